Background: an optimization exercise with open tools, aiming at small area and a short achievable clock period. Do not read the settings as production practice. Where RTL was checked, it was by simulation tests only, not by an equivalence proof against the original. Runs are listed by start time; runs that overlapped did not see each other's results, and the first one shown may already differ from the original design. Not every run is shown, and edits may drop behaviour that the tests do not exercise. Function not checked in runs 1 to 4, 6 and 9: the RTL went through the layout flow alone. Power figures rest on the tool's default switching activity, not on a simulated workload.

==> flow/design.v <==
module block(inp_north, inp_west, clk, rst, outp_south, outp_east, result);
input [15:0] inp_north, inp_west;   
output reg [31:0] outp_south, outp_east;   
input clk, rst;
output reg [31:0] result;   
always @(posedge clk) begin
    if (rst) begin
        result <= 0;
        outp_east <= 0;
        outp_south <= 0;
    end else begin
        result <= result + (inp_west * inp_north);   
        outp_east <= inp_west;   
        outp_south <= inp_north;   
    end
end
endmodule
module systolic_array(
    inp_west0, inp_west4, inp_west8, inp_west12,
    inp_north0, inp_north1, inp_north2, inp_north3,
    result0, result1, result2, result3, result4, result5, result6, result7,
    result8, result9, result10, result11, result12, result13, result14, result15,
    clk, rst,count
);
input wire [31:0] inp_west0, inp_west4, inp_west8, inp_west12,
                  inp_north0, inp_north1, inp_north2, inp_north3;
output wire [63:0] result0, result1, result2, result3, result4, result5, result6, result7,
                   result8, result9, result10, result11, result12, result13, result14, result15;
output reg [7:0] count;
input clk, rst;
wire [31:0] outp_south0, outp_south1, outp_south2, outp_south3, outp_south4, outp_south5, outp_south6, outp_south7,
            outp_south8, outp_south9, outp_south10, outp_south11, outp_south12, outp_south13, outp_south14, outp_south15;
wire [31:0] outp_east0, outp_east1, outp_east2, outp_east3, outp_east4, outp_east5, outp_east6, outp_east7,
            outp_east8, outp_east9, outp_east10, outp_east11, outp_east12, outp_east13, outp_east14, outp_east15;
always @(posedge clk) begin
    if (rst) begin
	count<=0;
    end else begin
	count<=count+1;
    end
end
block P0 (inp_north0, inp_west0, clk, rst, outp_south0, outp_east0, result0[31:0]);
block P1 (inp_north1, outp_east0, clk, rst, outp_south1, outp_east1, result1[31:0]);
block P2 (inp_north2, outp_east1, clk, rst, outp_south2, outp_east2, result2[31:0]);
block P3 (inp_north3, outp_east2, clk, rst, outp_south3, outp_east3, result3[31:0]);
block P4 (outp_south0, inp_west4, clk, rst, outp_south4, outp_east4, result4[31:0]);
block P5 (outp_south1, outp_east4, clk, rst, outp_south5, outp_east5, result5[31:0]);
block P6 (outp_south2, outp_east5, clk, rst, outp_south6, outp_east6, result6[31:0]);
block P7 (outp_south3, outp_east6, clk, rst, outp_south7, outp_east7, result7[31:0]);
block P8 (outp_south4, inp_west8, clk, rst, outp_south8, outp_east8, result8[31:0]);
block P9 (outp_south5, outp_east8, clk, rst, outp_south9, outp_east9, result9[31:0]);
block P10 (outp_south6, outp_east9, clk, rst, outp_south10, outp_east10, result10[31:0]);
block P11 (outp_south7, outp_east10, clk, rst, outp_south11, outp_east11, result11[31:0]);
block P12 (outp_south8, inp_west12, clk, rst, outp_south12, outp_east12, result12[31:0]);
block P13 (outp_south9, outp_east12, clk, rst, outp_south13, outp_east13, result13[31:0]);
block P14 (outp_south10, outp_east13, clk, rst, outp_south14, outp_east14, result14[31:0]);
block P15 (outp_south11, outp_east14, clk, rst, outp_south15, outp_east15, result15[31:0]);
assign result0[63:32] = 32'd0;
assign result1[63:32] = 32'd0;
assign result2[63:32] = 32'd0;
assign result3[63:32] = 32'd0;
assign result4[63:32] = 32'd0;
assign result5[63:32] = 32'd0;
assign result6[63:32] = 32'd0;
assign result7[63:32] = 32'd0;
assign result8[63:32] = 32'd0;
assign result9[63:32] = 32'd0;
assign result10[63:32] = 32'd0;
assign result11[63:32] = 32'd0;
assign result12[63:32] = 32'd0;
assign result13[63:32] = 32'd0;
assign result14[63:32] = 32'd0;
assign result15[63:32] = 32'd0;
endmodule
==> flow/run.sh <==
#!/bin/bash
# synth_recipe.tcl (not shown) runs the flow's synth.tcl, then flattens the netlist and writes it again
# the make line also repeats each setting of config.mk as NAME=value (left out here)
make -C /OpenROAD-flow-scripts/flow DESIGN_CONFIG=/design/flow/config.mk WORK_HOME=/design/flow/orfs CLKGATE_MAP_FILE= SYNTH_SCRIPT=/design/flow/synth_recipe.tcl finish
==> flow/config.mk <==
export PLATFORM = sky130hd
export DESIGN_NAME = systolic_array
export DESIGN_NICKNAME = systolic_array
export VERILOG_FILES = /design/flow/design.v
export SDC_FILE = /design/flow/constraint.sdc
export NUM_CORES = 4
export LEC_CHECK = 0
export CAP_MARGIN = 20
export CORE_MARGIN = 2
export CORE_UTILIZATION = 40
export SETUP_SLACK_MARGIN = 0.1
export SLEW_MARGIN = 20
==> flow/constraint.sdc <==
create_clock -name core_clock -period 7.0 [get_ports {clk}]
set_input_delay 1.4000 -clock core_clock [delete_from_list [all_inputs] [get_ports {clk}]]
set_output_delay 1.4000 -clock core_clock [all_outputs]
set_load 0.01 [all_outputs]
==> results of run 1 <==
==> repair_timing <==
action	in CTS	in global routing
setup buffers	0	4
pin swaps	0	19
endpoints found under the setup margin	2	59
resized for setup	2	114
==> routing by layer <==
| layer | share of wire [%] | routed length (um) | vias to the layer above |
|---|---|---|---|
| met5 | 0.056 | 287 | - |
| met4 | 5.1 | 26000 | 46 |
| met3 | 5.5 | 27900 | 706 |
| met2 | 48 | 247000 | 2919 |
| met1 | 41 | 210000 | 66117 |
| li1 | - | - | 60280 |
==> stage by stage <==
step / hold slack [ns] / instance area (um^2) / std cells
floorplan: 0.465 / 180000 / 20704
global placement: 0.461 / 196000 / 27214
detailed placement: 0.466 / 196000 / 27214
CTS: 0.479 / 201000 / 27473
global route: 0.524 / 202000 / 27507
finish: 0.478 / 202000 / 27520
==> kinds of logic (layout without fill, tap and decap cells) <==
logic type / count (synthesis) / in the layout / share of synthesized area, %
AOI/OAI and AO/OA: 1270 / 1270 / 4.63
xor gates and xnor gates: 405 / 405 / 2.00
adders and majority gates: 5185 / 5185 / 51.7
buffers and inverters: 6552 / 7421 / 14.9
DFF: 904 / 904 / 10.2
muxes: 14 / 14 / 0.0859
other: 1 / 555 / 0.00211
and+or+nand+nor: 5862 / 5862 / 16.4
==> power breakdown <==
group	internal, uW	switching [uW]
Clock	4500	3120
Sequential	6160	1080
Combinational	17100	19200
==> final timing paths <==
path / cells after the start / slack [ns] / start / endpoint
worst max-delay path: 26 / 0.24 / inp_north2[10] / P2.result[29]
worst min-delay path: 1 / 0.48 / count[0] / count[0]
worst max register to register: 20 / 0.31 / P9.outp_east[8] / P10.result[31]
worst min register to register: 1 / 0.48 / count[0] / count[0]
==> cells in the final DEF, fill, tap and decap left out, drive strengths merged, types with 50 or more instances in the layout <==
| cell | n |
|---|---|
| a21o | 272 |
| a21oi | 354 |
| a31oi | 66 |
| and2 | 1922 |
| and3 | 61 |
| buf | 1156 |
| clkbuf | 184 |
| clkdlybuf4s50 | 636 |
| conb | 512 |
| dfxtp | 904 |
| fa | 3600 |
| ha | 1585 |
| inv | 5369 |
| nand2 | 2408 |
| nand2b | 50 |
| nand3 | 80 |
| nand4 | 58 |
| nor2 | 535 |
| nor2b | 523 |
| nor3 | 101 |
| o21a | 58 |
| o21ai | 233 |
| xnor2 | 235 |
| xor2 | 170 |
==> area by class of cell <==
class	instances	area share, %
clock buffers	184	1.98
flip-flops and latches	904	9.00
well taps	5904	3.66
inverters	5358	9.97
repair buffers	1804	7.89
clock inverters	75	0.422
diodes	43	0.0534
multi-input cells	13248	67.0
==> flow_metrics.tcl, run 1 <==
set metrics [dict create \
    vias_per_cell 4.73 \
    dp_hpwl_um 432000 \
    use_met3_pct 3.56 \
    seq_area_frac_synth_pct 10.2 \
    final.min_clock_period_ns 6.76 \
    die_w_um 670 \
    ir_drop_mv 0.938 \
    cts_tree "done" \
    syn_avg_cell_area_um2 8.80 \
    use_met1_pct 29.1 \
    ctsRootBufferMaster "clkbuf_16" \
    yosysTopAreaCell "fa_1" \
    outcome "no timing/DRC/antenna violations" \
    coreArea_mm2 0.442 \
    grt_pass1_wl_um 805000 \
    crit_fanout 8 \
    final_hold_viol_count 0 \
    synthToLayoutAreaGrowth_pct 13.5 \
    grt_max_degree 161 \
    grt_pass1_vias 138757 \
    async_flop_share_pct 0 \
    hold_buffers 0 \
    synthesis.area_mm2 0.178 \
    synth_flop_cell "dfxtp_1" \
    required_ns 7.81 \
    post-route-period-util_pct 96.5 \
    route.detailed.drc 0 \
    fillers 43534 \
    nets 26902 \
    netlist-cell-type-count 76 \
    fmax_mhz 148 \
    synth_common_cells "inv_1, fa_1, nand2_1, and2_1, ha_1" \
    path_class "in -> reg" \
    dp_slack_ns -0.900 \
    crit_slowest_cell "fa_1" \
    clock-sinks 904 \
    synth_edf_count 0 \
    via_count 130068 \
    ios 1290 \
    fin_ws_ns 0.245 \
    cp-end-kind "flip-flop" \
    die-area_mm2 0.449 \
    utilization_pct 45.6 \
    yosys_warnings 34 \
    top_usage_layer "met2" \
    antenna_found_initial 51 \
    fin_worst_skew_ns 0.0597 \
    drt_iter0_markers 6470 \
    crit_top_cell "fa_1" \
    cp-start-kind "input pin" \
    power.total_uw 51200 \
    routed_wl_um 511000 \
    drv_cap 0 \
    synth.most_common_cell "inv_1" \
    max_slew_margin_pct 32.8 \
    synth_top_area_share_pct 40.6 \
    ys_seq_elements 904 \
    drt_pass1_iterations 6 \
    ant_nets 0 \
    avgRoutedWirePerCell_um 18.6 \
    use_met2_pct 39.0 \
    drive_gt1_share_pct 7.13 \
    clockBufferDepth 4 \
    gp_congestion 0.920 \
    worstMarginPinSlew_ns 1.01 \
    multi_input_area_mm2 0.135 \
    power.density_mw_per_mm2 254 \
    cts_max_level 4 \
    ys_top_cells_by_area "fa_1, inv_1, ha_1" \
    io_buffers 649 \
    rsz0062_at_grt "yes" \
    die-height_um 670 \
    overflow 0 \
    critical_path_buf_inv_count 10 \
    rows 244 \
    seqCellArea_mm2 0.0181 \
    crit_path_max_incr_delay_ns 0.53 \
    path_clk_slew_ns 0.06 \
    start_util_pct 40.2 \
    hold_class "reg -> reg" \
    path_delay_family "adder cells" \
    tns_ns 0 \
    grt.total_usage_pct 23.0 \
    postSynthCellCount 20193 \
    drv_slew 0 \
    clk_latency_ns 0.89 \
    total_leakage_power_uw 0.105 \
    setup_viol_count_final 0 \
    cp_data_arrival_time_ns 7.56 \
    numCtsBuffers 143 \
]
--- run 2: outline of the changes from run 1 ---
flow/design.v: 74 -> 12112 lines; modules unchanged: 0
  fa: new, 6 lines
  systolic_array: edited, 57 -> 12106 lines, shown in part
  removed: block
==> module fa as of run 2 <==
module fa(a, b, c, s, co);
input a, b, c;
output s, co;
assign s = a ^ b ^ c;
assign co = (a & b) | (a & c) | (b & c);
endmodule
==> module systolic_array as of run 2, first 49 of 12106 lines <==
module systolic_array(
    inp_west0, inp_west4, inp_west8, inp_west12,
    inp_north0, inp_north1, inp_north2, inp_north3,
    result0, result1, result2, result3, result4, result5, result6, result7,
    result8, result9, result10, result11, result12, result13, result14, result15,
    clk, rst, count
);
input wire [31:0] inp_west0, inp_west4, inp_west8, inp_west12,
                  inp_north0, inp_north1, inp_north2, inp_north3;
output wire [63:0] result0, result1, result2, result3, result4, result5, result6, result7,
                   result8, result9, result10, result11, result12, result13, result14, result15;
output reg [7:0] count;
input clk, rst;
always @(posedge clk) begin
    if (rst) count <= 0;
    else count <= count + 1;
end
wire [15:0] a0 = ~inp_west0[15:0];
wire [15:0] b0 = ~inp_north0[15:0];
reg [31:0] acc0;
reg [15:0] e0_0;
reg [15:0] s0_0;
wire m0_p0_0 = ~(a0[0] | b0[0]);
wire m0_p0_1 = ~(a0[0] | b0[1]);
wire m0_p0_2 = ~(a0[0] | b0[2]);
wire m0_p0_3 = ~(a0[0] | b0[3]);
wire m0_p0_4 = ~(a0[0] | b0[4]);
wire m0_p0_5 = ~(a0[0] | b0[5]);
wire m0_p0_6 = ~(a0[0] | b0[6]);
wire m0_p0_7 = ~(a0[0] | b0[7]);
wire m0_p0_8 = ~(a0[0] | b0[8]);
wire m0_p0_9 = ~(a0[0] | b0[9]);
wire m0_p0_10 = ~(a0[0] | b0[10]);
wire m0_p0_11 = ~(a0[0] | b0[11]);
wire m0_p0_12 = ~(a0[0] | b0[12]);
wire m0_p0_13 = ~(a0[0] | b0[13]);
wire m0_p0_14 = ~(a0[0] | b0[14]);
wire m0_p0_15 = ~(a0[0] | b0[15]);
wire m0_p1_0 = ~(a0[1] | b0[0]);
wire m0_p1_1 = ~(a0[1] | b0[1]);
wire m0_p1_2 = ~(a0[1] | b0[2]);
wire m0_p1_3 = ~(a0[1] | b0[3]);
wire m0_p1_4 = ~(a0[1] | b0[4]);
wire m0_p1_5 = ~(a0[1] | b0[5]);
wire m0_p1_6 = ~(a0[1] | b0[6]);
wire m0_p1_7 = ~(a0[1] | b0[7]);
wire m0_p1_8 = ~(a0[1] | b0[8]);
wire m0_p1_9 = ~(a0[1] | b0[9]);
wire m0_p1_10 = ~(a0[1] | b0[10]);
--- a/flow/config.mk
+++ b/flow/config.mk
@@ -12 +12,2 @@
 export SLEW_MARGIN = 20
+export SYNTH_HIERARCHICAL = 1
==> run 2 against run 1 <==
  * Combinational power fell by 2%
  * Flip-flop and latch count did not move
  * Final area fell by 15%
  * Count of clock-buffer cells in the layout rose by 1
  * Wire length fell by 2.5%
  * Global-route usage rose by 3.5 points
  * Sequential share of layout area rose by 1.6 points
  * Synthesized cell count fell by 27%
  * Non-clock buffer count rose by 8
  * First-iteration DRC count rose by 11%
  * Setup slack got worse by 0.031 ns
  * Fmax fell by 0.45%
  * Critical path type unchanged
==> flow_metrics.tcl, run 2 <==
set metrics [dict create \
    routed_wl_um 498000 \
    cts_setup_buffers 0 \
    seq_area_frac_synth_pct 12.1 \
    fin_worst_skew_ns 0.0701 \
    drt_pass1_iterations 6 \
    rows 224 \
    grt_pass1_vias 119709 \
    drive_gt1_share_pct 10.9 \
    power.total_uw 51200 \
    yosys_warnings 7 \
    drv_slew 0 \
    ios 1290 \
    synthesis.area_mm2 0.150 \
    worstMarginPinSlew_ns 1.12 \
    synth_common_cells "fa_1, nor2_1, nor2b_1, clkbuf_1, dfxtp_1" \
    antenna_found_initial 39 \
    ctsRootBufferMaster "clkbuf_16" \
    final_common_cell "fa_1" \
    ys_seq_elements 904 \
    synthToLayoutAreaGrowth_pct 14.2 \
    clockBufferDepth 4 \
    yosysTopAreaCell "fa_1" \
    path_class "in -> reg" \
    cp-end-kind "flip-flop" \
    synth_edf_count 0 \
    outcome "no timing/DRC/antenna violations" \
    start_util_pct 40.2 \
    p_comb_share_pct 69.8 \
    rsz0062_at_grt "yes" \
    hold_class "reg -> reg" \
    netlist-cell-type-count 80 \
    max_slew_margin_pct 25.2 \
    syn_avg_cell_area_um2 10.2 \
    ys_top_cells_by_area "fa_1, dfxtp_1, nor2_1" \
    via_count 109849 \
    power.density_mw_per_mm2 299 \
    cts_max_level 4 \
    seq_power_share_pct 15.5 \
    ant_nets 0 \
    clk_latency_ns 0.89 \
    numCtsBuffers 141 \
    route.detailed.drc 0 \
    grt.total_usage_pct 26.5 \
    final_hold_viol_count 0 \
    p_sw_uw 23400 \
    cp_data_arrival_time_ns 7.52 \
    clock-sinks 904 \
    drv_cap 0 \
    path_clk_slew_ns 0.06 \
    vias_per_cell 5.30 \
    avgRoutedWirePerCell_um 24.0 \
    post-route-period-util_pct 96.9 \
    grt_max_degree 192 \
    swShare_pct 45.6 \
    async_flop_share_pct 0 \
    required_ns 7.73 \
    rrSetupSlack_ns 0.33 \
    dp_hpwl_um 411000 \
    synth.most_common_cell "fa_1" \
    fmax_mhz 147 \
    grt_pass1_wl_um 760000 \
    postSynthCellCount 14664 \
    overflow 0 \
    die-area_mm2 0.380 \
    cts_tree "done" \
    hold_buffers 0 \
    total_leakage_power_uw 0.0830 \
    synth_flop_cell "dfxtp_1" \
    ir_drop_mv 1.16 \
    die-height_um 616 \
    cp-start-kind "input pin" \
    synth_top_area_share_pct 48.1 \
    die_w_um 616 \
    crit_fanout 6 \
    drt_iter0_markers 7168 \
    power_frac_clock_pct 14.7 \
    final.min_clock_period_ns 6.79 \
    io_buffers 649 \
    setup_viol_count_final 0 \
    final_cell_mix "fa_1, nor2_1, nor2b_1" \
    coreArea_mm2 0.372 \
    gp_congestion 0.938 \
    p_int_uw 27800 \
    nets 20252 \
    tns_ns 0 \
]
-- run 2: changes by cell type in the layout (fill, tap and decap cells not counted), sizes merged, moves of 32 or more --
cell | before | now
a21o | 272 | 313
nand2b | 50 | 162
nor2b | 523 | 1632
nor2 | 535 | 2935
a21oi | 354 | 408
a211oi | 41 | 74
nand2 | 2408 | 253
and2 | 1922 | 288
ha | 1585 | 753
inv | 5369 | 115
o21bai | 44 | 76
or2 | 23 | 269
-- run 2: area by class of cell --
cell class | instances | area, um^2
fillers | 35214 | 201000
multi-input cells | 12684 | 126000
flip-flops and latches | 904 | 18100
repair buffers | 1812 | 15800
well taps | 4972 | 6220
clock buffers | 185 | 3970
clock inverters | 65 | 772
inverters | 98 | 368
diodes | 25 | 62.6
-- run 2: worst paths after layout --
| check | startpoint | cells past startpoint | endpoint |
|---|---|---|---|
| worst max-delay path | inp_north1[0] | 19 | acc1[30] |
| worst min-delay path | e3_0[15] | 1 | e3_1[15] |
| worst max register to register | s1_3[6] | 18 | acc11[28] |
| worst min register to register | e3_0[15] | 1 | e3_1[15] |
-- run 2: timing repair --
| action | 4_1_cts | 5_1_grt |
|---|---|---|
| endpoints found under the hold margin | 0 | 0 |
| resized for setup | 0 | 6 |
| setup endpoints to repair | 0 | 6 |
-- run 2: modules after synthesis, one instance, submodules excluded --
| module | cells | area (um^2) |
|---|---|---|
| fa | 1 | 20.0 |
| systolic_array | 11080 | 78100 |
-- run 2: power by group through the flow --
| stage | Combinational, uW | Sequential, uW | Clock, uW |
|---|---|---|---|
| final | 35700 | 7950 | 7540 |
| after global routing | 39800 | 8050 | 7950 |
| after CTS | 35700 | 7990 | 7820 |
| after detailed placement | 35300 | 8080 | 0 |
| after global placement | 35200 | 8120 | 0 |
| after floorplan | 22000 | 7280 | 0 |
-- run 2: cell families (layout without fill, tap and decap cells) --
| group | count (synthesis) | count (layout) | share of synthesized area [%] |
|---|---|---|---|
| simple gates | 5919 | 5919 | 19.3 |
| compound gates | 1464 | 1464 | 6.39 |
| flops | 904 | 904 | 12.1 |
| other cells | 1 | 537 | 0.00250 |
| xor+xnor | 418 | 418 | 2.44 |
| buf+inv | 1587 | 2160 | 5.26 |
| mux | 18 | 18 | 0.136 |
| fa+ha+maj | 4353 | 4353 | 54.4 |
-- run 2: layer usage --
layer,up-vias,GRT usage [%],wire length [um]
met3,912,4.58,34300
met1,57146,34.6,201000
met2,4280,42.4,233000
met4,16,13.8,29700
li1,47495,-,-
met5,-,0,100
-- run 2: critical path: stages --
cell and delay [ns]:
clkdlybuf4s50_1 0.59, nor2b_1 0.24, fa_1 0.43, fa_1 0.47, fa_1 0.50, fa_1 0.59
fa_1 0.42, ha_1 0.20, ha_1 0.30, ha_1 0.30, a21o_1 0.20, a21o_1 0.17
o21ai_0 0.16, a31oi_1 0.11, or4_1 0.45, a31oi_1 0.39, or3_1 0.19, a32oi_1 0.11
mux2_2 0.28
-- run 2: through the flow --
stage	instance area, um^2	hold slack [ns]	instances	util (%)	setup WS (ns)
global route	171000	0.491	20740	45.9	0.0891
detailed placement	166000	0.439	20470	44.7	-0.615
floorplan	152000	0.465	15175	-	0.117
global placement	166000	0.434	20470	44.7	-0.625
CTS	171000	0.458	20720	45.9	0.297
finish	171000	0.448	20745	45.9	0.214
==> run 3: changes to the inputs <==
--- a/flow/config.mk
+++ b/flow/config.mk
@@ -10,3 +10,3 @@
 export CORE_UTILIZATION = 40
-export SETUP_SLACK_MARGIN = 0.1
+export SETUP_SLACK_MARGIN = 2.5
 export SLEW_MARGIN = 20
==> run 3 against run 2 <==
  * Now fails the layout checks on antenna rules
  * Sequential share of layout area down 1.1 points
  * Largest cell class unchanged
  * Synthesized cell count unchanged
  * Clock skew up 0.0032 ns
  * Critical path type unchanged
  * Count of clock-buffer cells in the layout down 12
  * Sequential power down 1%
  * Wire length up 8.5%
  * Non-clock buffer count up 1002
  * Die area unchanged
  * First-iteration DRC count up 6.7%
  * Via count up 5.9%
  * Largest power group unchanged
  * Flip-flop and latch count unchanged
==> flow_metrics.tcl, run 3 <==
set metrics [dict create \
    swShare_pct 44.9 \
    dp_hpwl_um 406000 \
    routed_wl_um 541000 \
    final_common_cell "fa_1" \
    critical_path.cell_chain "buf_6, buf_8, buf_6, nor2b_4, fa_2, fa_2, fa_1, fa_1, fa_1, fa_1, ha_4, a21o_1, a221o_1, a21o_1, a221o_1, a21o_1, a311oi_2, xor2_1, nor2_1" \
    p_int_uw 36300 \
    p_comb_share_pct 76.5 \
    synth_flop_cell "dfxtp_1" \
    io_buffers 649 \
    total_leakage_power_uw 0.0895 \
    via_count 116375 \
    overflow 0 \
    path_class "in -> reg" \
    ios 1290 \
    rrSetupSlack_ns 0.92 \
    synth_edf_count 0 \
    ys_top_cells_by_area "fa_1, dfxtp_1, nor2_1" \
    rows 224 \
    synthesis.area_mm2 0.150 \
    clk_latency_ns 0.90 \
    crit_top_cell "fa_1" \
    power_frac_clock_pct 11.6 \
    clock-sinks 904 \
    post-route-period-util_pct 87.2 \
    crit_path_max_incr_delay_ns 0.56 \
    synth_common_cells "fa_1, nor2_1, nor2b_1, clkbuf_1, dfxtp_1" \
    final.min_clock_period_ns 6.10 \
    ys_seq_elements 904 \
    drt_iter0_markers 7645 \
    cts_max_level 4 \
    route.detailed.drc 0 \
    async_flop_share_pct 0 \
    yosys_warnings 7 \
    grt_pass1_vias 126586 \
    grt_max_degree 147 \
    numCtsBuffers 139 \
    ctsRootBufferMaster "clkbuf_16" \
    seq_power_share_pct 11.9 \
    drive_gt1_share_pct 36.0 \
    yosysTopAreaCell "fa_1" \
    avgRoutedWirePerCell_um 24.8 \
    outcome "complete, but fails checks" \
    max_slew_margin_pct 40.4 \
    worstMarginPinSlew_ns 0.895 \
    coreArea_mm2 0.372 \
    fin_worst_skew_ns 0.0733 \
    synth.most_common_cell "fa_1" \
    cts_tree "done" \
    power.density_mw_per_mm2 329 \
    syn_avg_cell_area_um2 10.2 \
    die-area_mm2 0.380 \
    synthToLayoutAreaGrowth_pct 33.7 \
    die_w_um 616 \
    drt_pass1_iterations 6 \
    netlist-cell-type-count 80 \
    start_util_pct 40.2 \
    fmax_mhz 164 \
    seqCellArea_mm2 0.0191 \
    cp-end-kind "flip-flop" \
    seq_area_frac_synth_pct 12.1 \
    vias_per_cell 5.33 \
    final_cell_mix "fa_1, nor2_1, buf_4" \
    timing.hold.ws_ns 0.488 \
    synth_top_area_share_pct 48.1 \
    gp_congestion 0.914 \
    die-height_um 616 \
    drv_slew 0 \
    required_ns 7.71 \
    grt.total_usage_pct 28.2 \
    final_hold_viol_count 0 \
    grt_pass1_wl_um 807000 \
    multi_input_area_mm2 0.141 \
    drv_cap 0 \
    crit_fanout 5 \
    utilization_pct 53.8 \
    so_faults "antenna rules" \
    hold_class "reg -> reg" \
    path_clk_slew_ns 0.06 \
    cp-start-kind "input pin" \
    postSynthCellCount 14664 \
    ir_drop_mv 0.928 \
    setup_viol_count_final 0 \
    crit_slowest_cell "fa_1" \
    nets 21252 \
    ant_nets 1 \
    cp_data_arrival_time_ns 6.81 \
    rsz0062_at_grt "yes" \
    antenna_found_initial 56 \
    fillers 31921 \
    clockBufferDepth 4 \
    p_sw_uw 29600 \
]
-- run 3: cell count changes in the layout (fill, tap and decap cells not counted), sizes merged, moves of 5 or more --
| cell | before | now |
|---|---|---|
| clkbuf | 185 | 178 |
| diode | 25 | 122 |
| clkdlybuf4s50 | 648 | 520 |
| buf | 1164 | 2255 |
| dlygate4sd2 | 0 | 5 |
| bufbuf | 0 | 17 |
| clkdlybuf4s15 | 0 | 12 |
-- run 3: final timing paths --
kind	from	depth (start not counted)	end
setup / recovery	inp_north2[6]	19	acc2[30]
hold / removal	count[0]	1	count[0]
setup reg to reg	s1_3[9]	18	acc11[28]
hold reg to reg	count[0]	1	count[0]
-- run 3: repair_timing --
| action | in CTS | in global routing |
|---|---|---|
| buffers inserted | 867 | 282 |
| resized for setup | 3036 | 985 |
| cloned | 34 | 3 |
| setup endpoints to repair | 357 | 345 |
| hold buffers | 0 | 0 |
| pin swaps | 1101 | 856 |
-- run 3: cell type report --
cell class / count / share of cell area, %
clock buffer: 173 / 1.90
sequential: 904 / 9.52
clock inverter: 67 / 0.484
antenna: 122 / 0.152
inverter: 98 / 0.187
tap: 4972 / 3.11
multi-input combinational: 12684 / 70.5
timing repair buffer: 2814 / 14.1
-- run 3: per-layer routing --
layer	part of all wire [%]	vias up	wire length, um	global-route usage (%)
met4	6.9	10	37200	15.7
met5	0.013	-	69	0
met2	48	4555	259000	46.4
li1	-	49660	-	-
met1	38	60939	205000	35.0
met3	7.3	1211	39400	5.42
-- run 3: through the flow --
stage | instances | power, uW | TNS (ns) | instance area (um^2) | setup WS (ns)
final | 21834 | 65800 | 0 | 200000 | 0.897
after global routing | 21822 | 70600 | 0 | 200000 | 0.805
after CTS | 21427 | 62200 | 0 | 194000 | 0.852
after detailed placement | 20286 | 47500 | -3.18 | 172000 | -0.433
after global placement | 20286 | 47300 | -2.90 | 172000 | -0.450
after floorplan | 15175 | 35000 | 0 | 163000 | 0.377
-- run 3: modules after synthesis (local to each module, per instance) --
module | area (um^2) | flip-flops and latches | cells | copies in the design
fa | 20.0 | 0 | 1 | 3584
systolic_array | 78100 | 904 | 11080 | 1
-- run 3: critical path, delay by kind of cell --
family / cells / cell delay [ns]
adder cells (fa/ha/maj): 7 / 3.15
XOR/XNOR: 1 / 0.19
AND/OR/NAND/NOR: 2 / 0.17
buffers and inverters: 3 / 0.33
AO/OA/AOI/OAI: 6 / 1.56
-- run 3: logic make-up after synthesis --
logic type               share of synthesized area (%)
adder cells (fa/ha/maj)                           54.4
AO/OA/AOI/OAI                                     6.39
XOR/XNOR                                          2.44
buffers and inverters                             5.26
AND/OR/NAND/NOR                                   19.3
other                                          0.00250
flip-flops                                        12.1
multiplexers                                     0.136
-- run 3: power groups by stage --
stage	Combinational, uW	Clock, uW	Sequential [uW]
final	50400	7630	7840
after global routing	54600	8020	7950
after CTS	46500	7840	7880
after global placement	39200	0	8090
after floorplan	27700	0	7290
after detailed placement	39500	0	8050
## Run 4: large edit since run 3, in outline
flow/design.v: 12112 -> 17593 lines; modules unchanged: 1
  aoi21: new, 5 lines
  oai21: new, 5 lines
  nand2: new, 5 lines
  nor2: new, 5 lines
  inv1: new, 5 lines
  systolic_array: edited, 12106 -> 17562 lines, shown in part
==> module aoi21 as of run 4 <==
module aoi21(a1, a2, b1, y);
input a1, a2, b1;
output y;
assign y = ~((a1 & a2) | b1);
endmodule
==> module oai21 as of run 4 <==
module oai21(a1, a2, b1, y);
input a1, a2, b1;
output y;
assign y = ~((a1 | a2) & b1);
endmodule
==> module nand2 as of run 4 <==
module nand2(a, b, y);
input a, b;
output y;
assign y = ~(a & b);
endmodule
==> module nor2 as of run 4 <==
module nor2(a, b, y);
input a, b;
output y;
assign y = ~(a | b);
endmodule
==> module inv1 as of run 4 <==
module inv1(a, y);
input a;
output y;
assign y = ~a;
endmodule
==> module systolic_array as of run 4, first 37 of 17562 lines <==
module systolic_array(
    inp_west0, inp_west4, inp_west8, inp_west12,
    inp_north0, inp_north1, inp_north2, inp_north3,
    result0, result1, result2, result3, result4, result5, result6, result7,
    result8, result9, result10, result11, result12, result13, result14, result15,
    clk, rst, count
);
input wire [31:0] inp_west0, inp_west4, inp_west8, inp_west12,
                  inp_north0, inp_north1, inp_north2, inp_north3;
output wire [63:0] result0, result1, result2, result3, result4, result5, result6, result7,
                   result8, result9, result10, result11, result12, result13, result14, result15;
output reg [7:0] count;
input clk, rst;
always @(posedge clk) begin
    if (rst) count <= 0;
    else count <= count + 1;
end
wire [15:0] a0 = inp_west0[15:0];
wire [15:0] b0 = inp_north0[15:0];
reg [31:0] acc0;
reg [15:0] e0_0;
reg [15:0] s0_0;
wire [15:0] m0_m = a0;
wire [17:0] m0_r = {2'b00, b0, 1'b0};
wire m0_one0 = m0_r[1] ^ m0_r[0];
wire m0_two0 = (m0_r[2] & ~m0_r[1] & ~m0_r[0]) | (~m0_r[2] & m0_r[1] & m0_r[0]);
wire m0_neg0 = m0_r[2] & ~(m0_r[1] & m0_r[0]);
wire m0_x0_0 = ((m0_one0 & m0_m[0])) ^ m0_neg0;
wire m0_x0_1 = ((m0_one0 & m0_m[1]) | (m0_two0 & m0_m[0])) ^ m0_neg0;
wire m0_x0_2 = ((m0_one0 & m0_m[2]) | (m0_two0 & m0_m[1])) ^ m0_neg0;
wire m0_x0_3 = ((m0_one0 & m0_m[3]) | (m0_two0 & m0_m[2])) ^ m0_neg0;
wire m0_x0_4 = ((m0_one0 & m0_m[4]) | (m0_two0 & m0_m[3])) ^ m0_neg0;
wire m0_x0_5 = ((m0_one0 & m0_m[5]) | (m0_two0 & m0_m[4])) ^ m0_neg0;
wire m0_x0_6 = ((m0_one0 & m0_m[6]) | (m0_two0 & m0_m[5])) ^ m0_neg0;
wire m0_x0_7 = ((m0_one0 & m0_m[7]) | (m0_two0 & m0_m[6])) ^ m0_neg0;
wire m0_x0_8 = ((m0_one0 & m0_m[8]) | (m0_two0 & m0_m[7])) ^ m0_neg0;
wire m0_x0_9 = ((m0_one0 & m0_m[9]) | (m0_two0 & m0_m[8])) ^ m0_neg0;
--- a/flow/config.mk
+++ b/flow/config.mk
@@ -10,3 +10,3 @@
 export CORE_UTILIZATION = 40
-export SETUP_SLACK_MARGIN = 2.5
+export SETUP_SLACK_MARGIN = 0.1
 export SLEW_MARGIN = 20
==> run 4 against run 3 <==
  * The run now finishes clean
  * Final cell count is 4.6% higher
  * Flip-flop and latch count did not move
  * Non-clock buffer count down 1549
  * Final area shrank 16%
  * First-iteration DRC count grew 53%
  * Die area is 2.1% higher
  * Synthesized cell count rose by 19%
  * Clock skew fell by 0.0093 ns
  * Wire length shrank 0.64%
  * Largest cell class unchanged
==> flow_metrics.tcl, run 4 <==
set metrics [dict create \
    final_hold_viol_count 0 \
    multi_input_area_mm2 0.124 \
    cp_data_arrival_time_ns 7.07 \
    yosys_warnings 7 \
    yosysTopAreaCell "fa_1" \
    seq_area_frac_synth_pct 11.8 \
    ys_top_cells_by_area "fa_1, xnor2_1, dfxtp_1" \
    clockBufferDepth 4 \
    numCtsBuffers 145 \
    hold_buffers 0 \
    fin_ws_ns 0.706 \
    synthesis.area_mm2 0.153 \
    antenna_found_initial 41 \
    route.detailed.drc 0 \
    setup_viol_count_final 0 \
    dp_slack_ns -0.113 \
    critical_path_buf_inv_count 2 \
    path_class "reg -> reg" \
    synth_flop_cell "dfxtp_1" \
    grt_max_degree 151 \
    cts_resized 0 \
    crit_top_cell "fa_1" \
    synth_top_area_share_pct 28.9 \
    ctsRootBufferMaster "clkbuf_16" \
    post-route-period-util_pct 89.9 \
    rows 227 \
    required_ns 7.77 \
    clk_latency_ns 0.88 \
    seqCellArea_mm2 0.0181 \
    rsz0062_at_grt "no" \
    drv_slew 0 \
    synth.most_common_cell "xnor2_1" \
    synth_xor_area_share_pct 16.3 \
    ant_nets 0 \
    fin_worst_skew_ns 0.0640 \
    max_slew_margin_pct 26.7 \
    syn_avg_cell_area_um2 8.76 \
    final.min_clock_period_ns 6.29 \
    io_buffers 649 \
    die-area_mm2 0.387 \
    ios 1290 \
    start_util_pct 40.1 \
    avgRoutedWirePerCell_um 23.5 \
    cts_tree "done" \
    drive_gt1_share_pct 9.79 \
    synth-compound-area-share_pct 16.6 \
    synth_edf_count 0 \
    drv_cap 0 \
    ys_seq_elements 904 \
    path_clk_slew_ns 0.06 \
    via_count 124213 \
    synthMuxAreaShare_pct 0.0785 \
    outcome "no timing/DRC/antenna violations" \
    overflow 0 \
    vias_per_cell 5.44 \
    final_common_cell "xnor2_1" \
    gp_congestion 0.971 \
    cts_max_level 4 \
    path_delay_family "adder cells" \
    die_w_um 622 \
    crit_slowest_cell "dfxtp_1" \
    nets 20766 \
    netlist-cell-type-count 33 \
    synthAdderAreaFrac_pct 34.0 \
    synthToLayoutAreaGrowth_pct 10.4 \
    die-height_um 622 \
    synth_top_family_by_area "adder cells" \
    drt_pass1_iterations 7 \
    critical_path.cell_chain "ha_1, nand2b_1, inv_2, xnor2_1, fa_1, fa_1, fa_1, fa_1, fa_1, nor2_1, o21ai_1, a21oi_2, o21ai_1, inv_1, o21ai_1, a21oi_2, xnor2_1, xnor2_1, xnor3_1, nor2_1" \
    crit_fanout 17 \
    fmax_mhz 159 \
    dp_hpwl_um 434000 \
    fillers 37570 \
    cts_setup_buffers 0 \
    crit_path_max_incr_delay_ns 0.70 \
    coreArea_mm2 0.381 \
    drt_iter0_markers 11692 \
    async_flop_share_pct 0 \
    grt_pass1_wl_um 812000 \
    grt.total_usage_pct 27.3 \
    grt_pass1_vias 126650 \
    utilization_pct 44.3 \
    cp-end-kind "flip-flop" \
    postSynthCellCount 17466 \
    worstMarginPinSlew_ns 1.10 \
    hold_class "reg -> reg" \
    synth_common_cells "xnor2_1, fa_1, nand2_1, a22oi_1, nor2_1" \
    cp-start-kind "flip-flop" \
    routed_wl_um 537000 \
    synth-simple-area-share_pct 12.7 \
    clock-sinks 904 \
    final_cell_mix "xnor2_1, fa_1, nand2_1" \
]
run 4: cell type report:
type / count / share of cell area, %
antenna: 18 / 0.0267
clock buffer: 173 / 2.27
clock inverter: 86 / 0.721
inverter: 1040 / 2.31
multi-input combinational: 14319 / 73.3
sequential: 904 / 10.7
tap: 5038 / 3.73
timing repair buffer: 1265 / 6.88
run 4: per-module statistics from Yosys, one instance, submodules excluded:
module,flip-flops and latches,cells inside
fa,0,1
oai21,0,1
nor2,0,1
aoi21,0,1
systolic_array,904,11066
nand2,0,1
inv1,0,1
run 4: stage by stage:
step | cells | instance area, um^2 | hold slack [ns] | setup TNS (ns)
6_report | 22843 | 169000 | 0.507 | 0
5_1_grt | 22835 | 169000 | 0.523 | 0
4_1_cts | 22825 | 169000 | 0.503 | 0
3_5_place_dp | 22566 | 164000 | 0.490 | -0.358
3_3_place_gp | 22566 | 164000 | 0.481 | -0.248
2_1_floorplan | 17977 | 155000 | 0.465 | 0
run 4: logic make-up (layout without fill, tap and decap cells):
family          Yosys count  after routing
compound gates         3648           3648
xor+xnor               2822           2822
fa+ha+maj              2833           2833
buf+inv                2754           2564
flops                   904            904
mux                      12             12
other cells               1            530
simple gates           4492           4492
run 4: worst register-to-register path: cells and delay by family (launching register included):
family | cells | cell delay (ns)
adder cells (fa/ha/maj) | 6 | 2.70
XOR/XNOR | 4 | 0.91
flip-flops | 1 | 0.70
AO/OA/AOI/OAI | 5 | 0.88
AND/OR/NAND/NOR | 3 | 0.59
buffers and inverters | 2 | 0.43
run 4: per-layer routing:
metal  vias to the layer above  GRT usage (%)  part of all wire [%]
met1                     61580           36.3                    42
met4                        26           11.6                   5.0
met5                         -              0                 0.031
li1                      56515              -                     -
met2                      5132           43.4                    45
met3                       960           5.00                   7.6
run 4: final timing paths:
kind	startpoint	endpoint	slack, ns	depth (start not counted)
max	s1_2[9]	acc10[31]	0.71	20
min reg2reg	count[0]	count[0]	0.51	1
max reg2reg	s1_2[9]	acc10[31]	0.71	20
min	count[0]	count[0]	0.51	1
Power of run 4 is left out: the tool's default activity adds up to more than one toggle a clock period on the data nets, which glitch-free logic cannot reach.
==> run 5: too many edits to list; what changed since run 4 <==
flow/design.v: 17593 -> 20713 lines; modules unchanged: 6
  systolic_array: edited, 17562 -> 20682 lines, shown in part
==> module systolic_array as of run 5, first 49 of 20682 lines <==
module systolic_array(
    inp_west0, inp_west4, inp_west8, inp_west12,
    inp_north0, inp_north1, inp_north2, inp_north3,
    result0, result1, result2, result3, result4, result5, result6, result7,
    result8, result9, result10, result11, result12, result13, result14, result15,
    clk, rst, count
);
input wire [31:0] inp_west0, inp_west4, inp_west8, inp_west12,
                  inp_north0, inp_north1, inp_north2, inp_north3;
output wire [63:0] result0, result1, result2, result3, result4, result5, result6, result7,
                   result8, result9, result10, result11, result12, result13, result14, result15;
output reg [7:0] count;
input clk, rst;
always @(posedge clk) begin
    if (rst) count <= 0;
    else count <= count + 1;
end
wire [15:0] a0 = ~inp_west0[15:0];
wire [15:0] b0 = ~inp_north0[15:0];
reg [31:0] acc0;
reg [15:0] e0_0;
reg [15:0] s0_0;
wire m0_p0_0 = ~(a0[0] | b0[0]);
wire m0_p0_1 = ~(a0[0] | b0[1]);
wire m0_p0_2 = ~(a0[0] | b0[2]);
wire m0_p0_3 = ~(a0[0] | b0[3]);
wire m0_p0_4 = ~(a0[0] | b0[4]);
wire m0_p0_5 = ~(a0[0] | b0[5]);
wire m0_p0_6 = ~(a0[0] | b0[6]);
wire m0_p0_7 = ~(a0[0] | b0[7]);
wire m0_p0_8 = ~(a0[0] | b0[8]);
wire m0_p0_9 = ~(a0[0] | b0[9]);
wire m0_p0_10 = ~(a0[0] | b0[10]);
wire m0_p0_11 = ~(a0[0] | b0[11]);
wire m0_p0_12 = ~(a0[0] | b0[12]);
wire m0_p0_13 = ~(a0[0] | b0[13]);
wire m0_p0_14 = ~(a0[0] | b0[14]);
wire m0_p0_15 = ~(a0[0] | b0[15]);
wire m0_p1_0 = ~(a0[1] | b0[0]);
wire m0_p1_1 = ~(a0[1] | b0[1]);
wire m0_p1_2 = ~(a0[1] | b0[2]);
wire m0_p1_3 = ~(a0[1] | b0[3]);
wire m0_p1_4 = ~(a0[1] | b0[4]);
wire m0_p1_5 = ~(a0[1] | b0[5]);
wire m0_p1_6 = ~(a0[1] | b0[6]);
wire m0_p1_7 = ~(a0[1] | b0[7]);
wire m0_p1_8 = ~(a0[1] | b0[8]);
wire m0_p1_9 = ~(a0[1] | b0[9]);
wire m0_p1_10 = ~(a0[1] | b0[10]);
==> run 5 against run 4 <==
  * Still clean on timing, DRC and antenna
  * Setup slack got worse by 0.11 ns
  * Register-to-register slack better by 0.20 ns
  * Final cell count shrank 3.4%
  * Wire length down 4.1%
  * Critical path depth is 1 lower
  * First-iteration DRC count fell by 34%
  * Via count down 7.9%
  * Utilization increased by 1.1 points
  * Synthesized cell count fell by 7.8%
  * Largest cell class unchanged
==> flow_metrics.tcl, run 5 <==
set metrics [dict create \
    cts_resized 0 \
    outcome "no timing/DRC/antenna violations" \
    routed_wl_um 515000 \
    required_ns 7.69 \
    critical_path.cell_chain "clkdlybuf4s50_1, buf_4, nor2b_1, fa_1, fa_1, fa_1, fa_1, fa_1, fa_1, nor2_1, nor2_1, nand2_1, nor2_1, nand2_1, o21ai_1, buf_4, xor2_1, xnor2_1, nor2_1" \
    cp_data_arrival_time_ns 7.10 \
    synthMuxAreaShare_pct 0 \
    synthAdderAreaFrac_pct 50.2 \
    ios 1290 \
    synth-compound-area-share_pct 6.71 \
    syn_avg_cell_area_um2 9.55 \
    fin_ws_ns 0.593 \
    synthesis.area_mm2 0.154 \
    numCtsBuffers 145 \
    synth_common_cells "nor2_1, fa_1, nor2b_1, nand2_1, dfxtp_1" \
    gp_congestion 0.950 \
    ir_drop_mv 0.761 \
    grt_max_degree 172 \
    route.detailed.drc 0 \
    crit_top_cell "fa_1" \
    postSynthCellCount 16102 \
    async_flop_share_pct 0 \
    clk_latency_ns 0.90 \
    cp-start-kind "input pin" \
    ys_top_cells_by_area "fa_1, dfxtp_1, nor2_1" \
    synthToLayoutAreaGrowth_pct 13.0 \
    yosys_warnings 7 \
    clockBufferDepth 4 \
    ant_nets 0 \
    tns_ns 0 \
    drt_pass1_iterations 6 \
    drv_slew 0 \
    vias_per_cell 5.19 \
    final_common_cell "nor2_1" \
    fillers 36612 \
    io_buffers 649 \
    nets 21137 \
    cp-end-kind "flip-flop" \
    grt_pass1_vias 125256 \
    post-route-period-util_pct 91.5 \
    synth_top_area_share_pct 47.7 \
    power.density_mw_per_mm2 320 \
    drt_iter0_markers 7715 \
    path_delay_family "adder cells" \
    netlist-cell-type-count 26 \
    instances_no_fill 22069 \
    synth_xor_area_share_pct 4.85 \
    crit_slowest_cell "clkdlybuf4s50_1" \
    cts_setup_buffers 0 \
    final_cell_mix "nor2_1, fa_1, nor2b_1" \
    timing.hold.ws_ns 0.447 \
    rows 227 \
    drive_gt1_share_pct 12.1 \
    synth-simple-area-share_pct 20.7 \
    antenna_found_initial 29 \
    final.min_clock_period_ns 6.41 \
    path_clk_slew_ns 0.06 \
    die_w_um 624 \
    clock-sinks 904 \
    total_leakage_power_uw 0.0785 \
    synth_flop_cell "dfxtp_1" \
    path_class "in -> reg" \
    critical_path_buf_inv_count 3 \
    dp_slack_ns -0.194 \
    cts_tree "done" \
    postPlaceCellArea_mm2 0.169 \
    crit_fanout 10 \
    hold_buffers 0 \
    synth.most_common_cell "nor2_1" \
    dp_hpwl_um 425000 \
    fin_worst_skew_ns 0.0677 \
    synth_edf_count 0 \
    grt_pass1_wl_um 789000 \
    die-height_um 624 \
    avgRoutedWirePerCell_um 23.3 \
    ctsRootBufferMaster "clkbuf_16" \
    fin_area_mm2 0.174 \
    via_count 114461 \
    cts_max_level 4 \
    setup_viol_count_final 0 \
    die-area_mm2 0.390 \
    fmax_mhz 156 \
    hold_class "reg -> reg" \
    drv_cap 0 \
    crit_path_max_incr_delay_ns 0.79 \
    dp_cells 21801 \
    worstMarginPinSlew_ns 1.09 \
    grt.total_usage_pct 26.8 \
    final_hold_viol_count 0 \
    overflow 0 \
    start_util_pct 40.2 \
    yosysTopAreaCell "fa_1" \
    synth_top_family_by_area "adder cells" \
    rsz0062_at_grt "no" \
    ys_seq_elements 904 \
    seq_area_frac_synth_pct 11.8 \
    coreArea_mm2 0.383 \
    max_slew_margin_pct 27.2 \
]
run 5: cells by family (layout without fill, tap and decap cells):
group           Yosys count  after routing
buf+inv                1829           2237
flops                   904            904
xor+xnor                851            851
compound gates         1558           1558
simple gates           6990           6990
fa+ha+maj              3969           3969
other cells               1            522
run 5: modules after synthesis, one instance, submodules excluded:
module	flops+latches	times used	cell area [um^2]	cells
aoi21	0	672	8.76	1
inv1	0	416	3.75	1
nand2	0	928	3.75	1
oai21	0	880	5.00	1
nor2	0	1056	3.75	1
systolic_array	904	1	61200	8486
fa	0	3664	20.0	1
run 5: worst paths after layout:
check                start       end  slack (ns)  cells past startpoint
max          inp_west8[11]  acc8[22]        0.59                     19
min               e3_1[10]  e3_2[10]        0.45                      1
max reg2reg        s1_1[8]  acc9[22]        0.91                     17
min reg2reg       e3_1[10]  e3_2[10]        0.45                      1
run 5: power breakdown:
part	switching [uW]	internal [uW]
combinational	22400	17400
sequential	1610	6190
clock	3190	4790
total	27200	28400
run 5: through the flow:
stage	power, uW	utilization [%]
after floorplan	34700	-
after global placement	47400	44.1
after detailed placement	47500	44.1
after CTS	56000	45.4
after global routing	60300	45.4
final	55600	45.4
run 5: routing by layer:
layer / share of wire [%] / vias to the layer above / track usage (%)
met5: 0.015 / - / 0
met3: 7.1 / 1044 / 5.02
met1: 39 / 59078 / 33.4
li1: - / 50002 / -
met2: 48 / 4325 / 44.2
met4: 6.4 / 12 / 14.2
run 5: cell type report:
type	count	area [um^2]	area share [%]
antenna	10	25.0	0.0144
inverter	417	1570	0.901
tap	5038	6300	3.63
multi-input combinational	13880	129000	74.1
clock inverter	85	1130	0.653
sequential	904	18100	10.4
timing repair buffer	1562	14000	8.04
clock buffer	173	3910	2.25
## Run 6: large edit since run 5, in outline
flow/design.v: 20713 -> 21867 lines; modules unchanged: 6
  xor2: new, 5 lines
  xnor2: new, 5 lines
  systolic_array: edited, 20682 -> 21826 lines, shown in part
==> module xor2 as of run 6 <==
module xor2(a, b, y);
input a, b;
output y;
assign y = a ^ b;
endmodule
==> module xnor2 as of run 6 <==
module xnor2(a, b, y);
input a, b;
output y;
assign y = ~(a ^ b);
endmodule
==> module systolic_array, changes in run 6, first 42 of 6057 lines <==
@@ -17,3 +17,3 @@
 end
-wire [15:0] a0 = ~inp_west0[15:0];
+wire [15:0] a0 = rst ? 16'hffff : ~inp_west0[15:0];
 wire [15:0] b0 = ~inp_north0[15:0];
@@ -278,6 +278,6 @@
 wire m0_p15_15 = ~(a0[15] | b0[15]);
-wire m0_s1 = m0_p0_0 ^ acc0[0];
-wire m0_c2 = m0_p0_0 & acc0[0];
+wire m0_s1 = m0_p0_0 ^ (acc0[0] & ~rst);
+wire m0_c2 = m0_p0_0 & (acc0[0] & ~rst);
 wire m0_s3, m0_c4;
-fa m0_s3_fa (.a(acc0[1]), .b(m0_p0_1), .c(m0_p1_0), .s(m0_s3), .co(m0_c4));
+fa m0_s3_fa (.a((acc0[1] & ~rst)), .b(m0_p0_1), .c(m0_p1_0), .s(m0_s3), .co(m0_c4));
 wire m0_s5 = m0_c2 ^ m0_s3;
@@ -285,3 +285,3 @@
 wire m0_s7, m0_c8;
-fa m0_s7_fa (.a(acc0[2]), .b(m0_p0_2), .c(m0_p1_1), .s(m0_s7), .co(m0_c8));
+fa m0_s7_fa (.a((acc0[2] & ~rst)), .b(m0_p0_2), .c(m0_p1_1), .s(m0_s7), .co(m0_c8));
 wire m0_s9, m0_c10;
@@ -291,3 +291,3 @@
 wire m0_s13, m0_c14;
-fa m0_s13_fa (.a(acc0[3]), .b(m0_p0_3), .c(m0_p1_2), .s(m0_s13), .co(m0_c14));
+fa m0_s13_fa (.a((acc0[3] & ~rst)), .b(m0_p0_3), .c(m0_p1_2), .s(m0_s13), .co(m0_c14));
 wire m0_s15, m0_c16;
@@ -299,3 +299,3 @@
 wire m0_s21, m0_c22;
-fa m0_s21_fa (.a(acc0[4]), .b(m0_p0_4), .c(m0_p1_3), .s(m0_s21), .co(m0_c22));
+fa m0_s21_fa (.a((acc0[4] & ~rst)), .b(m0_p0_4), .c(m0_p1_3), .s(m0_s21), .co(m0_c22));
 wire m0_s23, m0_c24;
@@ -309,3 +309,3 @@
 wire m0_s31, m0_c32;
-fa m0_s31_fa (.a(acc0[5]), .b(m0_p0_5), .c(m0_p1_4), .s(m0_s31), .co(m0_c32));
+fa m0_s31_fa (.a((acc0[5] & ~rst)), .b(m0_p0_5), .c(m0_p1_4), .s(m0_s31), .co(m0_c32));
 wire m0_s33, m0_c34;
@@ -319,3 +319,3 @@
 wire m0_s41, m0_c42;
-fa m0_s41_fa (.a(acc0[6]), .b(m0_p0_6), .c(m0_p1_5), .s(m0_s41), .co(m0_c42));
+fa m0_s41_fa (.a((acc0[6] & ~rst)), .b(m0_p0_6), .c(m0_p1_5), .s(m0_s41), .co(m0_c42));
 wire m0_s43, m0_c44;
@@ -331,3 +331,3 @@
 wire m0_s53, m0_c54;
--- a/flow/config.mk
+++ b/flow/config.mk
@@ -10,4 +10,5 @@
 export CORE_UTILIZATION = 40
-export SETUP_SLACK_MARGIN = 0.1
+export SETUP_SLACK_MARGIN = 2.0
 export SLEW_MARGIN = 20
 export SYNTH_HIERARCHICAL = 1
+export TNS_END_PERCENT = 0
==> run 6 against run 5 <==
  * Still clean
  * Critical path depth down 1
  * Register-to-register slack better by 0.55 ns
  * Area after synthesis up 2.6%
  * Sequential share of layout area down 0.46 points
  * Critical path type unchanged
  * Largest cell class unchanged
==> flow_metrics.tcl, run 6 <==
set metrics [dict create \
    ctsRootBufferMaster "clkbuf_16" \
    io_buffers 649 \
    tns_ns 0 \
    clk_latency_ns 0.90 \
    swShare_pct 44.8 \
    max_slew_margin_pct 21.4 \
    ys_top_cells_by_area "fa_1, dfxtp_1, nor2_1" \
    ios 1290 \
    drive_gt1_share_pct 21.3 \
    seq_power_share_pct 21.6 \
    drv_slew 0 \
    cts_max_level 4 \
    fin_ws_ns 1.14 \
    die-area_mm2 0.400 \
    clockBufferDepth 4 \
    p_sw_uw 15400 \
    yosys_warnings 7 \
    power_frac_clock_pct 22.5 \
    required_ns 7.76 \
    clock-sinks 904 \
    cp_data_arrival_time_ns 6.62 \
    grt_pass1_wl_um 776000 \
    crit_top_cell "fa_1" \
    crit_path_max_incr_delay_ns 0.62 \
    post-route-period-util_pct 83.8 \
    avgRoutedWirePerCell_um 22.4 \
    nets 21470 \
    hold_buffers 0 \
    start_util_pct 40.2 \
    total_leakage_power_uw 0.0849 \
    rsz0062_at_grt "yes" \
    fmax_mhz 171 \
    synth_flop_cell "dfxtp_1" \
    via_count 114912 \
    crit_fanout 17 \
    grt.total_usage_pct 25.5 \
    ant_nets 0 \
    fillers 37174 \
    routed_wl_um 506000 \
    dp_slack_ns -0.0737 \
    drt_iter0_markers 7467 \
    drt_pass1_iterations 6 \
    ir_drop_mv 0.391 \
    rows 230 \
    numCtsBuffers 145 \
    synth_edf_count 0 \
    rr_worst_depth 16 \
    seqCellArea_mm2 0.0181 \
    setup_viol_count_final 0 \
    die-height_um 632 \
    postSynthCellCount 16296 \
    multi_input_area_mm2 0.132 \
    die_w_um 632 \
    synthesis.area_mm2 0.158 \
    netlist-cell-type-count 30 \
    postPlaceCellArea_mm2 0.175 \
    seq_area_frac_synth_pct 11.5 \
    hold_class "reg -> reg" \
    p_int_uw 18900 \
    synth.most_common_cell "fa_1" \
    rrSetupSlack_ns 1.46 \
    fin_worst_skew_ns 0.0657 \
    final_common_cell "fa_1" \
    outcome "no timing/DRC/antenna violations" \
    grt_max_degree 38 \
    utilization_pct 46.3 \
    dp_hpwl_um 410000 \
    power.density_mw_per_mm2 189 \
    route.detailed.drc 0 \
    synth_top_area_share_pct 46.5 \
    cp-end-kind "flip-flop" \
    worstMarginPinSlew_ns 1.18 \
    antenna_found_initial 16 \
    synthToLayoutAreaGrowth_pct 15.1 \
    fin_area_mm2 0.182 \
    crit_slowest_cell "clkdlybuf4s50_1" \
    vias_per_cell 5.09 \
    coreArea_mm2 0.393 \
    cp-start-kind "input pin" \
    yosysTopAreaCell "fa_1" \
    final_cell_mix "fa_1, nor2_1, nor2_2" \
    syn_avg_cell_area_um2 9.69 \
    ys_seq_elements 904 \
    timing.hold.ws_ns 0.493 \
    drv_cap 0 \
    overflow 0 \
    path_class "in -> reg" \
    cts_tree "done" \
    p_comb_share_pct 55.9 \
    gp_congestion 0.942 \
    synth_common_cells "fa_1, nor2_1, nand2_1, dfxtp_1, o21ai_1" \
    final.min_clock_period_ns 5.86 \
    critical_path.cell_chain "clkdlybuf4s50_1, nand2b_1, buf_12, nor2_1, fa_1, fa_1, fa_1, fa_2, fa_1, fa_2, fa_1, nor2_1, o21ai_2, a21oi_2, o21ai_1, a21oi_2, o21ai_1, xor2_1" \
    grt_pass1_vias 126855 \
    async_flop_share_pct 0 \
    worstHoldPathCells 2 \
    final_hold_viol_count 0 \
    path_clk_slew_ns 0.06 \
]
==> run 6: power groups by stage <==
stage | clock network, uW | logic [uW] | registers [uW]
2_1_floorplan | 0 | 12200 | 7000
3_3_place_gp | 0 | 18400 | 7540
3_5_place_dp | 0 | 18500 | 7510
4_1_cts | 7990 | 18900 | 7420
5_1_grt | 8150 | 21100 | 7470
6_report | 7710 | 19200 | 7420
==> run 6: worst paths after layout <==
kind,end,from
setup / recovery,acc1[31],inp_north1[1]
hold / removal,s1_0[10],s0_0[10]
setup reg to reg,acc15[23],s2_3[2]
hold reg to reg,s1_0[10],s0_0[10]
==> run 6: timing repair <==
| action | 4_1_cts | 5_1_grt |
|---|---|---|
| resized for setup | 169 | 291 |
| setup buffers | 19 | 12 |
| pin swaps | 29 | 59 |
| endpoints found under the setup margin | 375 | 374 |
| cloned | 8 | 3 |
==> run 6: stage by stage <==
step                      cells  total power (uW)
after global routing      22579             36700
after CTS                 22561             34300
final                     22587             34300
after global placement    22273             25900
after detailed placement  22273             26000
after floorplan           16807             19200
==> run 6: layout make-up <==
cell class,instances,area share [%]
diodes,10,0.0138
inverters,465,0.961
repair buffers,1831,10.0
well taps,5220,3.59
clock inverters,73,0.472
multi-input cells,13896,72.8
clock buffers,188,2.22
flip-flops and latches,904,9.96
==> run 6: worst max-delay path, delay by kind of cell <==
| kind | cells | cell delay [ns] |
|---|---|---|
| compound gates | 5 | 0.68 |
| xor+xnor | 1 | 0.17 |
| fa+ha+maj | 7 | 2.90 |
| buf+inv | 2 | 0.79 |
| simple gates | 3 | 0.64 |
==> run 6: logic make-up (layout without fill, tap and decap cells) <==
family / Yosys count / in the layout / share of synthesized area, %
other cells: 1 / 522 / 0.00238
compound gates: 1558 / 1558 / 6.54
fa+ha+maj: 3969 / 3969 / 48.9
simple gates: 7006 / 7006 / 20.9
buf+inv: 2007 / 2557 / 7.45
xor+xnor: 851 / 851 / 4.72
flops: 904 / 904 / 11.5
==> run 6: metal layers <==
metal | up-vias | share of wire [%] | track usage, %
met5 | - | 0.0081 | 0.0483
met4 | 6 | 4.9 | 10.9
met3 | 922 | 6.9 | 4.63
met2 | 3986 | 48 | 41.9
met1 | 59299 | 41 | 32.9
li1 | 50699 | - | -
==> run 6: Yosys stat by module (local to each module, per instance) <==
module | cells inside | times used | cell area (um^2)
systolic_array | 7864 | 1 | 58100
fa | 1 | 3664 | 20.0
aoi21 | 1 | 672 | 8.76
xnor2 | 1 | 208 | 8.76
xor2 | 1 | 608 | 8.76
oai21 | 1 | 880 | 5.00
inv1 | 1 | 416 | 3.75
nand2 | 1 | 928 | 3.75
nor2 | 1 | 1056 | 3.75
==> run 7: too many edits to list; what changed since run 6 <==
flow/design.v: 21867 -> 21967 lines; modules unchanged: 8
  booth_enc: new, 7 lines
  booth_sel: new, 5 lines
  systolic_array: edited, 21826 -> 21914 lines, shown in part
==> module booth_enc as of run 7 <==
module booth_enc(r2, r1, r0, one, two, neg);
input r2, r1, r0;
output one, two, neg;
assign one = r1 ^ r0;
assign two = (r2 & ~r1 & ~r0) | (~r2 & r1 & r0);
assign neg = r2 & ~(r1 & r0);
endmodule
==> module booth_sel as of run 7 <==
module booth_sel(one, two, neg, a, am, x);
input one, two, neg, a, am;
output x;
assign x = ((one & a) | (two & am)) ^ neg;
endmodule
==> module systolic_array, changes in run 7, first 42 of 2825 lines <==
@@ -17,3 +17,3 @@
 end
-wire [15:0] a0 = rst ? 16'hffff : ~inp_west0[15:0];
+wire [15:0] a0 = ~inp_west0[15:0];
 wire [15:0] b0 = ~inp_north0[15:0];
@@ -278,6 +278,6 @@
 wire m0_p15_15 = ~(a0[15] | b0[15]);
-wire m0_s1 = m0_p0_0 ^ (acc0[0] & ~rst);
-wire m0_c2 = m0_p0_0 & (acc0[0] & ~rst);
+wire m0_s1 = m0_p0_0 ^ acc0[0];
+wire m0_c2 = m0_p0_0 & acc0[0];
 wire m0_s3, m0_c4;
-fa m0_s3_fa (.a((acc0[1] & ~rst)), .b(m0_p0_1), .c(m0_p1_0), .s(m0_s3), .co(m0_c4));
+fa m0_s3_fa (.a(acc0[1]), .b(m0_p0_1), .c(m0_p1_0), .s(m0_s3), .co(m0_c4));
 wire m0_s5 = m0_c2 ^ m0_s3;
@@ -285,3 +285,3 @@
 wire m0_s7, m0_c8;
-fa m0_s7_fa (.a((acc0[2] & ~rst)), .b(m0_p0_2), .c(m0_p1_1), .s(m0_s7), .co(m0_c8));
+fa m0_s7_fa (.a(acc0[2]), .b(m0_p0_2), .c(m0_p1_1), .s(m0_s7), .co(m0_c8));
 wire m0_s9, m0_c10;
@@ -291,3 +291,3 @@
 wire m0_s13, m0_c14;
-fa m0_s13_fa (.a((acc0[3] & ~rst)), .b(m0_p0_3), .c(m0_p1_2), .s(m0_s13), .co(m0_c14));
+fa m0_s13_fa (.a(acc0[3]), .b(m0_p0_3), .c(m0_p1_2), .s(m0_s13), .co(m0_c14));
 wire m0_s15, m0_c16;
@@ -299,3 +299,3 @@
 wire m0_s21, m0_c22;
-fa m0_s21_fa (.a((acc0[4] & ~rst)), .b(m0_p0_4), .c(m0_p1_3), .s(m0_s21), .co(m0_c22));
+fa m0_s21_fa (.a(acc0[4]), .b(m0_p0_4), .c(m0_p1_3), .s(m0_s21), .co(m0_c22));
 wire m0_s23, m0_c24;
@@ -309,3 +309,3 @@
 wire m0_s31, m0_c32;
-fa m0_s31_fa (.a((acc0[5] & ~rst)), .b(m0_p0_5), .c(m0_p1_4), .s(m0_s31), .co(m0_c32));
+fa m0_s31_fa (.a(acc0[5]), .b(m0_p0_5), .c(m0_p1_4), .s(m0_s31), .co(m0_c32));
 wire m0_s33, m0_c34;
@@ -319,3 +319,3 @@
 wire m0_s41, m0_c42;
-fa m0_s41_fa (.a((acc0[6] & ~rst)), .b(m0_p0_6), .c(m0_p1_5), .s(m0_s41), .co(m0_c42));
+fa m0_s41_fa (.a(acc0[6]), .b(m0_p0_6), .c(m0_p1_5), .s(m0_s41), .co(m0_c42));
 wire m0_s43, m0_c44;
@@ -331,3 +331,3 @@
 wire m0_s53, m0_c54;
==> run 7 against run 6 <==
  * Critical path type unchanged
  * Critical endpoint is now acc12[24]
  * Sequential power grew 5.5%
  * Final area shrank 3.9%
  * Wire length grew 2.8%
  * Setup slack gained 0.12 ns
  * Sequential share of layout area grew 0.47 points
  * First-iteration DRC count grew 3.7%
  * Non-clock buffer count shrank 545
==> flow_metrics.tcl, run 7 <==
set metrics [dict create \
    cp-start-kind "input pin" \
    outcome "no timing/DRC/antenna violations" \
    vias_per_cell 5.18 \
    clock-sinks 904 \
    drive_gt1_share_pct 13.4 \
    max_slew_margin_pct 28.1 \
    setup_viol_count_final 0 \
    antenna_found_initial 55 \
    ant_nets 0 \
    clockBufferDepth 4 \
    synth_flop_cell "dfxtp_1" \
    fin_worst_skew_ns 0.0653 \
    start_util_pct 40.2 \
    ctsRootBufferMaster "clkbuf_16" \
    cts_tree "done" \
    synth.most_common_cell "fa_1" \
    crit_slowest_cell "fa_1" \
    gp_congestion 0.960 \
    io_buffers 649 \
    path_clk_slew_ns 0.05 \
    power.total_uw 56100 \
    critical_path.cell_chain "clkdlybuf4s50_1, buf_12, nor2b_2, fa_1, fa_1, fa_1, fa_1, fa_1, fa_2, nor2_4, o21ai_2, a21oi_2, o21ai_1, a21oi_2, o21ai_1, buf_4, xor2_4, nor2b_1" \
    hold_end "count[7]" \
    dp_hpwl_um 419000 \
    total_leakage_power_uw 0.0799 \
    path_delay_family "adder cells" \
    yosys_warnings 7 \
    rows 228 \
    route.detailed.drc 0 \
    ir_drop_mv 0.731 \
    postPlaceCellArea_mm2 0.168 \
    ys_top_cells_by_area "fa_1, dfxtp_1, nor2b_1" \
    timing.hold.ws_ns 0.512 \
    r2r-end "acc6[22]" \
    final.min_clock_period_ns 5.74 \
    async_flop_share_pct 0 \
    ios 1290 \
    critical_path_buf_inv_count 3 \
    die-area_mm2 0.392 \
    rr_worst_depth 16 \
    final_common_cell "fa_1" \
    netlist-cell-type-count 26 \
    hold_class "reg -> reg" \
    reg2reg_from "s0_2[1]" \
    crit_top_cell "fa_1" \
    worstMarginPinSlew_ns 1.08 \
    overflow 0 \
    die-height_um 626 \
    grt_pass1_wl_um 790000 \
    final_hold_viol_count 0 \
    min_from "count[7]" \
    worstHoldPathCells 2 \
    fmax_mhz 174 \
    synth_top_area_share_pct 47.3 \
    syn_avg_cell_area_um2 9.62 \
    power.density_mw_per_mm2 321 \
    rrSetupSlack_ns 1.30 \
    cp-end-kind "flip-flop" \
    crit_fanout 12 \
    grt_pass1_vias 125389 \
    fin_area_mm2 0.175 \
    coreArea_mm2 0.386 \
    required_ns 7.71 \
    cp_data_arrival_time_ns 6.46 \
    nets 20860 \
    path_class "in -> reg" \
    numCtsBuffers 144 \
    grt.total_usage_pct 26.8 \
    clk_latency_ns 0.89 \
    die_w_um 626 \
    fillers 37159 \
    ys_seq_elements 904 \
    final_cell_mix "fa_1, nor2_1, nor2b_1" \
    postSynthCellCount 16102 \
    rsz0062_at_grt "yes" \
    grt_max_degree 141 \
    drv_cap 0 \
    crit_path_max_incr_delay_ns 0.56 \
    seq_area_frac_synth_pct 11.7 \
    avgRoutedWirePerCell_um 23.7 \
    cts_max_level 4 \
    drt_iter0_markers 7741 \
    post-route-period-util_pct 82.0 \
    synth_edf_count 0 \
    drt_pass1_iterations 6 \
    synthToLayoutAreaGrowth_pct 12.7 \
    synthesis.area_mm2 0.155 \
    yosysTopAreaCell "fa_1" \
    via_count 113680 \
    drv_slew 0 \
    routed_wl_um 520000 \
    synth_common_cells "fa_1, nor2_1, nor2b_1, nand2_1, dfxtp_1" \
]
run 7: changes by cell type in the layout (fill, tap and decap cells not counted), sizes merged, moves of 28 or more:
cell           delta
nor2b          +1520
nor2           -1056
buf             -537
and2            -512
inv              -43
dlygate4sd2      +34
diode            +29
clkdlybuf4s50    -28
run 7: worst register-to-register path, delay by kind of cell, from the launching register on:
kind | cells | cell delay, ns
AND/OR/NAND/NOR | 7 | 1.18
adder cells (fa/ha/maj) | 7 | 3.21
XOR/XNOR | 1 | 0.17
AO/OA/AOI/OAI | 1 | 0.32
flip-flops | 1 | 0.71
run 7: where the power goes:
group | switching [uW] | internal (uW)
Clock | 3280 | 4890
Sequential | 1650 | 6180
Combinational | 22700 | 17300
Total | 27700 | 28400
run 7: kinds of logic (layout without fill, tap and decap cells):
logic type / after synthesis / after routing / synth area share, %
buffers and inverters: 1829 / 1963 / 5.73
XOR/XNOR: 851 / 851 / 4.81
AO/OA/AOI/OAI: 1558 / 1558 / 6.66
other: 1 / 551 / 0.00242
AND/OR/NAND/NOR: 6990 / 6990 / 21.3
adder cells (fa/ha/maj): 3969 / 3969 / 49.8
flip-flops: 904 / 904 / 11.7
run 7: worst max path at each step:
stage	start	end	cells past startpoint	slack [ns]
2_1_floorplan	inp_west0[9]	acc0[29]	18	1.27
3_3_place_gp	inp_north2[4]	acc2[23]	19	-0.02
3_5_place_dp	inp_north2[4]	acc2[23]	19	0.02
4_1_cts	inp_west12[10]	acc12[24]	18	1.35
5_1_grt	inp_north3[4]	acc3[31]	20	1.12
6_report	inp_west12[10]	acc12[24]	18	1.26
run 7: layer usage:
layer  track usage, %  wire length, um  vias to the layer above
met4             11.9            28000                       14
met2             44.5           248000                     4404
li1                 -                -                    49466
met5                0               92                        -
met3             6.07            40700                     1041
met1             33.4           202000                    58755
run 7: timing repair:
| item | in CTS | in global routing |
|---|---|---|
| hold buffers | 0 | 0 |
| endpoints found under the setup margin | 319 | 342 |
| gates resized for setup | 226 | 155 |
| hold endpoints to repair | 0 | 0 |
| pin swaps | 21 | 11 |
| setup buffers | 12 | 1 |
run 7: stage by stage:
| step | TNS, ns | setup WS [ns] | utilization (%) | cells |
|---|---|---|---|---|
| 3_3_place_gp | -0.0160 | -0.0160 | 43.7 | 21649 |
| 5_1_grt | 0 | 1.12 | 45.3 | 21946 |
| 4_1_cts | 0 | 1.35 | 45.1 | 21921 |
| 2_1_floorplan | 0 | 1.27 | - | 16613 |
| 6_report | 0 | 1.26 | 45.3 | 21961 |
| 3_5_place_dp | 0 | 0.0239 | 43.7 | 21649 |
run 7: area by class of cell:
cell class / count / area (um^2) / area share (%)
multi-input combinational: 13880 / 131000 / 75.0
sequential: 904 / 18200 / 10.4
timing repair buffer: 1286 / 12100 / 6.93
tap: 5175 / 6470 / 3.71
clock buffer: 165 / 3790 / 2.17
inverter: 417 / 1570 / 0.896
clock inverter: 95 / 1380 / 0.789
antenna: 39 / 97.6 / 0.0559
run 7: per-module statistics from Yosys (local to each module, per instance):
module | cells inside | cell area (um^2) | flops+latches
xnor2 | 1 | 8.76 | 0
nor2 | 1 | 3.75 | 0
systolic_array | 7670 | 55100 | 904
inv1 | 1 | 3.75 | 0
oai21 | 1 | 5.00 | 0
xor2 | 1 | 8.76 | 0
aoi21 | 1 | 8.76 | 0
fa | 1 | 20.0 | 0
nand2 | 1 | 3.75 | 0
==> run 8: changes to the inputs <==
--- a/flow/config.mk
+++ b/flow/config.mk
@@ -9,3 +9,3 @@
 export CORE_MARGIN = 2
-export CORE_UTILIZATION = 40
+export CORE_UTILIZATION = 60
 export SETUP_SLACK_MARGIN = 2.0
==> run 8 against run 7 <==
  * Synthesized cell count did not move
  * Clock power fell by 15%
  * Via count increased by 3.6%
  * Sequential share of layout area rose by 0.19 points
  * Critical path depth fell by 1
  * Utilization rose by 22 points
  * Setup slack about the same
  * Flip-flop and latch count unchanged
  * Clock skew down 0.020 ns
  * Final area shrank 1.3%
  * Combinational power is 5.7% higher
  * Register-to-register slack gained 0.04 ns
  * Highest routed layer unchanged
==> flow_metrics.tcl, run 8 <==
set metrics [dict create \
    fmax_mhz 174 \
    postSynthCellCount 16102 \
    drv_cap 0 \
    hold_buffers 0 \
    final.min_clock_period_ns 5.74 \
    gp_congestion 0.995 \
    numCtsBuffers 119 \
    fillers 20218 \
    seq_power_share_pct 13.7 \
    cts_tree "done" \
    coreArea_mm2 0.257 \
    grt_pass1_vias 129944 \
    ys_top_cells_by_area "fa_1, dfxtp_1, nor2b_1" \
    drv_slew 0 \
    crit_path_max_incr_delay_ns 0.49 \
    drive_gt1_share_pct 14.4 \
    multi_input_area_mm2 0.132 \
    tns_ns 0 \
    hold_class "reg -> reg" \
    crit_end "acc3[26]" \
    clock-sinks 904 \
    synth.most_common_cell "fa_1" \
    outcome "no timing/DRC/antenna violations" \
    fin_worst_skew_ns 0.0452 \
    final_cell_mix "fa_1, nor2_1, nor2b_1" \
    worstMarginPinSlew_ns 1.18 \
    postPlaceCellArea_mm2 0.165 \
    syn_avg_cell_area_um2 9.62 \
    total_leakage_power_uw 0.0797 \
    synth_common_cells "fa_1, nor2_1, nor2b_1, nand2_1, dfxtp_1" \
    synthToLayoutAreaGrowth_pct 11.3 \
    synthesis.area_mm2 0.155 \
    power.density_mw_per_mm2 332 \
    rr_worst_depth 16 \
    die-area_mm2 0.262 \
    r2r-end "acc4[24]" \
    final_hold_viol_count 0 \
    rrSetupSlack_ns 1.34 \
    clk_latency_ns 0.81 \
    route.detailed.drc 0 \
    final_common_cell "fa_1" \
    fin_area_mm2 0.172 \
    synth_edf_count 0 \
    die-height_um 512 \
    power.total_uw 57200 \
    synth-simple-area-share_pct 21.3 \
    synth_top_family_by_area "adder cells" \
    crit_fanout 8 \
    seqCellArea_mm2 0.0183 \
    cp-end-kind "flip-flop" \
    start_util_pct 60.3 \
    crit_slowest_cell "fa_1" \
    reg2reg_from "s0_0[8]" \
    synth_top_area_share_pct 47.3 \
    p_comb_share_pct 74.2 \
    antenna_found_initial 47 \
    rsz0062_at_grt "yes" \
    setup_viol_count_final 0 \
    via_count 117743 \
    overflow 0 \
    required_ns 7.65 \
    seq_area_frac_synth_pct 11.7 \
    ctsRootBufferMaster "clkbuf_16" \
    grt_max_degree 177 \
    crit_start "inp_north3[2]" \
    drt_pass1_iterations 8 \
    cp.depth 17 \
    die_w_um 512 \
    p_int_uw 28600 \
    cts_max_level 3 \
    synth_flop_cell "dfxtp_1" \
    cp_data_arrival_time_ns 6.39 \
    critical_path.cell_chain "clkdlybuf4s15_1, nor2b_1, fa_1, fa_1, fa_1, fa_1, fa_2, fa_2, fa_2, nor2_4, o21ai_2, a21oi_2, o21ai_2, a21oi_2, o21ai_2, xor2_1, nor2b_1" \
    grt.total_usage_pct 39.0 \
    clockBufferDepth 3 \
    path_delay_family "adder cells" \
    netlist-cell-type-count 26 \
    synth_xor_area_share_pct 4.81 \
    rows 186 \
    dp_hpwl_um 401000 \
    p_sw_uw 28600 \
    synthMuxAreaShare_pct 0 \
    cp-start-kind "input pin" \
    path_class "in -> reg" \
    power_frac_clock_pct 12.1 \
    yosys_warnings 7 \
    ios 1290 \
    vias_per_cell 5.86 \
    critical_path_buf_inv_count 1 \
    synthAdderAreaFrac_pct 49.8 \
    path_clk_slew_ns 0.06 \
    drt_iter0_markers 10394 \
    synth-compound-area-share_pct 6.66 \
    io_buffers 649 \
    max_slew_margin_pct 20.9 \
    ir_drop_mv 1.10 \
    ys_seq_elements 904 \
    post-route-period-util_pct 82.0 \
    async_flop_share_pct 0 \
    nets 20823 \
    ant_nets 0 \
    avgRoutedWirePerCell_um 25.1 \
    routed_wl_um 505000 \
    crit_top_cell "fa_1" \
    swShare_pct 50.0 \
    grt_pass1_wl_um 776000 \
    yosysTopAreaCell "fa_1" \
]
-- run 8: cell counts after synthesis --
No cell type changed its count.
-- run 8: through the flow --
| stage | instances | utilization (%) | hold slack (ns) | worst slack, ns |
|---|---|---|---|---|
| final | 20108 | 67.1 | 0.447 | 1.26 |
| after global routing | 20101 | 67.1 | 0.487 | 1.15 |
| after CTS | 20070 | 66.9 | 0.450 | 1.40 |
| after detailed placement | 19738 | 64.3 | 0.436 | 0.0403 |
| after global placement | 19738 | 64.3 | 0.430 | 0.117 |
| after floorplan | 16613 | - | 0.492 | 1.27 |
-- run 8: worst min-delay path by stage --
stage / startpoint / end / slack, ns / depth (start not counted)
final: e3_1[12] / e3_2[12] / 0.45 / 1
after global routing: e3_1[12] / e3_2[12] / 0.49 / 1
after CTS: e3_1[12] / e3_2[12] / 0.45 / 1
after detailed placement: e3_1[12] / e3_2[12] / 0.44 / 1
after global placement: e3_1[12] / e3_2[12] / 0.43 / 1
after floorplan: count[0] / count[0] / 0.49 / 1
-- run 8: timing repair --
action / 4_1_cts / 5_1_grt
setup endpoints to repair: 325 / 334
pin swaps: 86 / 40
buffers inserted: 97 / 8
resized for setup: 551 / 171
cloned: 11 / 5
-- run 8: kinds of logic after synthesis --
| logic type | after synthesis |
|---|---|
| xor gates and xnor gates | 851 |
| other | 1 |
| and+or+nand+nor | 6990 |
| AOI/OAI and AO/OA | 1558 |
| DFF | 904 |
| buffers and inverters | 1829 |
| adders and majority gates | 3969 |
-- run 8: metal layers --
layer	track usage (%)	wire length [um]	vias to the layer above
met1	49.8	187000	59724
li1	-	-	49366
met4	23.2	36700	24
met5	0	195	-
met2	59.4	226000	6986
met3	11.0	55300	1643
-- run 8: worst register-to-register path, delay by kind of cell (launching register included) --
kind | cells | cell delay [ns]
compound gates | 3 | 0.49
xor+xnor | 1 | 0.17
fa+ha+maj | 7 | 3.00
flops | 1 | 1.07
simple gates | 5 | 0.84
-- run 8: area by class of cell --
| class | instances | share of cell area (%) |
|---|---|---|
| antenna | 25 | 0.0363 |
| clock buffer | 144 | 1.88 |
| clock inverter | 80 | 0.621 |
| inverter | 417 | 0.908 |
| multi-input combinational | 13880 | 76.4 |
| sequential | 904 | 10.6 |
| tap | 3384 | 2.46 |
| timing repair buffer | 1274 | 7.07 |
-- run 8: power groups by stage --
stage	registers [uW]	clock network (uW)	logic (uW)
2_1_floorplan	7280	0	28000
3_3_place_gp	7910	0	38300
3_5_place_dp	7900	0	38700
4_1_cts	7810	7060	41400
5_1_grt	7900	7250	46400
6_report	7830	6920	42400
-- run 8: per-module statistics from Yosys, one instance, submodules excluded --
module / area, um^2 / cells / copies in the design / flops+latches
nand2: 3.75 / 1 / 928 / 0
systolic_array: 55100 / 7670 / 1 / 904
inv1: 3.75 / 1 / 416 / 0
aoi21: 8.76 / 1 / 672 / 0
xnor2: 8.76 / 1 / 208 / 0
xor2: 8.76 / 1 / 608 / 0
nor2: 3.75 / 1 / 1056 / 0
oai21: 5.00 / 1 / 880 / 0
fa: 20.0 / 1 / 3664 / 0
==> run 9: too many edits to list; what changed since run 8 <==
flow/design.v: 21967 -> 23152 lines; modules unchanged: 10
  systolic_array: edited, 21914 -> 23099 lines, shown in part
==> module systolic_array as of run 9, first 52 of 23099 lines <==
module systolic_array(
    inp_west0, inp_west4, inp_west8, inp_west12,
    inp_north0, inp_north1, inp_north2, inp_north3,
    result0, result1, result2, result3, result4, result5, result6, result7,
    result8, result9, result10, result11, result12, result13, result14, result15,
    clk, rst, count
);
input wire [31:0] inp_west0, inp_west4, inp_west8, inp_west12,
                  inp_north0, inp_north1, inp_north2, inp_north3;
output wire [63:0] result0, result1, result2, result3, result4, result5, result6, result7,
                   result8, result9, result10, result11, result12, result13, result14, result15;
output reg [7:0] count;
input clk, rst;
always @(posedge clk) begin
    if (rst) count <= 0;
    else count <= count + 1;
end
wire [15:0] a0 = inp_west0[15:0];
wire [15:0] b0 = inp_north0[15:0];
reg [31:0] acc0;
reg [15:0] e0_0;
reg [15:0] s0_0;
wire m0_p0_0 = a0[0] & b0[0];
wire m0_p0_1 = a0[0] & b0[1];
wire m0_p0_2 = a0[0] & b0[2];
wire m0_p0_3 = a0[0] & b0[3];
wire m0_p0_4 = a0[0] & b0[4];
wire m0_p0_5 = a0[0] & b0[5];
wire m0_p0_6 = a0[0] & b0[6];
wire m0_p0_7 = a0[0] & b0[7];
wire m0_p0_8 = a0[0] & b0[8];
wire m0_p0_9 = a0[0] & b0[9];
wire m0_p0_10 = a0[0] & b0[10];
wire m0_p0_11 = a0[0] & b0[11];
wire m0_p0_12 = a0[0] & b0[12];
wire m0_p0_13 = a0[0] & b0[13];
wire m0_p0_14 = a0[0] & b0[14];
wire m0_p0_15 = a0[0] & b0[15];
wire m0_p1_0 = a0[1] & b0[0];
wire m0_p1_1 = a0[1] & b0[1];
wire m0_p1_2 = a0[1] & b0[2];
wire m0_p1_3 = a0[1] & b0[3];
wire m0_p1_4 = a0[1] & b0[4];
wire m0_p1_5 = a0[1] & b0[5];
wire m0_p1_6 = a0[1] & b0[6];
wire m0_p1_7 = a0[1] & b0[7];
wire m0_p1_8 = a0[1] & b0[8];
wire m0_p1_9 = a0[1] & b0[9];
wire m0_p1_10 = a0[1] & b0[10];
wire m0_p1_11 = a0[1] & b0[11];
wire m0_p1_12 = a0[1] & b0[12];
wire m0_p1_13 = a0[1] & b0[13];
--- a/flow/config.mk
+++ b/flow/config.mk
@@ -9,3 +9,3 @@
 export CORE_MARGIN = 2
-export CORE_UTILIZATION = 60
+export CORE_UTILIZATION = 40
 export SETUP_SLACK_MARGIN = 2.0
==> run 9 against run 8 <==
  * Still clean on timing, DRC and antenna
  * Wire length increased by 4.8%
  * First-iteration DRC count increased by 1.1%
  * Clock skew increased by 0.0099 ns
  * Critical path depth increased by 3
  * Sequential share of layout area decreased by 0.32 points
  * Flip-flop and latch count unchanged
  * Count of clock-buffer cells in the layout increased by 37
  * Register-to-register slack improved by 0.26 ns
  * Fmax increased by 5.2%
  * Global-route usage decreased by 12 points
  * Critical path type unchanged
==> flow_metrics.tcl, run 9 <==
set metrics [dict create \
    vias_per_cell 5.41 \
    grt_pass1_vias 128460 \
    synthesis.area_mm2 0.154 \
    hold_buffers 0 \
    clk_latency_ns 0.89 \
    outcome "no timing/DRC/antenna violations" \
    routed_wl_um 529000 \
    fin_area_mm2 0.178 \
    synthToLayoutAreaGrowth_pct 15.6 \
    synth_flop_cell "dfxtp_1" \
    drt_iter0_markers 10511 \
    cts_tree "done" \
    tns_ns 0 \
    synth.most_common_cell "fa_1" \
    coreArea_mm2 0.383 \
    clock-sinks 904 \
    post-route-period-util_pct 78.0 \
    drive_gt1_share_pct 15.8 \
    die-height_um 624 \
    synth-simple-area-share_pct 13.0 \
    rows 227 \
    io_buffers 649 \
    max_slew_margin_pct 32.5 \
    crit_fanout 18 \
    postSynthCellCount 17014 \
    start_util_pct 40.2 \
    seqCellArea_mm2 0.0183 \
    synth_top_family_by_area "adder cells" \
    cts_max_level 4 \
    async_flop_share_pct 0 \
    fillers 36815 \
    ctsRootBufferMaster "clkbuf_16" \
    r2r-end "acc7[21]" \
    synth-compound-area-share_pct 16.1 \
    final_hold_viol_count 0 \
    hold_end "count[6]" \
    netlist-cell-type-count 28 \
    numCtsBuffers 142 \
    rsz0062_at_grt "yes" \
    avgRoutedWirePerCell_um 23.0 \
    ys_seq_elements 904 \
    syn_avg_cell_area_um2 9.05 \
    postPlaceCellArea_mm2 0.165 \
    synth_common_cells "fa_1, xnor2_1, a22oi_1, nand2_1, nor2_1" \
    reg2reg_from "s0_3[1]" \
    gp_congestion 0.978 \
    drt_pass1_iterations 6 \
    ios 1290 \
    path_class "in -> reg" \
    rr_worst_depth 17 \
    overflow 0 \
    final_common_cell "xnor2_1" \
    yosysTopAreaCell "fa_1" \
    ys_top_cells_by_area "fa_1, xnor2_1, dfxtp_1" \
    antenna_found_initial 33 \
    yosys_warnings 7 \
    die_w_um 624 \
    worstMarginPinSlew_ns 1.01 \
    grt.total_usage_pct 26.8 \
    synth_edf_count 0 \
    grt_max_degree 144 \
    grt_pass1_wl_um 803000 \
    min_from "count[6]" \
    cp-start-kind "input pin" \
    hold_class "reg -> reg" \
    fin_worst_skew_ns 0.0552 \
    cp-end-kind "flip-flop" \
    setup_viol_count_final 0 \
    worstHoldPathCells 2 \
    multi_input_area_mm2 0.129 \
    dp_hpwl_um 417000 \
    die-area_mm2 0.390 \
    seq_area_frac_synth_pct 11.8 \
    path_clk_slew_ns 0.05 \
    synth_top_area_share_pct 29.9 \
    required_ns 7.73 \
    synthMuxAreaShare_pct 0 \
    cp_data_arrival_time_ns 6.19 \
    via_count 124283 \
    synth_xor_area_share_pct 16.8 \
    ant_nets 0 \
    fmax_mhz 183 \
    drv_slew 0 \
    rrSetupSlack_ns 1.60 \
    clockBufferDepth 4 \
    nets 20989 \
    drv_cap 0 \
    synthAdderAreaFrac_pct 34.8 \
    final_cell_mix "xnor2_1, fa_1, a22oi_1" \
    final.min_clock_period_ns 5.46 \
    route.detailed.drc 0 \
]
run 9: cell types whose count changed in the layout (fill, tap and decap cells not counted), sizes merged, moves of 150 or more:
| cell | delta |
|---|---|
| xnor2 | +2040 |
| or2 | -256 |
| buf | +440 |
| a22oi | +1695 |
| fa | -1365 |
| nand2 | +540 |
| o21ai | +150 |
| nor2 | -2159 |
| nor2b | -1147 |
| inv | +478 |
| ha | +300 |
run 9: cells by family after synthesis:
| group | Yosys count |
|---|---|
| simple gates | 4245 |
| flops | 904 |
| fa+ha+maj | 2904 |
| other cells | 1 |
| compound gates | 3508 |
| buf+inv | 2501 |
| xor+xnor | 2951 |
run 9: modules after synthesis (local to each module, per instance), excerpt:
module	times used	area, um^2	cells	flops+latches
inv1	521	3.75	1	0
aoi21	672	8.76	1	0
xnor2	2218	8.76	1	0
nand2	988	3.75	1	0
systolic_array	1	62600	7667	904
fa	2299	20.0	1	0
xor2	653	8.76	1	0
oai21	925	5.00	1	0
run 9: metrics by stage:
step	hold slack [ns]	cells	setup WS, ns	utilization (%)
after floorplan	0.472	17525	1.26	-
after global placement	0.488	22256	0.0323	43.2
after detailed placement	0.505	22256	0.0362	43.2
after CTS	0.512	22909	1.72	46.2
after global routing	0.532	22979	1.43	46.5
final	0.509	22987	1.54	46.5
run 9: timing repair:
item	4_1_cts	5_1_grt
pin swaps	102	47
setup buffers	398	62
cloned	4	1
setup endpoints to repair	362	342
resized for setup	970	209
run 9: area by class of cell:
| class | instances | share of cell area [%] |
|---|---|---|
| timing repair buffer | 1687 | 8.76 |
| clock inverter | 70 | 0.613 |
| multi-input combinational | 14120 | 72.4 |
| clock buffer | 181 | 2.21 |
| tap | 5038 | 3.54 |
| inverter | 972 | 2.20 |
| sequential | 904 | 10.3 |
| antenna | 15 | 0.0211 |
run 9: worst max-delay path, stage by stage:
cell,delay [ns]
clkdlybuf4s50_1,0.49
buf_8,0.19
nand2_1,0.07
nor2_1,0.09
a21oi_1,0.06
xnor2_1,0.21
fa_1,0.46
fa_1,0.40
fa_1,0.53
fa_1,0.43
ha_1,0.34
nor2_1,0.21
nor2_1,0.12
a21oi_2,0.19
o21ai_1,0.16
a21oi_2,0.26
inv_1,0.09
a21oi_2,0.22
xnor2_1,0.10
nor2b_1,0.13
run 9: layer usage:
metal	global-route usage, %	part of all wire [%]	vias to the layer above
li1	-	-	56176
met4	11.4	4.8	34
met2	43.1	46	5276
met5	0	0.042	-
met1	35.5	41	61737
met3	4.77	7.8	1060
run 9: worst max-delay path by stage:
| stage | from | to | depth (start not counted) |
|---|---|---|---|
| floorplan | inp_west0[9] | acc0[29] | 18 |
| global placement | inp_north0[10] | acc0[26] | 18 |
| detailed placement | inp_north0[10] | acc0[26] | 18 |
| CTS | inp_west0[11] | acc0[26] | 18 |
| global route | inp_west4[9] | acc4[30] | 18 |
| finish | inp_west12[11] | acc12[31] | 20 |
Power of run 9 is not shown: default switching activity piles up to over one toggle a cycle in this logic, so the estimate is an artifact.
--- run 10: outline of the changes from run 9 ---
flow/design.v: 23152 -> 23231 lines; modules unchanged: 10
  systolic_array: edited, 23099 -> 23178 lines, shown in part
==> module systolic_array, changes in run 10, first 57 of 2485 lines <==
@@ -22,1355 +22,1434 @@
 reg [15:0] s0_0;
-wire m0_p0_0 = a0[0] & b0[0];
-wire m0_p0_1 = a0[0] & b0[1];
-wire m0_p0_2 = a0[0] & b0[2];
-wire m0_p0_3 = a0[0] & b0[3];
-wire m0_p0_4 = a0[0] & b0[4];
-wire m0_p0_5 = a0[0] & b0[5];
-wire m0_p0_6 = a0[0] & b0[6];
-wire m0_p0_7 = a0[0] & b0[7];
-wire m0_p0_8 = a0[0] & b0[8];
-wire m0_p0_9 = a0[0] & b0[9];
-wire m0_p0_10 = a0[0] & b0[10];
-wire m0_p0_11 = a0[0] & b0[11];
-wire m0_p0_12 = a0[0] & b0[12];
-wire m0_p0_13 = a0[0] & b0[13];
-wire m0_p0_14 = a0[0] & b0[14];
-wire m0_p0_15 = a0[0] & b0[15];
-wire m0_p1_0 = a0[1] & b0[0];
-wire m0_p1_1 = a0[1] & b0[1];
-wire m0_p1_2 = a0[1] & b0[2];
-wire m0_p1_3 = a0[1] & b0[3];
-wire m0_p1_4 = a0[1] & b0[4];
-wire m0_p1_5 = a0[1] & b0[5];
-wire m0_p1_6 = a0[1] & b0[6];
-wire m0_p1_7 = a0[1] & b0[7];
-wire m0_p1_8 = a0[1] & b0[8];
-wire m0_p1_9 = a0[1] & b0[9];
-wire m0_p1_10 = a0[1] & b0[10];
-wire m0_p1_11 = a0[1] & b0[11];
-wire m0_p1_12 = a0[1] & b0[12];
-wire m0_p1_13 = a0[1] & b0[13];
-wire m0_p1_14 = a0[1] & b0[14];
-wire m0_p1_15 = a0[1] & b0[15];
-wire m0_p2_0 = a0[2] & b0[0];
-wire m0_p2_1 = a0[2] & b0[1];
-wire m0_p2_2 = a0[2] & b0[2];
-wire m0_p2_3 = a0[2] & b0[3];
-wire m0_p2_4 = a0[2] & b0[4];
-wire m0_p2_5 = a0[2] & b0[5];
-wire m0_p2_6 = a0[2] & b0[6];
-wire m0_p2_7 = a0[2] & b0[7];
-wire m0_p2_8 = a0[2] & b0[8];
-wire m0_p2_9 = a0[2] & b0[9];
-wire m0_p2_10 = a0[2] & b0[10];
-wire m0_p2_11 = a0[2] & b0[11];
-wire m0_p2_12 = a0[2] & b0[12];
-wire m0_p2_13 = a0[2] & b0[13];
-wire m0_p2_14 = a0[2] & b0[14];
-wire m0_p2_15 = a0[2] & b0[15];
-wire m0_p3_0 = a0[3] & b0[0];
-wire m0_p3_1 = a0[3] & b0[1];
-wire m0_p3_2 = a0[3] & b0[2];
-wire m0_p3_3 = a0[3] & b0[3];
-wire m0_p3_4 = a0[3] & b0[4];
-wire m0_p3_5 = a0[3] & b0[5];
-wire m0_p3_6 = a0[3] & b0[6];
==> run 10 against run 9 <==
  * Global-route usage is 0.76 points higher
  * Die area grew 0.21%
  * Critical path depth down 3
  * Setup slack better by 0.22 ns
  * First-iteration DRC count is 4.4% higher
  * Clock skew up 0.027 ns
==> flow_metrics.tcl, run 10 <==
set metrics [dict create \
    outcome "no timing/DRC/antenna violations" \
    async_flop_share_pct 0 \
    ios 1290 \
    final.min_clock_period_ns 5.24 \
    synth_top_area_share_pct 28.7 \
    nets 21179 \
    synthAdderAreaFrac_pct 33.7 \
    critical_path.cell_chain "clkdlybuf4s50_1, buf_12, a22oi_1, xnor2_1, fa_1, fa_2, fa_1, fa_1, fa_2, nor2_4, nor2_2, nand2_1, nor2_1, nand2_1, o21ai_2, xor2_1, nor2b_1" \
    yosys_warnings 7 \
    io_buffers 649 \
    via_count 126849 \
    ys_top_cells_by_area "fa_1, xnor2_1, dfxtp_1" \
    postSynthCellCount 17093 \
    synth-simple-area-share_pct 12.2 \
    coreArea_mm2 0.385 \
    synth.most_common_cell "xnor2_1" \
    synth_flop_cell "dfxtp_1" \
    min_from "count[0]" \
    hold_buffers 0 \
    synth_common_cells "xnor2_1, fa_1, a22oi_1, nand2_1, nor2_1" \
    rr_worst_depth 18 \
    yosysTopAreaCell "fa_1" \
    worstHoldPathCells 1 \
    reg2reg_from "s2_0[2]" \
    seq_area_frac_synth_pct 11.7 \
    cts_tree "done" \
    fmax_mhz 191 \
    die-area_mm2 0.391 \
    ant_nets 0 \
    drive_gt1_share_pct 21.1 \
    cp-end-kind "flip-flop" \
    synth_edf_count 0 \
    grt.total_usage_pct 27.6 \
    setup_viol_count_final 0 \
    clockBufferDepth 4 \
    path_clk_slew_ns 0.06 \
    path_delay_family "adder cells" \
    crit_top_cell "fa_1" \
    clk_latency_ns 0.91 \
    final_cell_mix "xnor2_1, fa_1, a22oi_1" \
    ctsRootBufferMaster "clkbuf_16" \
    overflow 0 \
    vias_per_cell 5.44 \
    critical_path_buf_inv_count 2 \
    clock-sinks 904 \
    drv_slew 0 \
    cp.depth 17 \
    gp_congestion 0.956 \
    tns_ns 0 \
    antenna_found_initial 63 \
    grt_pass1_vias 129774 \
    grt_max_degree 154 \
    drt_iter0_markers 10971 \
    path_class "in -> reg" \
    cp-start-kind "input pin" \
    cts_max_level 4 \
    m1WireLength_um 223000 \
    dp_hpwl_um 428000 \
    rsz0062_at_grt "yes" \
    die-height_um 625 \
    final_common_cell "xnor2_1" \
    ys_seq_elements 904 \
    synth_xor_area_share_pct 17.5 \
    route.detailed.drc 0 \
    synth_top_family_by_area "adder cells" \
    avgRoutedWirePerCell_um 23.6 \
    netlist-cell-type-count 32 \
    synthesis.area_mm2 0.154 \
    max_slew_margin_pct 26.9 \
    synthToLayoutAreaGrowth_pct 19.2 \
    hold_class "reg -> reg" \
    synthMuxAreaShare_pct 0 \
    crit_start "inp_west12[10]" \
    top_layer "met5" \
    syn_avg_cell_area_um2 9.02 \
    final_hold_viol_count 0 \
    crit_slowest_cell "fa_2" \
    fin_area_mm2 0.184 \
    crit_path_max_incr_delay_ns 0.62 \
    drt_pass1_iterations 8 \
    crit_fanout 11 \
    cp_data_arrival_time_ns 6.05 \
    grt_pass1_wl_um 824000 \
    routed_wl_um 550000 \
    numCtsBuffers 143 \
    dr_wl_met2_um 253000 \
    die_w_um 625 \
    fin_worst_skew_ns 0.0818 \
    drv_cap 0 \
    worstMarginPinSlew_ns 1.09 \
    rows 228 \
    dr_wl_met3_um 43900 \
    synth-compound-area-share_pct 16.7 \
    required_ns 7.81 \
    post-route-period-util_pct 74.8 \
    start_util_pct 40.1 \
    postPlaceCellArea_mm2 0.165 \
]
run 10: cell count changes in the layout (fill, tap and decap cells not counted), moves of 76 or more:
| cell | previous run | this run |
|---|---|---|
| nor2_1 | 1034 | 778 |
| and2_1 | 350 | 112 |
| fa_1 | 2252 | 2093 |
| nor2_2 | 126 | 277 |
| o21ai_1 | 787 | 653 |
| buf_4 | 905 | 1026 |
| nor2_4 | 45 | 160 |
| o21ai_2 | 151 | 264 |
| xnor2_1 | 2276 | 2376 |
| dfxtp_1 | 764 | 688 |
run 10: worst paths after layout:
| path | end | slack, ns |
|---|---|---|
| worst min register to register | count[0] | 0.48 |
| worst min-delay path | count[0] | 0.48 |
| worst max register to register | acc12[26] | 1.84 |
| worst max-delay path | acc12[26] | 1.76 |
run 10: kinds of logic after synthesis:
logic type | Yosys count
other | 1
xor gates and xnor gates | 3091
and+or+nand+nor | 4062
AOI/OAI and AO/OA | 3638
buffers and inverters | 2564
DFF | 904
adders and majority gates | 2833
run 10: final cells by class:
| cell class | instances | area (um^2) |
|---|---|---|
| Sequential cell | 904 | 18500 |
| Tap cell | 5060 | 6330 |
| Fill cell | 36695 | 201000 |
| Clock inverter | 89 | 1100 |
| Antenna cell | 48 | 120 |
| Multi-Input combinational cell | 14136 | 132000 |
| Clock buffer | 170 | 3810 |
| Inverter | 1008 | 4110 |
| Timing Repair Buffer | 1895 | 18000 |
run 10: stage by stage:
step	instances	worst slack (ns)	hold WS [ns]	utilization, %
2_1_floorplan	17604	1.32	0.472	-
3_3_place_gp	22315	0.0337	0.467	42.9
3_5_place_dp	22315	0.0247	0.465	42.9
4_1_cts	23189	1.92	0.479	47.2
5_1_grt	23301	1.68	0.511	47.8
6_report	23310	1.76	0.479	47.8
run 10: what timing repair did:
item | CTS | global route
pin swaps | 280 | 142
resized for setup | 1797 | 433
gates cloned | 8 | 6
setup buffers | 607 | 67
endpoints found under the setup margin | 357 | 322
run 10: Yosys stat by module (local to each module, per instance):
module          flops+latches  copies in the design  cells inside  area (um^2)
nor2                        0                  1072             1         3.75
systolic_array            904                     1          7685        63500
xor2                        0                   656             1         8.76
nand2                       0                   992             1         3.75
inv1                        0                   528             1         3.75
oai21                       0                   928             1         5.00
aoi21                       0                   672             1         8.76
fa                          0                  2208             1         20.0
xnor2                       0                  2352             1         8.76
run 10: layer usage:
layer / vias up / track usage [%]
met1: 63044 / 35.7
met2: 5566 / 43.9
met3: 1139 / 5.29
met4: 28 / 13.9
met5: - / 0
li1: 57072 / -
Power of run 10 is left out for the same reason.
==> run 11: too many edits to list; what changed since run 10 <==
flow/design.v: 23231 -> 22841 lines; modules unchanged: 10
  systolic_array: edited, 23178 -> 22788 lines, shown in part
==> module systolic_array, changes in run 11, first 7 of 15316 lines <==
@@ -17,467 +17,452 @@
 end
-wire [15:0] a0 = inp_west0[15:0];
-wire [15:0] b0 = inp_north0[15:0];
+wire [17:0] nenc0_r = {2'b00, inp_north0[15:0], 1'b0};
+wire [24:0] nenc0 = {nenc0_r[16], (nenc0_r[16] & ~(nenc0_r[15] & nenc0_r[14])), ((nenc0_r[16] & ~nenc0_r[15] & ~nenc0_r[14]) | (~nenc0_r[16] & nenc0_r[15] & nenc0_r[14])), (nenc0_r[15] ^ nenc0_r[14]), (nenc0_r[14] & ~(nenc0_r[13] & nenc0_r[12])), ((nenc0_r[14] & ~nenc0_r[13] & ~nenc0_r[12]) | (~nenc0_r[14] & nenc0_r[13] & nenc0_r[12])), (nenc0_r[13] ^ nenc0_r[12]), (nenc0_r[12] & ~(nenc0_r[11] & nenc0_r[10])), ((nenc0_r[12] & ~nenc0_r[11] & ~nenc0_r[10]) | (~nenc0_r[12] & nenc0_r[11] & nenc0_r[10])), (nenc0_r[11] ^ nenc0_r[10]), (nenc0_r[10] & ~(nenc0_r[9] & nenc0_r[8])), ((nenc0_r[10] & ~nenc0_r[9] & ~nenc0_r[8]) | (~nenc0_r[10] & nenc0_r[9] & nenc0_r[8])), (nenc0_r[9] ^ nenc0_r[8]), (nenc0_r[8] & ~(nenc0_r[7] & nenc0_r[6])), ((nenc0_r[8] & ~nenc0_r[7] & ~nenc0_r[6]) | (~nenc0_r[8] & nenc0_r[7] & nenc0_r[6])), (nenc0_r[7] ^ nenc0_r[6]), (nenc0_r[6] & ~(nenc0_r[5] & nenc0_r[4])), ((nenc0_r[6] & ~nenc0_r[5] & ~nenc0_r[4]) | (~nenc0_r[6] & nenc0_r[5] & nenc0_r[4])), (nenc0_r[5] ^ nenc0_r[4]), (nenc0_r[4] & ~(nenc0_r[3] & nenc0_r[2])), ((nenc0_r[4] & ~nenc0_r[3] & ~nenc0_r[2]) | (~nenc0_r[4] & nenc0_r[3] & nenc0_r[2])), (nenc0_r[3] ^ nenc0_r[2]), (nenc0_r[2] & ~(nenc0_r[1] & nenc0_r[0])), ((nenc0_r[2] & ~nenc0_r[1] & ~nenc0_r[0]) | (~nenc0_r[2] & nenc0_r[1] & nenc0_r[0])), (nenc0_r[1] ^ nenc0_r[0])};
+wire [17:0] nenc1_r = {2'b00, inp_north1[15:0], 1'b0};
removed: flow/run.sh
==> flow/flow/run.sh (new file) <==
#!/bin/bash
# The standard layout, with plain buf_2 cells as the port buffers instead of the
# delay buffer that buffer_ports picks by default. Every port still gets a buffer.
set -euo pipefail
export BUFFER_PORTS_ARGS="-buffer_cell sky130_fd_sc_hd__buf_2"
bash standard.sh > standard_flow.log 2>&1
==> flow/standard.sh (new file) <==
#!/bin/bash
# synth_recipe.tcl (not shown) runs the flow's synth.tcl, then flattens the netlist and writes it again
# the make line also repeats each setting of config.mk as NAME=value (left out here)
make -C /OpenROAD-flow-scripts/flow DESIGN_CONFIG=/design/flow/config.mk WORK_HOME=/design/flow/orfs CLKGATE_MAP_FILE= SYNTH_SCRIPT=/design/flow/synth_recipe.tcl "${@:-finish}"
==> run 11 against run 10 <==
  * Area after synthesis fell by 0.86%
  * Die area shrank 0.85%
  * Still clean
  * Highest routed layer unchanged
  * Hold slack is essentially flat
  * Critical path type unchanged
  * First-iteration DRC count fell by 3.8%
==> flow_metrics.tcl, run 11 <==
set metrics [dict create \
    cts_max_level 4 \
    clock-sinks 1040 \
    grt_max_degree 149 \
    drv_slew 0 \
    r2r-end "acc2[30]" \
    ys_seq_elements 1040 \
    max_slew_margin_pct 30.7 \
    synthesis.area_mm2 0.153 \
    async_flop_share_pct 0 \
    synth.most_common_cell "xnor2_1" \
    fin_worst_skew_ns 0.0824 \
    io_buffers 649 \
    synthToLayoutAreaGrowth_pct 10.1 \
    cts_tree "done" \
    rrSetupSlack_ns 2.02 \
    ys_top_cells_by_area "fa_1, xnor2_1, dfxtp_1" \
    final_hold_viol_count 0 \
    clk_latency_ns 0.94 \
    antenna_found_initial 17 \
    path_clk_slew_ns 0.06 \
    crit_fanout 6 \
    drt_pass1_iterations 6 \
    postSynthCellCount 16791 \
    fillers 37307 \
    worstHoldPathCells 1 \
    hold_buffers 0 \
    synth_top_area_share_pct 28.9 \
    drt_iter0_markers 10551 \
    yosys_warnings 7 \
    start_util_pct 40.1 \
    cp-start-kind "input pin" \
    nets 19821 \
    die_w_um 622 \
    dp_hpwl_um 396000 \
    overflow 0 \
    final_cell_mix "xnor2_1, fa_1, a22oi_1" \
    ctsRootBufferMaster "clkbuf_16" \
    required_ns 7.77 \
    rsz0062_at_grt "yes" \
    yosysTopAreaCell "fa_1" \
    rr_worst_depth 19 \
    numCtsBuffers 147 \
    synth_edf_count 0 \
    hold_class "reg -> reg" \
    final.min_clock_period_ns 5.05 \
    hold_end "count[0]" \
    drive_gt1_share_pct 18.0 \
    die-area_mm2 0.387 \
    gp_congestion 0.966 \
    fmax_mhz 198 \
    reg2reg_from "z15" \
    ant_nets 0 \
    cp_data_arrival_time_ns 5.81 \
    clockBufferDepth 4 \
    cp-end-kind "flip-flop" \
    grt.total_usage_pct 25.8 \
    routed_wl_um 514000 \
    min_from "count[0]" \
    synth_common_cells "xnor2_1, fa_1, a22oi_1, nand2_1, nor2_1" \
    setup_viol_count_final 0 \
    worstMarginPinSlew_ns 1.04 \
    ios 1290 \
    avgRoutedWirePerCell_um 23.4 \
    seq_area_frac_synth_pct 13.6 \
    path_class "in -> reg" \
    netlist-cell-type-count 35 \
    coreArea_mm2 0.381 \
    grt_pass1_vias 123219 \
    final_common_cell "xnor2_1" \
    post-route-period-util_pct 72.1 \
    synth_flop_cell "dfxtp_1" \
    die-height_um 622 \
    route.detailed.drc 0 \
    outcome "no timing/DRC/antenna violations" \
    rows 227 \
    grt_pass1_wl_um 775000 \
    syn_avg_cell_area_um2 9.11 \
    via_count 120091 \
    vias_per_cell 5.47 \
    tns_ns 0 \
    drv_cap 0 \
]
==> run 11: changes by cell type after synthesis, sizes merged, moves of 106 or more <==
cell,delta
clkbuf,+524
buf,-420
dfxtp,+136
nor2b,-136
a22oi,+112
nand2,-107
o21ai,-106
==> run 11: layout make-up <==
class                      instances  area [um^2]  area share [%]
antenna                            9         22.5          0.0134
clock buffer                     180         3980            2.37
clock inverter                    88         1130           0.673
inverter                        1008         3810            2.26
multi-input combinational      13594       125000            74.3
sequential                      1040        21200            12.6
tap                             5038         6300            3.74
timing repair buffer            1016         6790            4.03
==> run 11: cells by family after synthesis <==
logic type               after synthesis  synth area share (%)
AND/OR/NAND/NOR                     3675                  11.0
AO/OA/AOI/OAI                       3561                  16.5
XOR/XNOR                            3090                  17.7
adder cells (fa/ha/maj)             2756                  33.4
buffers and inverters               2668                  7.87
flip-flops                          1040                  13.6
other                                  1               0.00245
==> run 11: worst max path at each step <==
stage                       start        end  slack [ns]  depth (start not counted)
floorplan           inp_north0[3]   acc0[30]        1.42                         17
global placement    inp_north0[3]   acc0[25]        0.57                         17
detailed placement  inp_north0[3]   acc0[25]        0.57                         17
CTS                 inp_north0[2]   acc0[30]        1.93                         19
global route                  z15  acc13[30]        1.83                         18
finish              inp_north0[2]   acc0[31]        1.95                         19
==> run 11: timing repair <==
item,4_1_cts,5_1_grt
setup buffers,29,30
pin swaps,14,91
cloned,1,6
resized for setup,353,889
endpoints found under the setup margin,315,247
endpoints found under the hold margin,0,0
==> run 11: per-stage QoR <==
stage | instances | utilization (%) | instance area (um^2) | hold slack [ns] | setup slack [ns]
global route | 21969 | 44.2 | 168000 | 0.487 | 1.83
floorplan | 17302 | - | 155000 | 0.481 | 1.42
finish | 21973 | 44.2 | 168000 | 0.480 | 1.95
CTS | 21928 | 43.4 | 165000 | 0.481 | 1.93
global placement | 21630 | 41.7 | 159000 | 0.463 | 0.570
detailed placement | 21630 | 41.7 | 159000 | 0.468 | 0.569
==> run 11: layer usage <==
metal  global-route usage, %  routed length, um  share of wire, %  up-vias
met2                    40.8             233000                45     5322
met3                    5.35              43200               8.4      876
met4                    8.86              19900               3.9       14
met5                       0                 93             0.018        -
li1                        -                  -                 -    53938
met1                    35.0             218000                42    59941
==> run 11: critical path: stages <==
cell      delay [ns]
buf_2           0.15
nand2b_4        0.15
o21ai_4         0.21
buf_12          0.16
a22oi_1         0.09
xnor2_2         0.30
fa_2            0.50
fa_2            0.37
fa_2            0.36
fa_1            0.50
fa_2            0.64
nand2_1         0.12
o21ai_2         0.25
a21oi_2         0.12
o21ai_4         0.08
inv_1           0.05
o21ai_1         0.17
a21oi_2         0.06
xnor2_1         0.12
==> run 11: Yosys stat by module, one instance, submodules excluded <==
module          flops+latches  area [um^2]  copies in the design  cells inside
xor2                        0         8.76                   656             1
aoi21                       0         8.76                   672             1
nor2                        0         3.75                  1072             1
nand2                       0         3.75                   992             1
inv1                        0         3.75                   528             1
fa                          0         20.0                  2208             1
xnor2                       0         8.76                  2352             1
oai21                       0         5.00                   928             1
systolic_array           1040        62100                     1          7383
Power of run 11 is not shown: the default activity estimate is doubtful for this run.
==> run 12: changes to the inputs <==
==> flow/run.sh (new file) <==
#!/bin/bash
# synth_recipe.tcl (not shown) runs the flow's synth.tcl, then flattens the netlist and writes it again
# the make line also repeats each setting of config.mk as NAME=value (left out here)
make -C /OpenROAD-flow-scripts/flow DESIGN_CONFIG=/design/flow/config.mk WORK_HOME=/design/flow/orfs CLKGATE_MAP_FILE= SYNTH_SCRIPT=/design/flow/synth_recipe.tcl finish
removed: flow/flow/run.sh
removed: flow/standard.sh
==> run 12 against run 11 <==
  * Still clean on timing, DRC and antenna
  * Fmax fell by 0.82%
  * Utilization up 1.2 points
  * Global-route usage is 0.24 points higher
  * Register-to-register slack got worse by 0.03 ns
  * Wire length increased by 1.2%
  * Critical path depth is the same
  * Final area rose by 2.7%
  * Flip-flop and latch count did not move
  * Via count grew 0.56%
  * Synthesized cell count is the same
  * Setup slack got worse by 0.042 ns
  * Die area stayed put
==> flow_metrics.tcl, run 12 <==
set metrics [dict create \
    cp-end-kind "flip-flop" \
    hold_buffers 0 \
    start_util_pct 40.1 \
    ys_seq_elements 1040 \
    grt_pass1_wl_um 781000 \
    overflow 0 \
    grt.total_usage_pct 26.1 \
    numCtsBuffers 147 \
    fillers 36911 \
    tns_ns 0 \
    clock-sinks 1040 \
    clockBufferDepth 4 \
    coreArea_mm2 0.381 \
    dp_slack_ns 0.263 \
    synthesis.area_mm2 0.153 \
    die-area_mm2 0.387 \
    crit_top_cell "fa_1" \
    drt_iter0_markers 10825 \
    final_cell_mix "xnor2_1, fa_1, a22oi_1" \
    grt_max_degree 146 \
    post-route-period-util_pct 72.7 \
    yosys_warnings 7 \
    fin_worst_skew_ns 0.0520 \
    fin_area_mm2 0.173 \
    io_buffers 649 \
    outcome "no timing/DRC/antenna violations" \
    setup_viol_count_final 0 \
    drt_pass1_iterations 6 \
    synthToLayoutAreaGrowth_pct 13.1 \
    fin_ws_ns 1.91 \
    gp_congestion 0.970 \
    cp-start-kind "input pin" \
    routed_wl_um 520000 \
    synth.most_common_cell "xnor2_1" \
    cts_max_level 4 \
    max_slew_margin_pct 23.9 \
    dp_hpwl_um 404000 \
    async_flop_share_pct 0 \
    syn_avg_cell_area_um2 9.11 \
    synth_edf_count 0 \
    antenna_found_initial 37 \
    ctsRootBufferMaster "clkbuf_16" \
    synthMuxAreaShare_pct 0 \
    die-height_um 622 \
    cp_data_arrival_time_ns 5.83 \
    critical_path.cell_chain "clkdlybuf4s15_2, ha_4, nand2b_4, clkinvlp_4, buf_12, xnor2_2, fa_1, fa_1, fa_2, fa_1, fa_2, nor2_4, nor2_1, buf_4, a21oi_4, o21ai_1, a21oi_2, o21ai_2, xor2_1" \
    final_hold_viol_count 0 \
    yosysTopAreaCell "fa_1" \
    synth_top_family_by_area "adder cells" \
    worstMarginPinSlew_ns 1.14 \
    synth-simple-area-share_pct 11.0 \
    crit_path_max_incr_delay_ns 0.59 \
    utilization_pct 45.3 \
    required_ns 7.74 \
    synth-compound-area-share_pct 16.5 \
    vias_per_cell 5.44 \
    synth_top_area_share_pct 28.9 \
    seq_area_frac_synth_pct 13.6 \
    nets 20039 \
    ys_top_cells_by_area "fa_1, xnor2_1, dfxtp_1" \
    path_class "in -> reg" \
    drive_gt1_share_pct 15.5 \
    netlist-cell-type-count 35 \
    cts_tree "done" \
    die_w_um 622 \
    avgRoutedWirePerCell_um 23.4 \
    path_clk_slew_ns 0.06 \
    synth_xor_area_share_pct 17.7 \
    rows 227 \
    final_common_cell "xnor2_1" \
    synth_flop_cell "dfxtp_1" \
    postSynthCellCount 16791 \
    fmax_mhz 196 \
    multi_input_area_mm2 0.125 \
    rsz0062_at_grt "yes" \
    drv_cap 0 \
    crit_fanout 6 \
    synth_common_cells "xnor2_1, fa_1, a22oi_1, nand2_1, nor2_1" \
    via_count 120767 \
    hold_class "reg -> reg" \
    crit_slowest_cell "fa_1" \
    route.detailed.drc 0 \
    ios 1290 \
    grt_pass1_vias 123177 \
    synthAdderAreaFrac_pct 33.4 \
    final.min_clock_period_ns 5.09 \
    drv_slew 0 \
    clk_latency_ns 0.90 \
    ant_nets 0 \
    postPlaceCellArea_mm2 0.164 \
    seqCellArea_mm2 0.0211 \
]
[run 12: worst max-delay path: cells and delay by family]
kind | cells | cell delay (ns)
buffers and inverters | 4 | 0.72
AND/OR/NAND/NOR | 3 | 0.40
AO/OA/AOI/OAI | 4 | 0.51
adder cells (fa/ha/maj) | 6 | 2.50
XOR/XNOR | 2 | 0.29
[run 12: per-stage QoR]
step,hold slack [ns],cells
5_1_grt,0.512,22182
3_5_place_dp,0.471,21821
3_3_place_gp,0.466,21821
4_1_cts,0.484,22119
6_report,0.484,22190
2_1_floorplan,0.481,17302
[run 12: area by class of cell]
cell class | count | share of cell area (%)
Tap cell | 5038 | 3.64
Clock buffer | 179 | 2.32
Multi-Input combinational cell | 13595 | 72.4
Timing Repair Buffer | 1233 | 6.63
Sequential cell | 1040 | 12.2
Inverter | 1008 | 2.20
Clock inverter | 82 | 0.574
Antenna cell | 15 | 0.0217
[run 12: repair_timing]
action                     CTS  global route
setup buffers               30            46
pin swaps                   24           133
resized for setup          701           835
setup endpoints to repair  284           265
gates cloned                 7            10
[run 12: per-module statistics from Yosys (local to each module, per instance)]
| module | flops+latches | area [um^2] | copies in the design |
|---|---|---|---|
| systolic_array | 1040 | 62100 | 1 |
| fa | 0 | 20.0 | 2208 |
| aoi21 | 0 | 8.76 | 672 |
| xnor2 | 0 | 8.76 | 2352 |
| xor2 | 0 | 8.76 | 656 |
| oai21 | 0 | 5.00 | 928 |
| inv1 | 0 | 3.75 | 528 |
| nand2 | 0 | 3.75 | 992 |
| nor2 | 0 | 3.75 | 1072 |
[run 12: kinds of logic after synthesis]
kind of cell,after synthesis
flip-flops,1040
AO/OA/AOI/OAI,3561
buffers and inverters,2668
other,1
adder cells (fa/ha/maj),2756
XOR/XNOR,3090
AND/OR/NAND/NOR,3675
[run 12: path summary, 6_finish.rpt]
path	start	to	slack, ns	cells after the start
setup / recovery	inp_north0[10]	acc0[25]	1.91	19
hold / removal	count[7]	count[7]	0.48	2
setup reg to reg	z15	acc3[30]	1.99	19
hold reg to reg	count[7]	count[7]	0.48	2
[run 12: routing by layer]
| metal | routed length, um | track usage, % | share of wire [%] |
|---|---|---|---|
| met1 | 219000 | 35.3 | 42 |
| met2 | 233000 | 40.8 | 45 |
| met3 | 45400 | 5.55 | 8.7 |
| met4 | 22500 | 9.78 | 4.3 |
| met5 | 197 | 0.0494 | 0.038 |
Power of run 12 is not shown: the default activity estimate is doubtful for this run.
## Run 13: large edit since run 12, in outline
flow/design.v: 22841 -> 22169 lines; modules unchanged: 10
  systolic_array: edited, 22788 -> 22116 lines, shown in part
==> module systolic_array, changes in run 13, first 34 of 3216 lines <==
@@ -1078,4 +1078,3 @@
 inv1 m0_kinv1136_u (.a(m0_knand279), .y(m0_kinv1136));
-wire m0_kaoi21137;
-aoi21 m0_kaoi21137_u (.a1(m0_knor285), .a2(m0_kinv1136), .b1(m0_koai2184), .y(m0_kaoi21137));
+wire m0_kaoi21137 = ~((m0_knor285 & m0_kinv1136) | m0_koai2184);
 wire m0_kinv1138;
@@ -1086,80 +1085,60 @@
 inv1 m0_kinv1140_u (.a(m0_knand28), .y(m0_kinv1140));
-wire m0_kaoi21141;
-aoi21 m0_kaoi21141_u (.a1(m0_knor287), .a2(m0_kinv1140), .b1(m0_koai2186), .y(m0_kaoi21141));
+wire m0_kaoi21141 = ~((m0_knor287 & m0_kinv1140) | m0_koai2186);
 wire m0_knand2142;
 nand2 m0_knand2142_u (.a(m0_knor287), .b(m0_knor283), .y(m0_knand2142));
-wire m0_kaoi21143;
-aoi21 m0_kaoi21143_u (.a1(m0_knor289), .a2(m0_koai2184), .b1(m0_koai2188), .y(m0_kaoi21143));
+wire m0_kaoi21143 = ~((m0_knor289 & m0_koai2184) | m0_koai2188);
 wire m0_knand2144;
 nand2 m0_knand2144_u (.a(m0_knor289), .b(m0_knor285), .y(m0_knand2144));
-wire m0_kaoi21145;
-aoi21 m0_kaoi21145_u (.a1(m0_knor291), .a2(m0_koai2186), .b1(m0_koai2190), .y(m0_kaoi21145));
+wire m0_kaoi21145 = ~((m0_knor291 & m0_koai2186) | m0_koai2190);
 wire m0_knand2146;
 nand2 m0_knand2146_u (.a(m0_knor291), .b(m0_knor287), .y(m0_knand2146));
-wire m0_kaoi21147;
-aoi21 m0_kaoi21147_u (.a1(m0_knor293), .a2(m0_koai2188), .b1(m0_koai2192), .y(m0_kaoi21147));
+wire m0_kaoi21147 = ~((m0_knor293 & m0_koai2188) | m0_koai2192);
 wire m0_knand2148;
 nand2 m0_knand2148_u (.a(m0_knor293), .b(m0_knor289), .y(m0_knand2148));
-wire m0_kaoi21149;
-aoi21 m0_kaoi21149_u (.a1(m0_knor295), .a2(m0_koai2190), .b1(m0_koai2194), .y(m0_kaoi21149));
+wire m0_kaoi21149 = ~((m0_knor295 & m0_koai2190) | m0_koai2194);
 wire m0_knand2150;
 nand2 m0_knand2150_u (.a(m0_knor295), .b(m0_knor291), .y(m0_knand2150));
-wire m0_kaoi21151;
removed: flow/run.sh
==> flow/flow/run.sh (new file) <==
#!/bin/bash
# The standard layout, with plain buf_2 cells as the port buffers instead of the
# delay buffer that buffer_ports picks by default. Every port still gets a buffer.
set -euo pipefail
export BUFFER_PORTS_ARGS="-buffer_cell sky130_fd_sc_hd__buf_2"
bash standard.sh > standard_flow.log 2>&1
==> flow/standard.sh (new file) <==
#!/bin/bash
# synth_recipe.tcl (not shown) runs the flow's synth.tcl, then flattens the netlist and writes it again
# the make line also repeats each setting of config.mk as NAME=value (left out here)
make -C /OpenROAD-flow-scripts/flow DESIGN_CONFIG=/design/flow/config.mk WORK_HOME=/design/flow/orfs CLKGATE_MAP_FILE= SYNTH_SCRIPT=/design/flow/synth_recipe.tcl "${@:-finish}"
==> run 13 against run 12 <==
  * Critical path depth down 1
  * Final area is 3.2% lower
  * Register-to-register slack barely moved
  * Global-route usage is 0.42 points higher
  * Critical path type is now reg -> reg
  * Critical endpoint is now acc11[30]
==> flow_metrics.tcl, run 13 <==
set metrics [dict create \
    dp_hpwl_um 397000 \
    worstHoldPathCells 2 \
    worstMarginPinSlew_ns 0.976 \
    drv_slew 0 \
    cts_tree "done" \
    grt.total_usage_pct 26.5 \
    rsz0062_at_grt "yes" \
    ant_nets 0 \
    overflow 0 \
    cp-end-kind "flip-flop" \
    clk_latency_ns 0.87 \
    synth.most_common_cell "xnor2_1" \
    grt_pass1_vias 123035 \
    die_w_um 617 \
    synthesis.area_mm2 0.150 \
    drive_gt1_share_pct 15.8 \
    hold_end "count[7]" \
    crit_slowest_cell "fa_1" \
    clock-sinks 1040 \
    avgRoutedWirePerCell_um 23.7 \
    rrSetupSlack_ns 1.99 \
    setup_viol_count_final 0 \
    postSynthCellCount 16792 \
    crit_path_max_incr_delay_ns 0.56 \
    min_from "count[7]" \
    gp_congestion 0.964 \
    synth_common_cells "xnor2_1, fa_1, a22oi_1, nand2_1, nor2_1" \
    reg2reg_from "z15" \
    yosys_warnings 7 \
    clockBufferDepth 4 \
    rows 225 \
    ctsRootBufferMaster "clkbuf_16" \
    path_clk_slew_ns 0.06 \
    syn_avg_cell_area_um2 8.96 \
    cp-start-kind "flip-flop" \
    fmax_mhz 200 \
    ys_top_cells_by_area "fa_1, xnor2_1, dfxtp_1" \
    synth_edf_count 0 \
    crit_top_cell "fa_2" \
    cts_max_level 4 \
    drv_cap 0 \
    hold_class "reg -> reg" \
    drt_iter0_markers 10939 \
    outcome "no timing/DRC/antenna violations" \
    tns_ns 0 \
    rr_worst_depth 18 \
    vias_per_cell 5.48 \
    start_util_pct 40.1 \
    max_slew_margin_pct 34.8 \
    synth_flop_cell "dfxtp_1" \
    ios 1290 \
    routed_wl_um 518000 \
    synthToLayoutAreaGrowth_pct 11.4 \
    final_cell_mix "xnor2_1, fa_1, a22oi_1" \
    async_flop_share_pct 0 \
    route.detailed.drc 0 \
    r2r-end "acc11[30]" \
    critical_path.cell_chain "buf_4, buf_16, buf_6, buf_12, nor2b_2, fa_1, fa_2, fa_1, fa_2, fa_2, nor2_4, o21ai_1, a21oi_2, inv_1, a21oi_1, o21ai_1, a21oi_2, xnor2_1" \
    cp_data_arrival_time_ns 5.78 \
    post-route-period-util_pct 71.6 \
    final_hold_viol_count 0 \
    synth_top_area_share_pct 29.4 \
    required_ns 7.77 \
    ys_seq_elements 1040 \
    netlist-cell-type-count 33 \
    via_count 120059 \
    antenna_found_initial 29 \
    numCtsBuffers 151 \
    grt_pass1_wl_um 778000 \
    grt_max_degree 124 \
    fin_worst_skew_ns 0.0765 \
    drt_pass1_iterations 6 \
    hold_buffers 0 \
    yosysTopAreaCell "fa_1" \
    die-height_um 617 \
    final.min_clock_period_ns 5.01 \
    crit_fanout 17 \
    io_buffers 649 \
    die-area_mm2 0.381 \
    seq_area_frac_synth_pct 13.8 \
    coreArea_mm2 0.375 \
    path_class "reg -> reg" \
    final_common_cell "xnor2_1" \
    nets 19785 \
]
run 13: cell count changes in the layout (fill, tap and decap cells not counted), sizes merged, moves of 3 or more:
cell,change
buf,+309
clkdlybuf4s15,-32
dlymetal6s2s,-5
clkinv,-3
clkdlybuf4s50,-522
bufinv,+6
clkbuf,+12
dlygate4sd2,-16
clkdlybuf4s18,-3
diode,-5
run 13: through the flow:
stage / worst slack (ns) / area (um^2) / std cells / utilization, % / hold WS [ns]
after floorplan: 1.46 / 153000 / 17303 / - / 0.492
after global placement: 0.512 / 156000 / 21533 / 41.6 / 0.472
after detailed placement: 0.483 / 156000 / 21533 / 41.6 / 0.478
after CTS: 1.91 / 163000 / 21836 / 43.5 / 0.488
after global routing: 1.89 / 167000 / 21886 / 44.7 / 0.536
final: 1.99 / 167000 / 21892 / 44.7 / 0.486
run 13: layout make-up:
class / instances / area [um^2]
fillers: 36852 / 207000
multi-input cells: 13595 / 124000
flip-flops and latches: 1040 / 21200
repair buffers: 975 / 6700
well taps: 4994 / 6250
clock buffers: 182 / 4110
inverters: 1008 / 3810
clock inverters: 88 / 1130
diodes: 10 / 25.0
run 13: logic make-up after synthesis:
family	count (synthesis)	synth area share, %
AO/OA/AOI/OAI	3561	15.1
adder cells (fa/ha/maj)	2756	33.9
XOR/XNOR	3090	18.0
buffers and inverters	2668	7.99
AND/OR/NAND/NOR	3676	11.2
flip-flops	1040	13.8
other	1	0.00249
run 13: how the worst max path moves through the flow:
stage,start,to
2_1_floorplan,inp_north0[3],acc0[29]
4_1_cts,inp_north2[6],acc2[30]
6_report,z15,acc11[30]
5_1_grt,z15,acc15[27]
3_5_place_dp,inp_north0[1],acc0[28]
3_3_place_gp,inp_north0[1],acc0[28]
run 13: what timing repair did:
action                     4_1_cts  5_1_grt
pin swaps                       21      141
resized for setup              425     1259
setup endpoints to repair      275      273
gates cloned                     6        7
buffers inserted                27       39
run 13: modules after synthesis (local to each module, per instance):
| module | cells inside | flops+latches | copies in the design |
|---|---|---|---|
| inv1 | 1 | 0 | 528 |
| oai21 | 1 | 0 | 928 |
| xor2 | 1 | 0 | 656 |
| xnor2 | 1 | 0 | 2352 |
| systolic_array | 8056 | 1040 | 1 |
| fa | 1 | 0 | 2208 |
| nor2 | 1 | 0 | 1072 |
| nand2 | 1 | 0 | 992 |
run 13: layer usage:
layer	vias to the layer above	track usage [%]	wire [um]
met2	5434	42.2	237000
met1	59825	35.8	217000
met4	24	9.54	20700
met3	922	5.02	43400
met5	-	0	149
li1	53854	-	-
run 13: critical path, delay by kind of cell (launching register included):
| family | cells | cell delay (ns) |
|---|---|---|
| fa+ha+maj | 5 | 2.36 |
| buf+inv | 5 | 0.69 |
| flops | 1 | 0.36 |
| xor+xnor | 1 | 0.15 |
| simple gates | 2 | 0.61 |
| compound gates | 5 | 0.70 |
Power of run 13 is not shown: the default activity estimate is doubtful for this run.
==> run 14: changes to the inputs <==
--- a/flow/config.mk
+++ b/flow/config.mk
@@ -10,3 +10,3 @@
 export CORE_UTILIZATION = 40
-export SETUP_SLACK_MARGIN = 2.0
+export SETUP_SLACK_MARGIN = 3.0
 export SLEW_MARGIN = 20
==> run 14 against run 13 <==
  * Still clean
  * Non-clock buffer count is 12 higher
  * Area after synthesis stayed put
  * Sequential share of layout area is 0.068 points higher
  * Final cell count hardly changed
  * Flip-flop and latch count stayed put
  * Critical path depth stayed put
  * Final area is 0.66% lower
  * Fmax is 1.1% lower
  * Clock skew is 0.0019 ns higher
  * Register-to-register slack hardly changed
  * Global-route usage is 0.21 points higher
  * Synthesized cell count stayed put
  * Highest routed layer unchanged
==> flow_metrics.tcl, run 14 <==
set metrics [dict create \
    outcome "no timing/DRC/antenna violations" \
    grt_max_degree 124 \
    dp_hpwl_um 397000 \
    cp_data_arrival_time_ns 5.81 \
    tns_ns 0 \
    synth_xor_area_share_pct 18.0 \
    numCtsBuffers 151 \
    clockBufferDepth 4 \
    synth_common_cells "xnor2_1, fa_1, a22oi_1, nand2_1, nor2_1" \
    grt_pass1_wl_um 784000 \
    min_from "count[7]" \
    synth_top_family_by_area "adder cells" \
    seq_area_frac_synth_pct 13.8 \
    die-height_um 617 \
    grt_pass1_vias 123900 \
    synthMuxAreaShare_pct 0 \
    overflow 0 \
    syn_avg_cell_area_um2 8.96 \
    fmax_mhz 197 \
    drv_slew 0 \
    crit_start "inp_north0[5]" \
    vias_per_cell 5.48 \
    fin_worst_skew_ns 0.0784 \
    max_slew_margin_pct 22.9 \
    gp_congestion 0.964 \
    ios 1290 \
    die_w_um 617 \
    yosys_warnings 7 \
    ctsRootBufferMaster "clkbuf_16" \
    synthToLayoutAreaGrowth_pct 10.6 \
    synth_edf_count 0 \
    netlist-cell-type-count 33 \
    cp-end-kind "flip-flop" \
    via_count 119948 \
    drv_cap 0 \
    synth-simple-area-share_pct 11.2 \
    worstHoldPathCells 2 \
    cts_tree "done" \
    final_common_cell "xnor2_1" \
    required_ns 7.74 \
    final_cell_mix "xnor2_1, fa_1, a22oi_1" \
    post-route-period-util_pct 72.4 \
    antenna_found_initial 30 \
    setup_viol_count_final 0 \
    final_hold_viol_count 0 \
    ant_nets 0 \
    cts_max_level 4 \
    nets 19797 \
    rows 225 \
    die-area_mm2 0.381 \
    hold_class "reg -> reg" \
    avgRoutedWirePerCell_um 23.6 \
    start_util_pct 40.1 \
    path_clk_slew_ns 0.06 \
    yosysTopAreaCell "fa_1" \
    synth-compound-area-share_pct 15.1 \
    ys_top_cells_by_area "fa_1, xnor2_1, dfxtp_1" \
    async_flop_share_pct 0 \
    hold_buffers 0 \
    path_class "in -> reg" \
    synth_flop_cell "dfxtp_1" \
    drt_pass1_iterations 6 \
    synth_top_area_share_pct 29.4 \
    io_buffers 649 \
    synth.most_common_cell "xnor2_1" \
    rsz0062_at_grt "yes" \
    route.detailed.drc 0 \
    drive_gt1_share_pct 14.6 \
    postSynthCellCount 16792 \
    synthAdderAreaFrac_pct 33.9 \
    drt_iter0_markers 10684 \
    clock-sinks 1040 \
    cp-start-kind "input pin" \
    ys_seq_elements 1040 \
    worstMarginPinSlew_ns 1.15 \
    clk_latency_ns 0.87 \
    crit_fanout 8 \
    coreArea_mm2 0.375 \
    grt.total_usage_pct 26.7 \
    routed_wl_um 518000 \
    rr_worst_depth 18 \
    synthesis.area_mm2 0.150 \
    reg2reg_from "z15" \
    final.min_clock_period_ns 5.07 \
]
## run 14: changes by cell type in the layout (fill, tap and decap cells not counted), sizes merged
cell / delta
buf: +34
clkbuf: -27
bufbuf: +5
diode: -2
## run 14: cell families (layout without fill, tap and decap cells)
logic type | count (synthesis) | after routing
AO/OA/AOI/OAI | 3561 | 3561
XOR/XNOR | 3090 | 3090
adder cells (fa/ha/maj) | 2756 | 2756
buffers and inverters | 2668 | 2265
flip-flops | 1040 | 1040
other | 1 | 520
AND/OR/NAND/NOR | 3676 | 3676
## run 14: critical path: stages
cell,delay (ns)
buf_4,0.15
ha_1,0.32
buf_4,0.18
a22oi_2,0.23
xnor2_2,0.15
fa_2,0.47
fa_2,0.37
fa_2,0.39
fa_1,0.57
fa_2,0.50
nor2_4,0.23
nor2_4,0.07
a21oi_4,0.18
o21ai_2,0.09
buf_4,0.14
a21oi_2,0.10
o21ai_2,0.07
xor2_1,0.17
## run 14: Yosys stat by module, one instance, submodules excluded
module	cells inside	flops+latches	times used
fa	1	0	2208
xnor2	1	0	2352
oai21	1	0	928
xor2	1	0	656
systolic_array	8056	1040	1
nand2	1	0	992
inv1	1	0	528
nor2	1	0	1072
## run 14: area by class of cell
| type | count | area, um^2 |
|---|---|---|
| Clock buffer | 182 | 4110 |
| Fill cell | 36999 | 209000 |
| Sequential cell | 1040 | 21200 |
| Multi-Input combinational cell | 13595 | 123000 |
| Tap cell | 4994 | 6250 |
| Timing Repair Buffer | 987 | 6770 |
| Inverter | 1008 | 3810 |
| Clock inverter | 88 | 1130 |
| Antenna cell | 8 | 20.0 |
## run 14: final timing paths
kind / to / slack [ns]
hold reg to reg: count[7] / 0.49
setup reg to reg: acc11[24] / 1.99
setup / recovery: acc0[22] / 1.93
hold / removal: count[7] / 0.49
## run 14: what timing repair did
action                                   CTS  global route
setup buffers                             53            26
endpoints found under the setup margin   772           480
pin swaps                                106            57
resized for setup                       1067           282
cloned                                    12             0
## run 14: metal layers
layer	vias to the layer above	track usage [%]	share of wire [%]
li1	53862	-	-
met5	-	0	0.024
met3	877	5.09	8.4
met2	5481	42.5	46
met4	22	9.66	3.9
met1	59706	36.0	42
## run 14: per-stage QoR
stage          utilization [%]  setup slack [ns]  instance area, um^2  std cells  hold WS (ns)
4_1_cts                   44.1              2.06               165000      21868         0.488
2_1_floorplan                -              1.46               153000      17303         0.492
5_1_grt                   44.4              1.82               166000      21900         0.536
3_5_place_dp              41.6             0.483               156000      21533         0.478
6_report                  44.4              1.93               166000      21902         0.487
3_3_place_gp              41.6             0.512               156000      21533         0.472
Power of run 14 is not shown: the default activity estimate is doubtful for this run.

-- separate check: timing with driven ports --
Ports are ideal in the flow. The routed layouts listed here were re-timed in OpenROAD. Step 1 assumes that a clkbuf_16 drives the clock port and a buf_2 every other input. Step 2, shift: input delay + t, output delay - t, t = (earliest + latest rising clock arrival at the registers) / 2. This alone moves slack from input paths to output paths. Slacks: ideal / step 1 / step 2; pairs: ideal / step 1.
run | shift t [ns] | slack for setup (ns) | hold WS [ns] | latest minus earliest clock arrival (ns)
run 1 | 0.980 | 0.245 / 0.280 / -0.700 | 0.478 / 0.478 / 0.478 | 0.071 / 0.070
run 2 | 0.964 | 0.214 / 0.212 / -0.752 | 0.448 / 0.448 / 0.448 | 0.072 / 0.073
run 3 | 0.974 | 0.897 / 0.871 / -0.103 | 0.488 / 0.488 / 0.488 | 0.078 / 0.078
run 4 | 0.976 | 0.706 / 0.706 / -0.160 | 0.507 / 0.507 / 0.507 | 0.066 / 0.065
run 5 | 0.967 | 0.593 / 0.601 / -0.366 | 0.447 / 0.447 / 0.447 | 0.091 / 0.091
run 6 | 0.968 | 1.135 / 0.861 / -0.106 | 0.493 / 0.493 / 0.493 | 0.077 / 0.077
run 7 | 0.978 | 1.257 / 1.152 / 0.173 | 0.512 / 0.512 / 0.512 | 0.069 / 0.069
run 8 | 0.867 | 1.257 / 1.304 / 0.437 | 0.447 / 0.447 / 0.447 | 0.045 / 0.045
run 9 | 0.982 | 1.539 / 1.575 / 0.593 | 0.509 / 0.509 / 0.509 | 0.061 / 0.061
run 10 | 0.989 | 1.763 / 1.634 / 0.644 | 0.479 / 0.479 / 0.479 | 0.088 / 0.087
run 11 | 0.998 | 1.953 / 2.016 / 1.027 | 0.480 / 0.480 / 0.480 | 0.104 / 0.105
run 12 | 0.965 | 1.911 / 1.959 / 0.994 | 0.484 / 0.484 / 0.484 | 0.074 / 0.075
run 13 | 0.968 | 1.989 / 1.989 / 1.067 | 0.486 / 0.486 / 0.486 | 0.098 / 0.098
run 14 | 0.968 | 1.932 / 1.986 / 1.018 | 0.487 / 0.487 / 0.487 | 0.099 / 0.100
For run 6, which loses most, drivers alone change the setup slack by -0.274 ns; drivers and shift together by -1.241 ns.
